From an optimization exercise on the open Yosys and OpenROAD flow, aimed at small area; shortcuts taken in it are not production practice.
Only simulation tests tie the RTL to the original design; equivalence was not proved.
Order is by start time. A run may have started before the one above it ended, and the first run may already hold edits.
Not every run is shown, and edits may drop behaviour that the tests do not exercise.
In runs 6 to 14 the design's own scripts or RTL, not TritonCTS, make the clock network.
The clock input has no modelled driver; a real chip could not lean on it and would need a root buffer or a full tree.

**design/flow/design.v**
```verilog
`timescale 1ns / 1ps
module uart_tx_rx(
input clk,
input rst,  
input start,
input [7:0] txin,  
output reg tx,  
input rx,
output [7:0] rxout,
output rxdone, txdone   
);
parameter clk_value = 100_000, baud = 9600;  
parameter wait_count = clk_value/baud;  
reg bitDone;
integer count;
parameter idle = 0, send = 1, check = 2;
reg[1:0] state;
always@(posedge clk) begin
    if(rst) begin
        count <= 0;
        bitDone <= 0;
    end
    else if(state == idle) begin
        count <= 0;
    end
    else begin
        if(count ==  wait_count) begin
            bitDone <= 1;  
            count <= 0;  
        end
        else begin
            count <= count + 1;
            bitDone <= 0;
        end
    end
end
reg [9:0] txData;   
integer bitIndex;  
reg[9:0] shifttx;  
always@(posedge clk) begin
    if(rst) begin
        state <= idle;
        tx <= 1'b1;
        txData <= 0;
        bitIndex <= 0;
        shifttx <= 0;
    end
    else
    case(state)
        idle: begin
                tx <= 1'b1;   
                txData <= 0;  
                bitIndex <= 0;  
                shifttx <= 0;
                if(start == 1) begin
                    txData <= {1'b1, txin, 1'b0};  
                    state <= send;
                end
                else begin
                    state <= idle;  
                end
              end
        send: begin
                tx <= (bitIndex <= 9) ? txData[bitIndex] : 1'b1;  
                state <= check;
                shifttx <= {((bitIndex <= 9) ? txData[bitIndex] : 1'b1), shifttx[9:1]};
              end
        check: begin
                if(bitIndex <= 9)  
                    begin
                        if(bitDone == 1'b1)
                            begin
                                state <= send;
                                bitIndex <= bitIndex + 1;
                            end
                    end
                else begin     
                    state <= idle;
                    bitIndex <= 0;
                end
               end
        default: state <= idle;
    endcase
end
assign txdone = (bitIndex == 9 && bitDone == 1'b1) ? 1 : 0;  
integer rcount;  
integer rindex;  
parameter ridle = 0, rwait = 1, recv = 2, rcheck = 3;
reg [1:0] rstate;
reg [9:0] rxdata;
always@(posedge clk) begin
    if(rst) begin
        rstate <= ridle;
        rxdata <= 0;
        rindex <= 0;
        rcount <= 0;
    end
    else
    case(rstate)
        ridle: begin
                    rxdata <= 0;
                    rindex <= 0;
                    rcount <= 0;
                        if(rx == 0)  
                        begin
                            rstate <= rwait;
                        end
                        else begin
                            rstate <= ridle;
                        end
                end
        rwait: begin
                if(rcount < wait_count / 2)  
                    begin
                        rcount <= rcount + 1;
                        rstate <= rwait;
                    end
                    else begin
      rcount <= 0;
                        rstate <= recv;
                        rxdata <= {rx, rxdata[9:1]};  
                    end
                end
        recv: begin
                if(rindex <= 9) begin
                    if(bitDone == 1) begin
                        rindex <= rindex + 1;
                        rstate <= rwait;   
                    end
                end
                else begin
                    rstate <= ridle;
                    rindex <= 0;
                end
              end
        default: rstate <= idle;
    endcase
end
assign rxout = rxdata[8:1];  
assign rxdone = (rindex == 9 && bitDone == 1) ? 1 : 0;
endmodule
```
**design/flow/run.sh**
```bash
#!/bin/bash
# synth_recipe.tcl (not shown) runs the flow's synth.tcl, then flattens the netlist and writes it again
# the make line also repeats each setting of config.mk as NAME=value (left out here)
make -C /OpenROAD-flow-scripts/flow DESIGN_CONFIG=/design/flow/config.mk WORK_HOME=/design/flow/orfs CLKGATE_MAP_FILE= SYNTH_SCRIPT=/design/flow/synth_recipe.tcl finish
```
**design/flow/config.mk**
```make
export PLATFORM = sky130hd
export DESIGN_NAME = uart_tx_rx
export DESIGN_NICKNAME = uart_tx_rx
export VERILOG_FILES = /design/flow/design.v
export SDC_FILE = /design/flow/constraint.sdc
export NUM_CORES = 4
export LEC_CHECK = 0
export CAP_MARGIN = 20
export CORE_MARGIN = 2
export CORE_UTILIZATION = 40
export SLEW_MARGIN = 20
```
**design/flow/constraint.sdc**
```tcl
create_clock -name core_clock -period 10.0 [get_ports {clk}]
set_input_delay 2.0000 -clock core_clock [delete_from_list [all_inputs] [get_ports {clk}]]
set_output_delay 2.0000 -clock core_clock [all_outputs]
set_load 0.01 [all_outputs]
```
==> results of run 1 <==
cells in the mapped netlist (3+ instances only):
library cell	instances	area (µm²)
dfxtp_1	152	3043
nand2_1	88	330.3
nor2_1	70	262.8
a21oi_1	68	340.3
nand3_1	66	330.3
clkbuf_1	54	202.7
nand4_1	51	319.1
nor4_1	47	294.0
o21ai_0	41	205.2
inv_1	34	127.6
o31ai_1	32	240.2
or4_1	31	232.7
or3_1	28	175.2
a31oi_1	27	168.9
nor3_1	22	110.1
xnor2_1	21	183.9
and3_1	14	87.58
xor2_1	13	113.9
ha_1	10	125.1
and4_1	9	78.83
buf_4	8	60.06
o311ai_0	8	70.07
a311oi_1	6	52.55
buf_1	6	22.52
a211oi_1	5	37.54
o211ai_1	5	37.54
a211o_1	4	35.03
a21o_1	4	30.03
nand4b_1	4	35.03
nor4b_1	4	35.03
o31a_1	4	35.03
or4b_2	4	40.04
a41oi_1	3	26.28
buf_2	3	15.01
mux2i_1	3	30.03
nand2b_1	3	18.77
nor2b_1	3	18.77
o21ba_2	3	30.03
o41ai_1	3	26.28
cell families (layout without fill, tap and decap cells):
| kind of cell | after synthesis | after routing | share of synthesized area [%] |
|---|---|---|---|
| adder cells (fa/ha/maj) | 10 | 10 | 1.573 |
| multiplexers | 6 | 6 | 0.9435 |
| buffers and inverters | 107 | 101 | 5.472 |
| flip-flops | 152 | 152 | 38.25 |
| AND/OR/NAND/NOR | 457 | 457 | 31.34 |
| XOR/XNOR | 34 | 34 | 3.743 |
| AO/OA/AOI/OAI | 230 | 230 | 18.68 |
final timing paths:
path              startpoint        end  slack (ns)  cells after the start
setup / recovery   rindex[6]     rxdone        5.51                      4
setup reg to reg   rindex[6]  rindex[2]        6.92                      5
hold reg to reg    rxdata[9]  rxdata[8]        0.44                      2
hold / removal     rxdata[9]  rxdata[8]        0.44                      2
per-stage QoR:
step           instance area [µm²]  setup WS [ns]  std cells  hold slack [ns]
2_1_floorplan                 7956          6.763        996           0.4285
6_report                      8874          5.509       1255           0.4428
5_1_grt                       8874          5.265       1255           0.4712
3_3_place_gp                  8313          5.677       1223           0.4400
4_1_cts                       8874          5.495       1255           0.4493
3_5_place_dp                  8318          5.804       1223           0.4399
registers in the layout (all words and copies together), names as in the netlist:
name      cells
rxdata        9
bitDone       1
bitIndex     32
count        32
state         2
rstate        2
tx            1
txData        9
rcount       32
rindex       32
worst max-delay path, stage by stage, from the launching register on:
cell and delay (ns):
dfxtp_1 0.36, nor4_1 0.37, nand4_1 0.30, nor3_1 0.42
clkdlybuf4s50_1 0.62
final cells by class:
| cell class | instances | area, µm² | area share [%] |
|---|---|---|---|
| inverter | 36 | 135.1 | 1.523 |
| clock inverter | 15 | 130.1 | 1.466 |
| sequential | 152 | 3043 | 34.29 |
| clock buffer | 17 | 425.4 | 4.794 |
| timing repair buffer | 33 | 297.8 | 3.356 |
| multi-input combinational | 737 | 4511 | 50.83 |
| tap | 265 | 331.6 | 3.737 |
metal layers:
| layer | share of wire, % | global-route usage, % |
|---|---|---|
| met3 | 3.5 | 3.742 |
| met4 | 0.98 | 4.901 |
| met5 | 0 | 0 |
| met2 | 44 | 27.02 |
| met1 | 52 | 26.38 |
==> notes.md, run 1 <==
status = timing/DRC/antenna clean
Mean Syn Cell Area = 7.988 µm²
dominant synthesized flop cell = dfxtp_1
# fillers = 1904
Post CTS Setup Buffer Count = 0
Post-CTS Hold Buffers = 0
routed vias = 7356
number of routed nets with antenna violations = 0
layout cell share with drive strength beyond 1 = 6.869%
largest net degree at the start of global routing = 58
EDFF count, synth = 0
RSZ-0062 raised after global routing = no
Max-cap violations = 0
Diodes inserted = 0
most common cell after layout, fill and taps aside = dfxtp_1
Worst Skew = 0.009682 ns
DRT Pass-1 Iters = 4
Total Routed Length = 18830 µm
register bit total from synthesis = 152
FFs w/ async S/R, synth = 0%
Clock Root Buffer = clkbuf_16
Port Buffers = 22
die area = 21040 µm²
routed len/inst = 15.00 µm
Seq/Total Area, Yosys = 38.25%
Die Wd = 145.0 µm
syn nets = 1018
Startpoint Class = register
Die H = 145.0 µm
worst hold path class = reg2reg
most frequent cells in the layout = dfxtp_1 (152), nand2_1 (88), nor2_1 (69)
final setup fails = 0
Clock Latency Late Sink = 0.43 ns
Slew @ Worst Pin = 0.8383 ns
Area Overhead vs Synth = 11.53%
DRT iter0 DRCs = 579
final RePlAce weighted congestion = 0.8174
first-pass GRT wire length = 32500 µm
Finished Core Util = 45.59%
H-tree levels = 4
Crit Path Max Fanout = 7
Tmin final = 4.491 ns
GRT Total Usage = 18.09%
CTS Buf Count = 17
required time worst endpoint = 8.00 ns
Clock Path Buffers = 2
CP arrival = 2.49 ns
CTS tree = done
Slew Limit Fails = 0
total core area = 19460 µm²
DR vias/cell = 5.861
Post-route DRC = 0
initial antenna violation count = 0
Syn Inst Count = 996
IO Count = 23
CP Class = reg2out
Final nets = 999
synthesized area = 7956 µm²
Starting Density = 40.88%
fin crit share = 44.91%
DPL Wire Length = 12460 µm
gr ovfl total = 0
total clock sinks = 152
fmax = 0.2227 GHz
CP Capture Type = output pin
vias in the first global route = 6457
Fin. Hold Viols = 0
Yosys warnings = 1
Clock Pin Slew Worst Setup and Hold Paths = 0.06 ns
setup_tns = 0 ns
std cell rows = 51
Distinct cells, synth = 63
PostCTS Resize Cnt = 0
max_slew headroom = 43.40%
Power of run 1 is not shown: the default activity estimate is doubtful for this run.
==> inputs of run 2 (changes only) <==
==> design/flow/design.v (replaced) <==
`timescale 1ns / 1ps
module uart_tx_rx(
input clk,
input rst,  
input start,
input [7:0] txin,
output tx,
input rx,
output [7:0] rxout,
output rxdone, txdone
);
reg [3:0] m;    
reg [3:0] c;    
reg [7:0] d;    
wire idle  = c[3] & c[2] & ~c[1];           
wire m10   = m[3] & m[1];                   
wire m9    = m[3] & m[0];                   
wire cend  = c[3] & ~c[2] & c[0];           
wire go    = idle & start;
wire bitDone = m9 & ~(c[3] & c[2] & ~c[0]);  
always @(posedge clk) begin
    if (go)
        m <= 4'd9;
    else if (m10)
        m <= 4'd0;
    else
        m <= m + 4'd1;
end
always @(posedge clk) begin
    if (rst)
        c <= 4'd12;
    else if (idle) begin
        if (start) c <= 4'd14;
    end
    else if (cend)
        c <= 4'd12;
    else if (m10)
        c <= c + 4'd1;
end
always @(posedge clk)
    if (idle) d <= txin;
assign tx = c[3] ? ~(c[2] & c[1] & (c[0] | m[1])) : d[c[2:0]];
assign txdone = m9 & (c == 4'd8);
reg [2:0] rc;
reg [3:0] ri;
reg [7:0] rd;
wire ri9  = ri[3] & ri[0];
wire ri10 = ri[3] & ri[1];
always @(posedge clk) begin
    if (rst)
        rc <= 3'd7;
    else case (rc)
        3'd7: if (!rx) rc <= 3'd0;
        3'd6: if (ri10) rc <= 3'd7; else if (bitDone) rc <= 3'd0;
        default: rc <= rc + 3'd1;
    endcase
end
always @(posedge clk) begin
    if (rc == 3'd7)
        ri <= 4'd0;
    else if (rc == 3'd6 && !ri10 && bitDone)
        ri <= ri + 4'd1;
end
always @(posedge clk)
    if (rc == 3'd5 && !ri9) rd <= {rx, rd[7:1]};
assign rxout = rd;
assign rxdone = ri9 & bitDone;
endmodule
==> run 2 against run 1 <==
- synthesized cell count down 88%
- global-route usage down 3.5 points
- register-to-register slack better by 1.5 ns
- hold slack better by 0.010 ns
- critical endpoint is now tx
- final area down 80%
- core utilization up 5.3 points
- sequential share of layout area up 11 points
- routed wire length down 86%
- non-clock buffer count down 11
- via count down 87%
==> notes.md, run 2 <==
die area = 4109 µm²
DRT Pass-1 Iters = 4
slowest stage delay, CP = 0.64 ns
gr ovfl total = 0
Synth top area share = 33.25%
most common cell after layout, fill and taps aside = clkdlybuf4s50_1
syn nets = 139
Post CTS Setup Buffer Count = 0
Clock Pin Slew Worst Setup and Hold Paths = 0.10 ns
Startpoint Class = register
max_slew headroom = 68.66%
crit path cell chain = mux4_1, mux2i_1, o21ai_1, clkdlybuf4s50_1
DPL Wire Length = 1967 µm
setup_tns = 0 ns
FFs w/ async S/R, synth = 0%
Non-Filler Instances = 190
CP arrival = 2.30 ns
Die H = 64.11 µm
slowest CP cell = mux4_1
DR vias/cell = 5.105
Die Wd = 64.11 µm
H-tree levels = 2
routed vias = 970
EDFF count, synth = 16
Starting Density = 42.31%
RSZ-0062 raised after global routing = no
number of routed nets with antenna violations = 0
Diodes inserted = 0
Clock Path Buffers = 2
std cell rows = 21
routed len/inst = 13.72 µm
Buf/Inv on CP = 1
vias in the first global route = 922
Clock Root Buffer = clkbuf_4
Yosys warnings = 1
Crit Path Max Fanout = 12
Area Overhead vs Synth = 20.35%
Slew Limit Fails = 0
Post-synth top cells = edfxtp_1 (16), dfxtp_1 (15), nand2_1 (10), nor2_1 (10), ha_1 (8)
top-count cell post-synth = edfxtp_1
CTS Buf Count = 5
first-pass GRT wire length = 4464 µm
delay-heaviest family, CP = multiplexers
CP Capture Type = output pin
Worst Skew = 0.01151 ns
fmax = 0.2328 GHz
Top Registers = d (8), rd (8)
CTS tree = done
layout cell share with drive strength beyond 1 = 9.028%
total core area = 3416 µm²
Mean Syn Cell Area = 12.14 µm²
final RePlAce weighted congestion = 0.8201
Clock Latency Late Sink = 0.33 ns
Max-cap violations = 0
Tmin final = 4.295 ns
register bit total from synthesis = 31
required time worst endpoint = 8.00 ns
total clock sinks = 31
Distinct cells, synth = 39
largest net degree at the start of global routing = 13
Total Routed Length = 2607 µm
cell area after layout = 1739 µm²
fin crit share = 42.95%
Seq/Total Area, Yosys = 54.03%
GRT Total Usage = 14.59%
dpl cells = 182
IO Count = 23
Post-CTS Hold Buffers = 0
CP Class = reg2out
worst hold path class = reg2reg
Post-route DRC = 0
initial antenna violation count = 0
Fin. Hold Viols = 0
Synth area leaders = edfxtp_1 (33%), dfxtp_1 (21%), ha_1 (6.9%)
final setup fails = 0
Final nets = 163
most frequent cells in the layout = clkdlybuf4s50_1 (22), edfxtp_1 (16), dfxtp_1 (15)
synthesized area = 1445 µm²
dominant synthesized flop cell = edfxtp_1
status = timing/DRC/antenna clean
dpl cell area = 1690 µm²
Port Buffers = 22
Syn Inst Count = 119
cell taking the most area after synthesis = edfxtp_1
DRT iter0 DRCs = 53
PostCTS Resize Cnt = 0
Slew @ Worst Pin = 0.4694 ns
-- run 2: cell count changes after synthesis, moves of 40 or more --
cell / before / now
dfxtp_1: 152 / 15
nand2_1: 88 / 10
nand3_1: 66 / 1
a21oi_1: 68 / 4
nor2_1: 70 / 10
clkbuf_1: 54 / 1
nand4_1: 51 / 1
nor4_1: 47 / 0
o21ai_0: 41 / 1
-- run 2: per-layer routing --
layer  vias to the layer above  part of all wire, %  GRT usage [%]
met5                         -                    0              0
met4                         0                  2.2          7.181
met3                         6                  4.5          5.282
met2                        24                   47          22.79
met1                       456                   46          17.80
li1                        484                    -              -
-- run 2: final timing paths --
check | slack (ns) | from | cells after the start | end
setup reg to reg | 8.43 | c[0] | 5 | c[1]
setup / recovery | 5.70 | c[0] | 4 | tx
hold / removal | 0.45 | rd[5] | 0 | rd[4]
hold reg to reg | 0.45 | rd[5] | 0 | rd[4]
-- run 2: worst register-to-register path, cell delays in order, from the launching register on --
cell	delay, ns
dfxtp_1	0.59
inv_1	0.09
ha_1	0.33
o21a_1	0.21
a211oi_2	0.16
a211oi_2	0.06
-- run 2: per-stage QoR --
step                      hold WS (ns)  util (%)  setup slack (ns)
final                           0.4532     50.92             5.705
after global routing            0.4693     50.92             5.611
after CTS                       0.4586     50.92             5.689
after detailed placement        0.4375     49.49             6.071
after global placement          0.4333     49.49             6.158
after floorplan                 0.4940         -             6.798
-- run 2: logic make-up after synthesis --
logic type	after synthesis	share of synthesized area (%)
mux	7	6.840
xor+xnor	4	2.425
simple gates	38	14.98
compound gates	21	11.25
flops	31	54.03
fa+ha+maj	8	6.927
buf+inv	10	3.550
-- run 2: cell type report --
| class | instances | area, µm² |
|---|---|---|
| Sequential cell | 31 | 780.7 |
| Clock inverter | 2 | 7.507 |
| Timing Repair Buffer | 22 | 220.2 |
| Clock buffer | 6 | 41.29 |
| Tap cell | 46 | 57.56 |
| Inverter | 5 | 18.77 |
| Multi-Input combinational cell | 78 | 613.1 |
| Fill cell | 327 | 1677 |
Power of run 2 is not shown: the default activity estimate is doubtful for this run.
==> inputs of run 3 (changes only) <==
==> design/flow/flow/run.sh (new file) <==
#!/bin/bash
set -euo pipefail
bash standard.sh \
  "BUFFER_PORTS_ARGS=-buffer_cell sky130_fd_sc_hd__buf_1" \
  "CTS_ARGS=-sink_clustering_enable -repair_clock_nets -dont_use_dummy_load -buf_list sky130_fd_sc_hd__clkbuf_8 -root_buf sky130_fd_sc_hd__clkbuf_8" \
  finish > standard.log 2>&1
==> design/flow/standard.sh (new file) <==
#!/bin/bash
# synth_recipe.tcl (not shown) runs the flow's synth.tcl, then flattens the netlist and writes it again
# the make line also repeats each setting of config.mk as NAME=value (left out here)
make -C /OpenROAD-flow-scripts/flow DESIGN_CONFIG=/design/flow/config.mk WORK_HOME=/design/flow/orfs CLKGATE_MAP_FILE= SYNTH_SCRIPT=/design/flow/synth_recipe.tcl "${@:-finish}"
--- a/design/flow/config.mk
+++ b/design/flow/config.mk
@@ -9,3 +9,3 @@
 export CORE_MARGIN = 2
-export CORE_UTILIZATION = 40
+export CORE_UTILIZATION = 70
 export SLEW_MARGIN = 20
removed: design/flow/run.sh
==> run 3 against run 2 <==
- highest routed layer unchanged
- non-clock buffer count is the same
- largest cell class unchanged
- synthesized area stayed put
- via count is 0.72% higher
==> notes.md, run 3 <==
Buf/Inv on CP = 1
CTS Buf Count = 5
required time worst endpoint = 8.00 ns
Post-CTS Hold Buffers = 0
Area Overhead vs Synth = 10.56%
H-tree levels = 2
Reg2Reg Depth = 4
most common cell after layout, fill and taps aside = buf_1
total core area = 1962 µm²
Seq/Total Area, Yosys = 54.03%
DPL Wire Length = 1770 µm
status = timing/DRC/antenna clean
Max-cap violations = 0
WHS = 0.4564 ns
register bit total from synthesis = 31
Fin. Hold Viols = 0
setup_tns = 0 ns
CP Capture Type = output pin
first-pass GRT wire length = 4091 µm
Startpoint Class = register
DR vias/cell = 5.815
fin crit share = 38.03%
std cell rows = 16
largest net degree at the start of global routing = 13
Synth top area share = 33.25%
DRT Pass-1 Iters = 4
Reg-to-Reg End = c[1]
Syn Inst Count = 119
Sequential Area = 780.7 µm²
Clock Path Buffers = 2
Final nets = 163
FFs w/ async S/R, synth = 0%
routed vias = 977
Die Wd = 49.44 µm
CP Class = reg2out
worst hold path class = reg2reg
gr ovfl total = 0
Multi-input gate area = 613.1 µm²
Yosys warnings = 1
syn nets = 139
routed len/inst = 14.91 µm
Port Buffers = 22
worst hold path endpoint = rd[4]
layout cell share with drive strength beyond 1 = 9.220%
Diodes inserted = 0
total clock sinks = 31
CP arrival = 1.80 ns
Total Routed Length = 2505 µm
# fillers = 131
fmax = 0.2629 GHz
Slew Limit Fails = 0
IO Count = 23
slowest stage delay, CP = 0.60 ns
Post-synth top cells = edfxtp_1 (16), dfxtp_1 (15), nand2_1 (10), nor2_1 (10), ha_1 (8)
PostCTS Resize Cnt = 0
initial antenna violation count = 0
Distinct cells, synth = 39
CTS tree = done
RSZ-0062 raised after global routing = no
GRT Total Usage = 23.66%
Critical R2R Launch = c[2]
synthesized area = 1445 µm²
Top Registers = d (8), rd (8)
max_slew headroom = 68.17%
final setup fails = 0
Tmin final = 3.803 ns
number of routed nets with antenna violations = 0
Slew @ Worst Pin = 0.4769 ns
Synth area leaders = edfxtp_1 (33%), dfxtp_1 (21%), ha_1 (6.9%)
top-count cell post-synth = edfxtp_1
Clock Pin Slew Worst Setup and Hold Paths = 0.06 ns
DRT iter0 DRCs = 20
Crit Path Max Fanout = 12
Worst Hold Depth = 0
internal reg-to-reg setup slack = 8.42 ns
final RePlAce weighted congestion = 0.7891
die area = 2444 µm²
Post CTS Setup Buffer Count = 0
Clock Latency Late Sink = 0.28 ns
EDFF count, synth = 16
delay-heaviest family, CP = multiplexers
Post-route DRC = 0
vias in the first global route = 917
crit path cell chain = mux4_1, mux2i_1, o21ai_1, buf_1
cell taking the most area after synthesis = edfxtp_1
Hold Startpoint = rd[5]
dominant synthesized flop cell = edfxtp_1
Starting Density = 73.66%
Worst Skew = 0.01491 ns
most frequent cells in the layout = buf_1 (22), edfxtp_1 (16), dfxtp_1 (15)
Die H = 49.44 µm
Mean Syn Cell Area = 12.14 µm²
Clock Root Buffer = clkbuf_8
slowest CP cell = mux4_1
## run 3: cell count changes in the layout (fill, tap and decap cells not counted)
cell,change
buf_1,+22
clkbuf_1,-1
clkbuf_4,-5
clkbuf_8,+5
clkdlybuf4s50_1,-22
clkinv_1,-2
## run 3: worst max-delay path by stage
stage | startpoint | endpoint | slack, ns | cells past startpoint
final | c[0] | tx | 6.20 | 4
after global routing | c[0] | tx | 6.09 | 4
after CTS | c[0] | tx | 6.19 | 4
after detailed placement | c[0] | tx | 6.49 | 4
after global placement | c[0] | tx | 6.51 | 4
after floorplan | c[0] | tx | 6.80 | 4
## run 3: layout make-up
type,instances,share of cell area [%]
flip-flops and latches,31,48.86
multi-input cells,78,38.37
repair buffers,22,5.168
clock buffers,5,4.307
well taps,27,2.114
inverters,5,1.175
## run 3: routing by layer
layer	wire [µm]	global-route usage, %	up-vias
met4	32	8.333	0
met2	1284	39.64	26
met5	0	0	-
li1	-	-	482
met3	129	11.04	3
met1	1058	26.40	466
## run 3: kinds of logic after synthesis
logic type	count (synthesis)	synth area share (%)
compound gates	21	11.25
xor+xnor	4	2.425
fa+ha+maj	8	6.927
buf+inv	10	3.550
flops	31	54.03
mux	7	6.840
simple gates	38	14.98
## run 3: through the flow
step | cell area [µm²] | std cells | setup WS (ns) | util, %
finish | 1598 | 168 | 6.197 | 81.44
global route | 1598 | 168 | 6.086 | 81.44
CTS | 1598 | 168 | 6.193 | 81.44
detailed placement | 1529 | 163 | 6.491 | 77.93
global placement | 1529 | 163 | 6.513 | 77.93
floorplan | 1445 | 119 | 6.798 | -
Power of run 3 is not shown: the default activity estimate is doubtful for this run.
==> inputs of run 4 (changes only) <==
==> design/flow/flow/run.sh (replaced) <==
#!/bin/bash
set -euo pipefail
bash standard.sh \
  "BUFFER_PORTS_ARGS=-buffer_cell sky130_fd_sc_hd__buf_1" \
  "CTS_ARGS=-sink_clustering_enable -sink_clustering_size 40 -sink_clustering_max_diameter 200 -repair_clock_nets -dont_use_dummy_load -buf_list sky130_fd_sc_hd__clkbuf_8 -root_buf sky130_fd_sc_hd__clkbuf_8" \
  finish > standard.log 2>&1
==> run 4 against run 3 <==
- fmax unchanged
- sequential cell count did not move
- register-to-register slack barely moved
- core utilization is the same
- critical path depth unchanged
==> notes.md, run 4 <==
Buf/Inv on CP = 1
setup_tns = 0 ns
total clock sinks = 31
Top Registers = d (8), rd (8)
Fin. Hold Viols = 0
DR vias/cell = 5.815
final RePlAce weighted congestion = 0.7891
Tmin final = 3.803 ns
Distinct cells, synth = 39
Seq/Total Area, Yosys = 54.03%
CP arrival = 1.80 ns
slowest CP cell = mux4_1
vias in the first global route = 917
number of routed nets with antenna violations = 0
gr ovfl total = 0
Max-cap violations = 0
die area = 2444 µm²
Clock Latency Late Sink = 0.28 ns
# fillers = 131
cell taking the most area after synthesis = edfxtp_1
Post-route DRC = 0
largest net degree at the start of global routing = 13
Total Routed Length = 2505 µm
Clock Root Buffer = clkbuf_8
RSZ-0062 raised after global routing = no
Slew @ Worst Pin = 0.4769 ns
routed len/inst = 14.91 µm
Synth area leaders = edfxtp_1 (33%), dfxtp_1 (21%), ha_1 (6.9%)
Clock Path Buffers = 2
DPL Wire Length = 1770 µm
initial antenna violation count = 0
PostCTS Resize Cnt = 0
Diodes inserted = 0
max_slew headroom = 68.17%
routed vias = 977
CTS Buf Count = 5
Post-synth top cells = edfxtp_1 (16), dfxtp_1 (15), nand2_1 (10), nor2_1 (10), ha_1 (8)
Mean Syn Cell Area = 12.14 µm²
Yosys warnings = 1
Clock Pin Slew Worst Setup and Hold Paths = 0.06 ns
Final nets = 163
register bit total from synthesis = 31
final setup fails = 0
Synth top area share = 33.25%
Worst Skew = 0.01491 ns
fmax = 0.2629 GHz
Post-CTS Hold Buffers = 0
dominant synthesized flop cell = edfxtp_1
layout cell share with drive strength beyond 1 = 9.220%
syn nets = 139
status = timing/DRC/antenna clean
std cell rows = 16
slowest stage delay, CP = 0.60 ns
total core area = 1962 µm²
most frequent cells in the layout = buf_1 (22), edfxtp_1 (16), dfxtp_1 (15)
worst hold path class = reg2reg
most common cell after layout, fill and taps aside = buf_1
IO Count = 23
Crit Path Max Fanout = 12
Starting Density = 73.66%
GRT Total Usage = 23.66%
Die Wd = 49.44 µm
Post CTS Setup Buffer Count = 0
Slew Limit Fails = 0
CP Capture Type = output pin
first-pass GRT wire length = 4091 µm
Startpoint Class = register
Area Overhead vs Synth = 10.56%
EDFF count, synth = 16
Syn Inst Count = 119
Port Buffers = 22
top-count cell post-synth = edfxtp_1
delay-heaviest family, CP = multiplexers
CTS tree = done
CP Class = reg2out
Non-Filler Instances = 168
dpl cells = 163
fin crit share = 38.03%
DRT Pass-1 Iters = 4
H-tree levels = 2
crit path cell chain = mux4_1, mux2i_1, o21ai_1, buf_1
DRT iter0 DRCs = 20
synthesized area = 1445 µm²
Die H = 49.44 µm
FFs w/ async S/R, synth = 0%
required time worst endpoint = 8.00 ns
## run 4: cell counts in the layout (fill, tap and decap cells not counted)
Identical to the previous run, type by type.
## run 4: through the flow
| stage | hold WS (ns) | worst slack [ns] | util, % | area, µm² |
|---|---|---|---|---|
| final | 0.4564 | 6.197 | 81.44 | 1598 |
| after floorplan | 0.4940 | 6.798 | - | 1445 |
| after detailed placement | 0.4488 | 6.491 | 77.93 | 1529 |
| after global routing | 0.4746 | 6.086 | 81.44 | 1598 |
| after CTS | 0.4573 | 6.193 | 81.44 | 1598 |
| after global placement | 0.4304 | 6.513 | 77.93 | 1529 |
## run 4: path summary, 6_finish.rpt
kind              startpoint  slack, ns  cells past startpoint    end
setup / recovery        c[0]       6.20                      4     tx
hold / removal         rd[5]       0.46                      0  rd[4]
setup reg to reg        c[2]       8.42                      4   c[1]
hold reg to reg        rd[5]       0.46                      0  rd[4]
## run 4: area by class of cell
cell class | count | area [µm²] | area share (%)
Clock buffer | 5 | 68.82 | 4.307
Sequential cell | 31 | 780.7 | 48.86
Multi-Input combinational cell | 78 | 613.1 | 38.37
Tap cell | 27 | 33.78 | 2.114
Inverter | 5 | 18.77 | 1.175
Timing Repair Buffer | 22 | 82.58 | 5.168
## run 4: kinds of logic (layout without fill, tap and decap cells)
family	Yosys count	count (layout)	synth area share [%]
AOI/OAI and AO/OA	21	21	11.25
DFF	31	31	54.03
buffers and inverters	10	32	3.550
muxes	7	7	6.840
xor gates and xnor gates	4	4	2.425
and+or+nand+nor	38	38	14.98
adders and majority gates	8	8	6.927
## run 4: routing by layer
layer	GRT usage [%]	wire length, µm
met4	8.333	32
met3	11.04	129
met1	26.40	1058
met5	0	0
met2	39.64	1284
Power of run 4 is not shown: the default activity estimate is doubtful for this run.
==> inputs of run 5 (changes only) <==
==> design/flow/flow/run.sh (replaced) <==
#!/bin/bash
set -euo pipefail
bash standard.sh \
  "BUFFER_PORTS_ARGS=-buffer_cell sky130_fd_sc_hd__buf_1" \
  "CTS_ARGS=-repair_clock_nets -dont_use_dummy_load -buf_list sky130_fd_sc_hd__clkbuf_4 -root_buf sky130_fd_sc_hd__clkbuf_4" \
  finish > standard.log 2>&1
--- a/design/flow/config.mk
+++ b/design/flow/config.mk
@@ -9,3 +9,3 @@
 export CORE_MARGIN = 2
-export CORE_UTILIZATION = 70
+export CORE_UTILIZATION = 85
 export SLEW_MARGIN = 20
==> run 5 against run 4 <==
- the run now fails in 3_1_place_gp_skip_io
- synthesized cell count unchanged
- synthesized area unchanged
==> notes.md, run 5 <==
Synth Area in Compound Gates = 11.26%
EDFF count, synth = 16
register bit total from synthesis = 31
Die H = 45.23 µm
Synth area leaders = edfxtp_1 (33%), dfxtp_1 (21%), ha_1 (6.9%)
status = did not finish
Exit stage = 3_1_place_gp_skip_io
Synth top area share = 33.25%
Post-Synth XOR/XNOR Area = 2.424%
Starting Density = 93.75%
FFs w/ async S/R, synth = 0%
Synth Area in Adders = 6.926%
First Err = [ERROR GPL-0301] Utilization 101.291 % exceeds 100%.
Mean Syn Cell Area = 12.14 µm²
Seq/Total Area, Yosys = 54.03%
cell taking the most area after synthesis = edfxtp_1
Synth Area in Simple Gates = 14.98%
Yosys warnings = 1
Die Wd = 45.23 µm
Syn Inst Count = 119
synthesized area = 1445 µm²
top-count cell post-synth = edfxtp_1
largest family of logic cells by synthesized area = simple AND/OR/NAND/NOR gates
std cell rows = 14
syn nets = 139
mux share of post-synthesis cell area = 6.840%
Post-synth top cells = edfxtp_1 (16), dfxtp_1 (15), nand2_1 (10), nor2_1 (10), ha_1 (8)
dominant synthesized flop cell = edfxtp_1
Distinct cells, synth = 39
-- run 5: cell counts after synthesis --
No cell type changed its count.
-- run 5: cell families after synthesis --
logic type,count (synthesis)
XOR/XNOR,4
AND/OR/NAND/NOR,38
buffers and inverters,10
multiplexers,7
AO/OA/AOI/OAI,21
adder cells (fa/ha/maj),8
flip-flops,31
==> inputs of run 6 (changes only) <==
==> design/flow/design.v (replaced) <==
`timescale 1ns / 1ps
module uart_tx_rx(
input clk,
input rst,  
input start,
input [7:0] txin,
output tx,
input rx,
output [7:0] rxout,
output rxdone, txdone
);
reg [3:0] m_q;    
reg [3:0] c_q;    
reg [7:0] d;      
wire [3:0] m = m_q ^ 4'd3;
wire [3:0] c = c_q ^ 4'd4;
wire idle = c[3] & c[2] & ~c[1];            
wire cend = c[3] & ~c[2] & c[0];            
wire go   = idle & start;
wire m9   = m[3] & m[0];
wire m10  = m[3] & m[1];
wire inc  = idle ? start : m10;
wire bitDone = m9 & (~(c[3] & c[2]) | (c[1] & c[0]));  
wire [3:0] m_n, c_n;
assign m_n[0] = go | ~(m[0] | m10);
assign m_n[1] = ~go & ~m10 & (m[1] ^ m[0]);
assign m_n[2] = ~go & (m[2] ^ (m[1] & m[0]));
assign m_n[3] = go | (m[3] & ~m[1]) | (m[2] & m[1] & m[0]);
assign c_n[0] = rst | (c[0] ^ inc);
assign c_n[1] = ~rst & (c[1] ^ (inc & c[0]));
assign c_n[2] = rst | cend | (c[2] ^ (inc & c[1] & c[0]));
assign c_n[3] = rst | (c[3] ^ (inc & c[2] & c[1] & c[0]));
always @(posedge clk) begin
    m_q <= m_n ^ 4'd3;
    c_q <= c_n ^ 4'd4;
end
always @(posedge clk)
    if (idle) d <= txin;
assign tx = c[3] ? ~(c[2] & c[1] & (c[0] | m[1])) : d[c[2:0]];
assign txdone = m9 & c[3] & ~c[2] & ~c[0];   
reg [2:0] rc_q;   
reg [3:0] ri_q;   
reg [7:0] rd;
wire [2:0] rc = rc_q ^ 3'd4;
wire [3:0] ri = ri_q ^ 4'd6;
wire ri9   = ri[3] & ri[0];
wire ri10  = ri[3] & ri[1];
wire ridle = rc[2] & rc[1] & rc[0];
wire recv  = rc[2] & rc[1] & ~rc[0];
wire samp  = rc[2] & ~rc[1] & rc[0];
reg [2:0] rc_n;
always @(*) begin
    if (rst)
        rc_n = 3'd7;
    else if (ridle)
        rc_n = rx ? 3'd7 : 3'd0;
    else if (recv)
        rc_n = ri10 ? 3'd7 : (bitDone ? 3'd0 : 3'd6);
    else
        rc_n = rc + 3'd1;
end
wire rinc = recv & bitDone & ~ri10;
wire [3:0] ri_n;
assign ri_n[0] = ~ridle & (ri[0] ^ rinc);
assign ri_n[1] = ~ridle & (ri[1] ^ (rinc & ri[0]));
assign ri_n[2] = ~ridle & (ri[2] ^ (rinc & ri[1] & ri[0]));
assign ri_n[3] = ~ridle & (ri[3] ^ (rinc & ri[2] & ri[1] & ri[0]));
always @(posedge clk) begin
    rc_q <= rc_n ^ 3'd4;
    ri_q <= ri_n ^ 4'd6;
end
always @(posedge clk)
    if (samp & ~ri9) rd <= {rx, rd[7:1]};
assign rxout = rd;
assign rxdone = ri9 & bitDone;
endmodule
==> design/flow/flow/run.sh (replaced) <==
#!/bin/bash
# The standard layout (standard.sh) with these changes, all for cell area:
#  - synthesis: flow/synth.tcl (no adder cells, ABC area script flow/abc.script)
#  - ports buffered with buf_1
#  - clock: CTS_HOOK_N buffers of type CTS_HOOK_CELL instead of TritonCTS's tree (flow/cts_hook.tcl)
set -euo pipefail
here=$(pwd)
export FLOW_ABC_SCRIPT=$here/flow/abc.script
export CTS_HOOK_CELL=${CTS_HOOK_CELL:-clkbuf_16} CTS_HOOK_N=${CTS_HOOK_N:-1}
bash standard.sh \
  "SYNTH_SCRIPT=$here/flow/synth.tcl" \
  "BUFFER_PORTS_ARGS=-buffer_cell sky130_fd_sc_hd__buf_1" \
  "PRE_CTS_TCL=$here/flow/cts_hook.tcl" \
  finish > standard.log 2>&1
==> design/flow/flow/abc.script (new file) <==
strash
dch
amap
==> design/flow/flow/cts_hook.tcl (new file) <==
# Clock tree: CTS_HOOK_N clock buffers of type CTS_HOOK_CELL, each driving the
# clock pins of one group of registers (grouped by x position) and placed at
# that group's centre; the clock port drives only the buffers. TritonCTS is
# not run.
set blk [ord::get_db_block]
set master [[ord::get_db] findMaster sky130_fd_sc_hd__$::env(CTS_HOOK_CELL)]
set nbuf $::env(CTS_HOOK_N)
set clknet [$blk findNet clk]
set sinks {}
foreach it [$clknet getITerms] {
  set bb [[$it getInst] getBBox]
  lappend sinks [list [expr {([$bb xMin] + [$bb xMax]) / 2}] [expr {([$bb yMin] + [$bb yMax]) / 2}] $it]
}
set sinks [lsort -integer -index 0 $sinks]
set total [llength $sinks]
$clknet setSigType CLOCK
for {set g 0} {$g < $nbuf} {incr g} {
  set lo [expr {$g * $total / $nbuf}]
  set hi [expr {($g + 1) * $total / $nbuf - 1}]
  set inst [odb::dbInst_create $blk $master clkbuf_root_$g]
  set net [odb::dbNet_create $blk clk_root_$g]
  $net setSigType CLOCK
  set sx 0; set sy 0; set k 0
  foreach s [lrange $sinks $lo $hi] {
    incr sx [lindex $s 0]; incr sy [lindex $s 1]; incr k
    set it [lindex $s 2]
    $it disconnect
    $it connect $net
  }
  $inst setLocation [expr {$sx / $k}] [expr {$sy / $k}]
  $inst setPlacementStatus PLACED
  [$inst findITerm A] connect $clknet
  [$inst findITerm X] connect $net
  puts "cts_hook: clkbuf_root_$g drives $k clock pins"
}
rename clock_tree_synthesis orfs_clock_tree_synthesis_unused
proc clock_tree_synthesis {args} { set_propagated_clock [all_clocks] }
==> design/flow/flow/synth.tcl (new file) <==
# The standard flow's synthesis script (synth_recipe.tcl) with two changes for area:
# no half/full adder extraction (the adder cells are large for these
# small counters) and ABC run with the area script in flow/abc.script.
proc synth {args} { yosys synth -nofsm -noshare {*}$args }
proc extract_fa {args} { puts "extract_fa skipped" }
proc abc {args} {
  set i [lsearch $args -script]
  set args [lreplace $args $i [expr {$i+1}] -script $::env(FLOW_ABC_SCRIPT)]
  yosys abc {*}$args
}
source $::env(SCRIPTS_DIR)/synth.tcl
# left out here: clear keep_hierarchy, flatten, clean up, hide names made inside functions, write 1_2_yosys.v
--- a/design/flow/config.mk
+++ b/design/flow/config.mk
@@ -9,3 +9,3 @@
 export CORE_MARGIN = 2
-export CORE_UTILIZATION = 85
+export CORE_UTILIZATION = 35
 export SLEW_MARGIN = 20
==> run 6 against run 5 <==
- the run now finishes clean
- synthesized area decreased by 20%
- synthesized cell count decreased by 9.2%
==> notes.md, run 6 <==
Post-route DRC = 0
layout cell share with drive strength beyond 1 = 0.7634%
Yosys warnings = 1
dominant synthesized flop cell = edfxtp_1
Reg2Reg Depth = 10
Slew @ Worst Pin = 0.7600 ns
Area Overhead vs Synth = 14.05%
DR vias/cell = 4.777
Worst Skew = 0.003010 ns
Top Registers = d (8), rd (8)
RSZ-0062 raised after global routing = no
most frequent cells in the layout = buf_1 (22), nor2_1 (18), edfxtp_1 (16)
DRT iter0 DRCs = 59
die area = 3783 µm²
fmax = 0.2763 GHz
delay-heaviest family, CP = compound AO/OA/AOI/OAI gates
number of routed nets with antenna violations = 0
Startpoint Class = register
synthesized area = 1157 µm²
Mean Syn Cell Area = 10.72 µm²
routed vias = 836
CP Class = reg2out
Syn Inst Count = 108
Die H = 61.51 µm
Clock Latency Late Sink = 0.16 ns
EDFF count, synth = 16
crit path cell chain = clkinv_1, a22oi_1, o21ai_0, a211oi_1, a31oi_1, buf_1
std cell rows = 20
DRT Pass-1 Iters = 4
slowest CP cell = dfxtp_1
Synth top area share = 41.51%
PostCTS Resize Cnt = 0
fin crit share = 36.19%
Final nets = 145
Max-cap violations = 0
Post-CTS Hold Buffers = 0
min setup slack post-route = 6.381 ns
first-pass GRT wire length = 3243 µm
Diodes inserted = 0
Worst path depth = 6
Die Wd = 61.51 µm
cell taking the most area after synthesis = edfxtp_1
gr ovfl total = 0
Tmin final = 3.619 ns
max_slew headroom = 49.15%
total core area = 3103 µm²
vias in the first global route = 771
CP Capture Type = output pin
Worst Hold Depth = 0
pre-CTS setup slack = 6.586 ns
register bit total from synthesis = 31
initial antenna violation count = 0
Post-synth top cells = nor2_1 (18), edfxtp_1 (16), dfxtp_1 (15)
Synth area leaders = edfxtp_1 (42%), dfxtp_1 (26%), nor2_1 (5.8%)
metal3 WL = 89 µm
setup_tns = 0 ns
Slew Limit Fails = 0
Distinct cells, synth = 21
Fin. Hold Viols = 0
largest net degree at the start of global routing = 32
final setup fails = 0
worst hold path class = reg2reg
IO Count = 23
Seq/Total Area, Yosys = 67.46%
most common cell after layout, fill and taps aside = buf_1
CP arrival = 1.62 ns
routed len/inst = 11.00 µm
DPL Wire Length = 1513 µm
final RePlAce weighted congestion = 0.8968
Starting Density = 37.30%
Post CTS Setup Buffer Count = 0
met1 WL = 908 µm
required time worst endpoint = 8.00 ns
Port Buffers = 22
slowest stage delay, CP = 0.47 ns
met2 wire length = 892 µm
syn nets = 120
top sig layer = met4
GRT Total Usage = 10.75%
Buf/Inv on CP = 2
FFs w/ async S/R, synth = 0%
Total Routed Length = 1925 µm
top-count cell post-synth = nor2_1
status = timing/DRC/antenna clean
Crit Path Max Fanout = 8
Clock Pin Slew Worst Setup and Hold Paths = 0.10 ns
run 6: cell count changes after synthesis, sizes merged, moves of 3 or more:
cell | before | now
and3 | 3 | 0
buf | 4 | 0
clkinv | 0 | 11
ha | 8 | 0
inv | 5 | 0
mux2i | 5 | 0
nand2b | 4 | 1
nor2 | 10 | 18
o21a | 4 | 1
o21ai | 2 | 10
o221ai | 0 | 3
xor2 | 3 | 0
run 6: through the flow:
step | instances | hold WS (ns) | instance area (µm²) | util [%]
final | 175 | 0.4587 | 1320 | 42.54
after global routing | 175 | 0.4796 | 1320 | 42.54
after CTS | 175 | 0.4627 | 1320 | 42.54
after detailed placement | 174 | 0.4364 | 1295 | 41.73
after global placement | 174 | 0.4372 | 1295 | 41.73
after floorplan | 108 | 0.4304 | 1157 | -
run 6: worst register-to-register path, stage by stage (launching register included):
cell	delay [ns]
dfxtp_1	0.39
clkinv_1	0.11
nor2_1	0.16
clkinv_1	0.10
nor2_1	0.59
nand2_1	0.19
o21ai_0	0.16
nand2_1	0.15
nor2_1	0.19
nor2_1	0.06
a2111oi_0	0.26
run 6: cell type report:
class	instances	area, µm²
Buffer	1	25.02
Fill cell	315	1783
Inverter	11	41.29
Multi-Input combinational cell	66	335.3
Sequential cell	31	780.7
Tap cell	44	55.05
Timing Repair Buffer	22	82.58
run 6: final timing paths:
path                 end    from  slack (ns)
setup reg to reg  c_q[2]  c_q[3]        7.53
setup / recovery      tx  c_q[0]        6.38
hold / removal     rd[2]   rd[3]        0.46
hold reg to reg    rd[2]   rd[3]        0.46
run 6: logic make-up after synthesis:
| group | after synthesis | synth area share (%) |
|---|---|---|
| flip-flops | 31 | 67.46 |
| AND/OR/NAND/NOR | 38 | 13.95 |
| AO/OA/AOI/OAI | 28 | 15.03 |
| buffers and inverters | 11 | 3.568 |
run 6: metal layers:
metal  up-vias  global-route usage [%]
met4         0                   3.040
li1        434                       -
met3         4                   1.261
met2        18                   17.29
met5         -                       0
met1       380                   15.32
Power of run 6 is not shown: the default activity estimate is doubtful for this run.
==> inputs of run 7 (changes only) <==
==> design/flow/design.v (replaced) <==
`timescale 1ns / 1ps
module uart_tx_rx(
input clk,
input rst,  
input start,
input [7:0] txin,
output tx,
input rx,
output [7:0] rxout,
output rxdone, txdone
);
reg [3:0] m_q;    
reg [3:0] c_q;    
reg [7:0] d;      
wire [3:0] m = m_q ^ 4'd8;
wire [3:0] c = c_q ^ 4'd1;
wire cidle = c[3] & ~c[1] & c[0];           
wire idle  = cidle & m[0];                  
wire go    = idle & start;
wire m9    = m[3] & m[0];
wire m10   = m[3] & m[1];
wire inc   = go | m10;                     
wire mset  = cidle | rst;
wire bitDone = m9 & ~(c[3] & (c[1] ^ c[0]));  
wire [3:0] m_n, c_n;
assign m_n[0] = mset | ~(m[0] | m10);
assign m_n[1] = ~mset & ~m10 & (m[1] ^ m[0]);
assign m_n[2] = ~mset & (m[2] ^ (m[1] & m[0]));
assign m_n[3] = mset | (m[3] & ~m[1]) | (m[2] & m[1] & m[0]);
assign c_n[0] = rst | (c[0] ^ inc);
assign c_n[1] = ~rst & (c[1] ^ (inc & c[0]));
assign c_n[2] = ~rst & (c[2] ^ (inc & c[1] & c[0] & ~c[3]));
assign c_n[3] = rst | (c[3] ^ (inc & c[1] & c[0] & (c[2] | c[3])));
always @(posedge clk) begin
    m_q <= m_n ^ 4'd8;
    c_q <= c_n ^ 4'd1;
end
always @(posedge clk)
    if (cidle) d <= txin;
assign tx = c[3] ? ~(c[1] & (c[0] | m[1])) : d[c[2:0]];
assign txdone = m9 & c[3] & ~c[1] & ~c[0];   
reg [2:0] rc_q;   
reg [3:0] ri_q;   
reg [7:0] rd;
wire [2:0] rc = rc_q ^ 3'd0;
wire [3:0] ri = ri_q ^ 4'd4;
wire ri9   = ri[3] & ri[0];
wire ri10  = ri[3] & ri[1];
wire ridle = rc[2] & rc[1] & rc[0];
wire recv  = rc[2] & rc[1] & ~rc[0];
wire samp  = rc[2] & ~rc[1] & rc[0];
reg [2:0] rc_n;
always @(*) begin
    if (rst)
        rc_n = 3'd7;
    else if (ridle)
        rc_n = rx ? 3'd7 : 3'd0;
    else if (recv)
        rc_n = ri10 ? 3'd7 : (bitDone ? 3'd0 : 3'd6);
    else
        rc_n = rc + 3'd1;
end
wire rinc = recv & bitDone & ~ri10;
wire [3:0] ri_n;
assign ri_n[0] = ~ridle & (ri[0] ^ rinc);
assign ri_n[1] = ~ridle & (ri[1] ^ (rinc & ri[0]));
assign ri_n[2] = ~ridle & (ri[2] ^ (rinc & ri[1] & ri[0]));
assign ri_n[3] = ~ridle & (ri[3] ^ (rinc & ri[2] & ri[1] & ri[0]));
always @(posedge clk) begin
    rc_q <= rc_n ^ 3'd0;
    ri_q <= ri_n ^ 4'd4;
end
always @(posedge clk)
    if (samp & ~ri9) rd <= {rx, rd[7:1]};
assign rxout = rd;
assign rxdone = ri9 & bitDone;
endmodule
--- a/design/flow/flow/run.sh
+++ b/design/flow/flow/run.sh
@@ -2,3 +2,3 @@
 # The standard layout (standard.sh) with these changes, all for cell area:
-#  - synthesis: flow/synth.tcl (no adder cells, ABC area script flow/abc.script)
+#  - synthesis: flow/synth.tcl (no adder cells; ABC with the best of the area scripts flow/abc*.script)
 #  - ports buffered with buf_1
@@ -7,3 +7,3 @@
 here=$(pwd)
-export FLOW_ABC_SCRIPT=$here/flow/abc.script
+export FLOW_ABC_DIR=$here/flow
 export CTS_HOOK_CELL=${CTS_HOOK_CELL:-clkbuf_16} CTS_HOOK_N=${CTS_HOOK_N:-1}
==> design/flow/flow/abc1.script (new file) <==
strash
dch
amap
==> design/flow/flow/abc10.script (new file) <==
strash
dch
amap
strash
dch
amap
==> design/flow/flow/abc2.script (new file) <==
strash
dch -f
amap
==> design/flow/flow/abc3.script (new file) <==
strash
dch
amap
strash
dch -f
amap
==> design/flow/flow/abc4.script (new file) <==
strash
rewrite -z
refactor -z
dch
amap
==> design/flow/flow/abc5.script (new file) <==
strash
dch
map -a
topo
dnsize
==> design/flow/flow/abc6.script (new file) <==
strash
ifraig
dch -f
amap
==> design/flow/flow/abc7.script (new file) <==
strash
dch
map -a
strash
dch
map -a
strash
dch
map -a
==> design/flow/flow/abc8.script (new file) <==
strash
dc2
dch
amap
==> design/flow/flow/abc9.script (new file) <==
&get -n
&st
&synch2
&nf -R 1000
&put
==> design/flow/flow/synth.tcl (replaced) <==
# The standard flow's synthesis script (synth_recipe.tcl) with two changes for area:
# no half/full adder extraction (the adder cells are large for these small
# counters), and the mapping ABC run is done with each of the area scripts
# flow/abc*.script in turn, keeping the one that gives the smallest area.
proc synth {args} { yosys synth -nofsm -noshare {*}$args }
proc extract_fa {args} { puts "extract_fa skipped" }
proc abc {args} {
  set i [lsearch $args -script]
  set liberty [lindex $args [expr {[lsearch $args -liberty] + 1}]]
  set scripts [lsort [glob $::env(FLOW_ABC_DIR)/abc*.script]]
  yosys design -save before_abc
  set best_area 1e30
  set best_script ""
  foreach s $scripts {
    yosys design -load before_abc
    yosys abc {*}[lreplace $args $i [expr {$i + 1}] -script $s]
    yosys tee -q -o $::env(RESULTS_DIR)/abc_try.txt stat -liberty $liberty
    set f [open $::env(RESULTS_DIR)/abc_try.txt]
    set txt [read $f]
    close $f
    regexp {Chip area for module '[^']*': ([0-9.]+)} $txt -> area
    puts "abc try: $s area $area"
    if {$area < $best_area - 0.001} { set best_area $area; set best_script $s }
  }
  puts "abc best: $best_script area $best_area"
  yosys design -load before_abc
  yosys abc {*}[lreplace $args $i [expr {$i + 1}] -script $best_script]
}
source $::env(SCRIPTS_DIR)/synth.tcl
# left out here: clear keep_hierarchy, flatten, clean up, hide names made inside functions, write 1_2_yosys.v
removed: design/flow/flow/abc.script
==> run 7 against run 6 <==
- first-iteration DRC count fell by 80%
- final area fell by 2.7%
- sequential cell count did not move
- via count fell by 3.6%
- critical path depth did not move
- register-to-register slack improved by 0.40 ns
- core utilization fell by 0.45 points
==> notes.md, run 7 <==
EDFF count, synth = 16
FFs w/ async S/R, synth = 0%
Mean Syn Cell Area = 11.34 µm²
IO Count = 23
Post-route DRC = 0
vias in the first global route = 687
Starting Density = 36.76%
Sequential Area = 780.7 µm²
Crit Path Max Fanout = 9
DPL Wire Length = 1443 µm
Slew Limit Fails = 0
Fin. Hold Viols = 0
GRT Total Usage = 10.05%
RSZ-0062 raised after global routing = no
initial antenna violation count = 0
DRT iter0 DRCs = 12
worst hold path class = reg2reg
max_slew headroom = 48.57%
Top Registers = d (8), rd (8)
CP Class = reg2out
Yosys warnings = 1
CP Capture Type = output pin
Post-Synth XOR/XNOR Area = 0%
first-pass GRT wire length = 2967 µm
final setup fails = 0
# fillers = 307
metal3 WL = 60 µm
slowest CP cell = dfxtp_1
cell taking the most area after synthesis = edfxtp_1
crit path cell chain = clkinv_1, o221ai_1, a21oi_1, a21oi_1, o41ai_1, buf_1
syn nets = 111
largest family of logic cells by synthesized area = compound AO/OA/AOI/OAI gates
gr ovfl total = 0
DRT Pass-1 Iters = 4
Synth Area in Simple Gates = 11.26%
Worst Skew = 0.003044 ns
number of routed nets with antenna violations = 0
Area Overhead vs Synth = 14.49%
Tmin final = 3.625 ns
register bit total from synthesis = 31
Synth area leaders = edfxtp_1 (43%), dfxtp_1 (27%), nor2_1 (5.4%)
Syn Inst Count = 99
DR vias/cell = 4.855
mux share of post-synthesis cell area = 0%
fmax = 0.2759 GHz
critical path's most frequent cell = a21oi_1
Synth top area share = 42.81%
dominant synthesized flop cell = edfxtp_1
Distinct cells, synth = 20
Clock Pin Slew Worst Setup and Hold Paths = 0.10 ns
Multi-input gate area = 304.0 µm²
met1 WL = 889 µm
status = timing/DRC/antenna clean
std cell rows = 20
largest net degree at the start of global routing = 32
PostCTS Resize Cnt = 0
Die H = 60.63 µm
Post CTS Setup Buffer Count = 0
met2 wire length = 856 µm
Total Routed Length = 1839 µm
Reg2Reg Depth = 7
total core area = 3053 µm²
Synth Area in Compound Gates = 15.83%
routed len/inst = 11.08 µm
Max-cap violations = 0
Startpoint Class = register
Seq/Total Area, Yosys = 69.57%
routed vias = 806
Post-CTS Hold Buffers = 0
Worst Hold Depth = 0
required time worst endpoint = 8.00 ns
setup_tns = 0 ns
layout cell share with drive strength beyond 1 = 0.8197%
Post-synth top cells = edfxtp_1 (16), nor2_1 (16), dfxtp_1 (15)
final RePlAce weighted congestion = 0.8223
slowest stage delay, CP = 0.50 ns
Slew @ Worst Pin = 0.7686 ns
Die Wd = 60.63 µm
Synth Area in Adders = 0%
Final nets = 136
most common cell after layout, fill and taps aside = buf_1
Diodes inserted = 0
fin crit share = 36.25%
top sig layer = met4
die area = 3675 µm²
Clock Latency Late Sink = 0.16 ns
synthesized area = 1122 µm²
Port Buffers = 22
CP arrival = 1.62 ns
most frequent cells in the layout = buf_1 (22), nor2_1 (16), edfxtp_1 (16)
run 7: changes by cell type after synthesis, sizes merged, moves of 2 or more:
cell / change
nand2: -4
a211oi: -2
a221oi: +2
nor2: -2
o21a: +2
o22ai: +2
or2: -2
run 7: metrics by stage:
step | utilization, % | cells | cell area [µm²] | hold slack [ns] | worst slack [ns]
2_1_floorplan | - | 99 | 1122 | 0.4364 | 6.880
3_3_place_gp | 41.27 | 165 | 1260 | 0.4368 | 6.727
3_5_place_dp | 41.27 | 165 | 1260 | 0.4372 | 6.586
4_1_cts | 42.09 | 166 | 1285 | 0.4652 | 6.371
5_1_grt | 42.09 | 166 | 1285 | 0.4797 | 6.211
6_report | 42.09 | 166 | 1285 | 0.4590 | 6.375
run 7: final timing paths:
path             end  slack [ns]  startpoint
max               tx        6.38      c_q[0]
min            rd[1]        0.46       rd[2]
max reg2reg  ri_q[2]        7.93      c_q[0]
min reg2reg    rd[1]        0.46       rd[2]
run 7: logic make-up after synthesis:
kind of cell,count (synthesis)
DFF,31
and+or+nand+nor,30
AOI/OAI and AO/OA,28
buffers and inverters,10
run 7: layer usage:
| layer | track usage, % | vias to the layer above |
|---|---|---|
| li1 | - | 410 |
| met1 | 14.54 | 379 |
| met2 | 17.20 | 15 |
| met3 | 0.6397 | 2 |
| met4 | 1.242 | 0 |
| met5 | 0 | - |
run 7: final cells by class:
| cell class | count | share of cell area, % |
|---|---|---|
| plain buffers | 1 | 1.947 |
| flip-flops and latches | 31 | 60.76 |
| well taps | 44 | 4.284 |
| repair buffers | 22 | 6.426 |
| multi-input cells | 58 | 23.66 |
| inverters | 10 | 2.921 |
run 7: critical path, delay by kind of cell (launching register included):
kind,cells,cell delay [ns]
buffers and inverters,2,0.38
AO/OA/AOI/OAI,4,0.57
flip-flops,1,0.50
Power of run 7 is not shown: the default activity estimate is doubtful for this run.
==> inputs of run 8 (changes only) <==
--- a/design/flow/flow/run.sh
+++ b/design/flow/flow/run.sh
@@ -8,3 +8,3 @@
 export FLOW_ABC_DIR=$here/flow
-export CTS_HOOK_CELL=${CTS_HOOK_CELL:-clkbuf_16} CTS_HOOK_N=${CTS_HOOK_N:-1}
+export CTS_HOOK_CELL=${CTS_HOOK_CELL:-clkbuf_4} CTS_HOOK_N=${CTS_HOOK_N:-3}
 bash standard.sh \
--- a/design/flow/config.mk
+++ b/design/flow/config.mk
@@ -10,2 +10,3 @@
 export CORE_UTILIZATION = 35
+export PLACE_DENSITY = 0.6
 export SLEW_MARGIN = 20
==> run 8 against run 7 <==
- global-route usage is 0.22 points higher
- die area is the same
- via count up 2.0%
- clock skew increased by 0.0085 ns
- routed wire length grew 2.1%
- hold slack about the same
- sequential share of layout area rose by 0.12 points
- sequential cell count is the same
- worst setup slack got worse by 0.0056 ns
- core utilization is 0.082 points lower
- synthesized area did not move
- highest routed layer unchanged
==> notes.md, run 8 <==
Seq/Total Area, Yosys = 69.57%
EDFF count, synth = 16
Synth top area share = 42.81%
cell taking the most area after synthesis = edfxtp_1
setup_tns = 0 ns
Buf/Inv on CP = 2
Clock Pin Slew Worst Setup and Hold Paths = 0.11 ns
DRT iter0 DRCs = 11
initial antenna violation count = 0
worst hold path class = reg2reg
critical path's most frequent cell = a21oi_1
status = timing/DRC/antenna clean
Fin. Hold Viols = 0
DRT Pass-1 Iters = 4
syn nets = 111
register bit total from synthesis = 31
largest net degree at the start of global routing = 12
Clock Latency Late Sink = 0.17 ns
Post-route DRC = 0
# fillers = 311
max_slew headroom = 48.71%
PostCTS Resize Cnt = 0
Yosys warnings = 1
layout cell share with drive strength beyond 1 = 2.419%
Mean Syn Cell Area = 11.34 µm²
Multi-input gate area = 304.0 µm²
fin crit share = 36.30%
most common cell after layout, fill and taps aside = buf_1
Syn Inst Count = 99
delay-heaviest family, CP = compound AO/OA/AOI/OAI gates
Diodes inserted = 0
slowest CP cell = dfxtp_1
RSZ-0062 raised after global routing = no
die area = 3675 µm²
Max-cap violations = 0
vias in the first global route = 717
dominant synthesized flop cell = edfxtp_1
CP Capture Type = output pin
Distinct cells, synth = 20
DR vias/cell = 4.893
CP Class = reg2out
Crit Path Max Fanout = 9
first-pass GRT wire length = 3036 µm
Startpoint Class = register
most frequent cells in the layout = buf_1 (22), nor2_1 (16), edfxtp_1 (16)
Sequential Area = 780.7 µm²
total core area = 3053 µm²
DPL Wire Length = 1443 µm
IO Count = 23
GRT Total Usage = 10.28%
final setup fails = 0
Slew Limit Fails = 0
Starting Density = 36.76%
FFs w/ async S/R, synth = 0%
synthesized area = 1122 µm²
slowest stage delay, CP = 0.50 ns
Tmin final = 3.630 ns
Post-synth top cells = edfxtp_1 (16), nor2_1 (16), dfxtp_1 (15)
fmax = 0.2755 GHz
required time worst endpoint = 8.00 ns
Post-CTS Hold Buffers = 0
std cell rows = 20
Port Buffers = 22
number of routed nets with antenna violations = 0
CP arrival = 1.63 ns
Worst Skew = 0.01154 ns
final RePlAce weighted congestion = 0.8223
Post CTS Setup Buffer Count = 0
Final nets = 138
Total Routed Length = 1878 µm
gr ovfl total = 0
crit path cell chain = clkinv_1, o221ai_1, a21oi_1, a21oi_1, o41ai_1, buf_1
Slew @ Worst Pin = 0.7665 ns
Finished Core Util = 42.01%
Die Wd = 60.63 µm
routed len/inst = 11.18 µm
routed vias = 822
Top Registers = d (8), rd (8)
Die H = 60.63 µm
Synth area leaders = edfxtp_1 (43%), dfxtp_1 (27%), nor2_1 (5.4%)
Area Overhead vs Synth = 14.27%
-- run 8: cell counts after synthesis --
No cell type changed its count.
-- run 8: layer usage --
| layer | wire [µm] | share of wire [%] | vias to the layer above | GRT usage [%] |
|---|---|---|---|---|
| li1 | - | - | 415 | - |
| met1 | 849 | 45 | 382 | 14.13 |
| met2 | 900 | 48 | 21 | 17.51 |
| met3 | 91 | 4.8 | 4 | 1.279 |
| met4 | 38 | 2.0 | 0 | 2.174 |
| met5 | 0 | 0 | - | 0 |
-- run 8: final cells by class --
class	instances	area share, %
Buffer	3	1.756
Inverter	10	2.927
Multi-Input combinational cell	58	23.71
Sequential cell	31	60.88
Tap cell	44	4.293
Timing Repair Buffer	22	6.439
-- run 8: logic make-up after synthesis --
logic type      after synthesis  share of synthesized area (%)
buf+inv                      10                          3.345
compound gates               28                          15.83
simple gates                 30                          11.26
flops                        31                          69.57
-- run 8: through the flow --
| step | setup WS (ns) | hold slack (ns) | instance area (µm²) | cells |
|---|---|---|---|---|
| finish | 6.370 | 0.4587 | 1282 | 168 |
| global route | 6.209 | 0.4805 | 1282 | 168 |
| global placement | 6.727 | 0.4368 | 1260 | 165 |
| CTS | 6.372 | 0.4636 | 1282 | 168 |
| floorplan | 6.880 | 0.4364 | 1122 | 99 |
| detailed placement | 6.586 | 0.4372 | 1260 | 165 |
-- run 8: worst register-to-register path, cell delays in order (launching register included) --
cell	delay, ns
dfxtp_1	0.50
clkinv_1	0.25
o22ai_1	0.16
o21ai_0	0.16
nor3_1	0.28
and2_0	0.23
nand2_1	0.10
a211o_1	0.29
-- run 8: worst paths after layout --
path,from,slack (ns),depth (start not counted),to
worst min-delay path,rd[2],0.46,0,rd[1]
worst min register to register,rd[2],0.46,0,rd[1]
worst max register to register,c_q[0],7.92,7,ri_q[2]
worst max-delay path,c_q[0],6.37,6,tx
Power of run 8 is not shown: the default activity estimate is doubtful for this run.
==> inputs of run 9 (changes only) <==
--- a/design/flow/design.v
+++ b/design/flow/design.v
@@ -14,3 +14,3 @@
 reg [7:0] d;      
-wire [3:0] m = m_q ^ 4'd8;
+wire [3:0] m = m_q ^ 4'd0;
 wire [3:0] c = c_q ^ 4'd1;
@@ -19,4 +19,4 @@
 wire go    = idle & start;
-wire m9    = m[3] & m[0];
-wire m10   = m[3] & m[1];
+wire m9    = (~m[1] & ~m[2]);
+wire m10   = (~m[2] & ~m[3]);
 wire inc   = go | m10;                     
@@ -24,7 +24,5 @@
 wire bitDone = m9 & ~(c[3] & (c[1] ^ c[0]));  
-wire [3:0] m_n, c_n;
-assign m_n[0] = mset | ~(m[0] | m10);
-assign m_n[1] = ~mset & ~m10 & (m[1] ^ m[0]);
-assign m_n[2] = ~mset & (m[2] ^ (m[1] & m[0]));
-assign m_n[3] = mset | (m[3] & ~m[1]) | (m[2] & m[1] & m[0]);
+wire mf = (~m[0] & ~m[1]) | (~m[2] & m[3]) | (m[2] & ~m[3]);
+wire [3:0] m_n = mset ? 4'd9 : {m[2:0], mf};
+wire [3:0] c_n;
 assign c_n[0] = rst | (c[0] ^ inc);
@@ -34,3 +32,3 @@
 always @(posedge clk) begin
-    m_q <= m_n ^ 4'd8;
+    m_q <= m_n ^ 4'd0;
     c_q <= c_n ^ 4'd1;
--- a/design/flow/config.mk
+++ b/design/flow/config.mk
@@ -10,3 +10,2 @@
 export CORE_UTILIZATION = 35
-export PLACE_DENSITY = 0.6
 export SLEW_MARGIN = 20
==> run 9 against run 8 <==
- synthesized area shrank 1.1%
- register-to-register slack lost 0.02 ns
- core utilization decreased by 0.066 points
- cell count fell by 1.2%
- clock skew shrank 0.0072 ns
- via count is 5.6% lower
- first-iteration DRC count up 55%
- global-route usage grew 0.70 points
- die area is 1.0% lower
- final area shrank 0.98%
- fmax grew 2.6%
- worst setup slack better by 0.092 ns
- highest routed layer unchanged
==> notes.md, run 9 <==
Worst Skew = 0.004334 ns
Non-Filler Instances = 166
layout cell share with drive strength beyond 1 = 2.459%
PostCTS Resize Cnt = 0
DRT Pass-1 Iters = 4
required time worst endpoint = 8.00 ns
Synth Area in Adders = 0%
Starting Density = 36.65%
Critical R2R Launch = c_q[1]
die area = 3637 µm²
Startpoint Class = register
Area Overhead vs Synth = 14.43%
GR Util met1 = 14.05%
DRT iter0 DRCs = 17
Total Routed Length = 1869 µm
Slew @ Worst Pin = 0.7903 ns
Worst Hold Depth = 0
routed vias = 776
# fillers = 292
final setup fails = 0
Seq/Total Area, Yosys = 70.35%
setup_tns = 0 ns
cell taking the most area after synthesis = edfxtp_1
Synth area leaders = edfxtp_1 (43%), dfxtp_1 (27%), nor2_1 (5.1%)
worst hold path endpoint = rd[6]
syn nets = 109
dpl cells = 163
mux share of post-synthesis cell area = 0%
internal reg-to-reg setup slack = 7.90 ns
CP arrival = 1.54 ns
fin crit share = 35.38%
EDFF count, synth = 16
routing usage on met2 = 18.94%
Reg-to-Reg End = c_q[2]
Mean Syn Cell Area = 11.44 µm²
Distinct cells, synth = 22
CP Class = reg2out
Finished Core Util = 41.94%
Hold Startpoint = rd[7]
Final nets = 136
Synth top area share = 43.29%
GRT Total Usage = 10.97%
gr busiest metal = met2
CP Capture Type = output pin
WHS = 0.4600 ns
Fin. Hold Viols = 0
Post-Synth XOR/XNOR Area = 0%
Post-CTS Hold Buffers = 0
largest net degree at the start of global routing = 12
Slew Limit Fails = 0
most frequent cells in the layout = buf_1 (22), edfxtp_1 (16), nor2_1 (15), dfxtp_1 (15), clkinv_1 (10)
FFs w/ async S/R, synth = 0%
worst hold path class = reg2reg
gr ovfl total = 0
Diodes inserted = 0
Clock Pin Slew Worst Setup and Hold Paths = 0.10 ns
Post-route DRC = 0
Top Registers = d (8), rd (8)
largest family of logic cells by synthesized area = compound AO/OA/AOI/OAI gates
max_slew headroom = 47.12%
Synth Area in Simple Gates = 11.95%
Port Buffers = 22
Crit Path Max Fanout = 9
initial antenna violation count = 0
Syn Inst Count = 97
Die H = 60.31 µm
Post CTS Setup Buffer Count = 0
Reg2Reg Depth = 9
dominant synthesized flop cell = edfxtp_1
GR Util met3 = 2.165%
register bit total from synthesis = 31
top-count cell post-synth = edfxtp_1
Die Wd = 60.31 µm
vias in the first global route = 711
first-pass GRT wire length = 3111 µm
total core area = 3028 µm²
Tmin final = 3.538 ns
DR vias/cell = 4.675
Post-synth top cells = edfxtp_1 (16), dfxtp_1 (15), nor2_1 (15)
routed len/inst = 11.26 µm
final RePlAce weighted congestion = 0.8502
Clock Latency Late Sink = 0.16 ns
Max-cap violations = 0
synthesized area = 1110 µm²
IO Count = 23
status = timing/DRC/antenna clean
DPL Wire Length = 1423 µm
std cell rows = 20
most common cell after layout, fill and taps aside = buf_1
fmax = 0.2827 GHz
number of routed nets with antenna violations = 0
Yosys warnings = 1
RSZ-0062 raised after global routing = no
Synth Area in Compound Gates = 14.32%
## run 9: changes by cell type after synthesis
cell and change:
a21oi_1 -1, a21o_1 +1, nor2b_1 +1, o211ai_1 +1, nand2_1 +1, nor2_1 -1, a2111oi_0 -1, o21ai_0 -1
o21a_1 -2
## run 9: worst max-delay path by stage
| stage | startpoint | slack, ns | endpoint | cells after the start |
|---|---|---|---|---|
| 2_1_floorplan | c_q[0] | 6.88 | tx | 5 |
| 3_3_place_gp | c_q[0] | 6.72 | tx | 6 |
| 3_5_place_dp | c_q[0] | 6.64 | tx | 6 |
| 4_1_cts | c_q[0] | 6.44 | tx | 6 |
| 5_1_grt | c_q[0] | 6.34 | rxdone | 5 |
| 6_report | c_q[0] | 6.46 | tx | 6 |
## run 9: logic make-up after synthesis
| group | after synthesis |
|---|---|
| DFF | 31 |
| buffers and inverters | 10 |
| and+or+nand+nor | 31 |
| AOI/OAI and AO/OA | 25 |
## run 9: area by class of cell
cell class	instances	area [µm²]	share of cell area, %
sequential	31	780.7	61.48
multi-input combinational	56	291.5	22.96
timing repair buffer	22	82.58	6.502
tap	44	55.05	4.335
inverter	10	37.54	2.956
buffer	3	22.52	1.773
## run 9: critical path: stages (launching register included)
cell	delay [ns]
dfxtp_1	0.49
clkinv_1	0.24
o221ai_1	0.24
a21oi_1	0.09
a21oi_1	0.12
o41ai_1	0.08
buf_1	0.13
## run 9: through the flow
step / setup WS (ns) / cell area (µm²)
finish: 6.462 / 1270
floorplan: 6.880 / 1110
detailed placement: 6.641 / 1247
global placement: 6.724 / 1247
CTS: 6.443 / 1270
global route: 6.344 / 1270
## run 9: routing by layer
metal | part of all wire, % | vias up
met3 | 5.0 | 6
met4 | 2.8 | 0
li1 | - | 403
met5 | 0 | -
met1 | 44 | 348
met2 | 48 | 19
Power of run 9 is not shown: the default activity estimate is doubtful for this run.
==> inputs of run 10 (changes only) <==
--- a/design/flow/design.v
+++ b/design/flow/design.v
@@ -43,3 +43,3 @@
 wire [2:0] rc = rc_q ^ 3'd0;
-wire [3:0] ri = ri_q ^ 4'd4;
+wire [3:0] ri = ri_q ^ 4'd12;
 wire ri9   = ri[3] & ri[0];
@@ -68,3 +68,3 @@
     rc_q <= rc_n ^ 3'd0;
-    ri_q <= ri_n ^ 4'd4;
+    ri_q <= ri_n ^ 4'd12;
 end
==> run 10 against run 9 <==
- still clean
- critical path depth unchanged
- clock skew up 0.015 ns
- via count decreased by 0.13%
- hold slack improved by 0.0029 ns
- final area is essentially flat
- routed wire length down 0.86%
- sequential share of layout area fell by 0.060 points
- core utilization is essentially flat
- synthesized cell count down 3.1%
- first-iteration DRC count up 18%
- critical endpoint unchanged
- largest cell class unchanged
- highest routed layer unchanged
==> notes.md, run 10 <==
required time worst endpoint = 8.00 ns
Distinct cells, synth = 22
routed len/inst = 11.30 µm
WHS = 0.4630 ns
Reg2Reg Depth = 8
Diodes inserted = 0
Post-route DRC = 0
setup_tns = 0 ns
Hold Startpoint = rd[4]
GRT Total Usage = 11.01%
CP Capture Type = output pin
Synth area leaders = edfxtp_1 (44%), dfxtp_1 (27%), o21ai_0 (4.5%)
RSZ-0062 raised after global routing = no
DPL Wire Length = 1401 µm
initial antenna violation count = 0
Synth top area share = 43.54%
dominant synthesized flop cell = edfxtp_1
Starting Density = 36.45%
slowest stage delay, CP = 0.45 ns
crit path cell chain = clkinv_1, o22ai_1, o22ai_1, a31oi_1, o31ai_1, buf_1
cell taking the most area after synthesis = edfxtp_1
Post-CTS Hold Buffers = 0
die area = 3618 µm²
layout cell share with drive strength beyond 1 = 3.333%
Final nets = 134
Crit Path Max Fanout = 7
std cell rows = 20
final setup fails = 0
worst hold path endpoint = rd[3]
Finished Core Util = 41.98%
most common cell after layout, fill and taps aside = buf_1
slowest CP cell = dfxtp_1
DRT iter0 DRCs = 20
Worst Hold Depth = 0
Post CTS Setup Buffer Count = 0
Reg-to-Reg End = ri_q[2]
Tmin final = 3.562 ns
Worst Skew = 0.01912 ns
register bit total from synthesis = 31
Startpoint Class = register
Top Registers = d (8), rd (8)
Clock Pin Slew Worst Setup and Hold Paths = 0.12 ns
synthesized area = 1104 µm²
Slew @ Worst Pin = 0.6042 ns
Syn Inst Count = 94
Buf/Inv on CP = 2
final RePlAce weighted congestion = 0.8420
Mean Syn Cell Area = 11.74 µm²
Clock Latency Late Sink = 0.17 ns
status = timing/DRC/antenna clean
EDFF count, synth = 16
Die Wd = 60.15 µm
PostCTS Resize Cnt = 0
Slew Limit Fails = 0
delay-heaviest family, CP = compound AO/OA/AOI/OAI gates
largest net degree at the start of global routing = 12
Post-synth top cells = edfxtp_1 (16), dfxtp_1 (15), nor2_1 (10), o21ai_0 (10), clkinv_1 (8)
fin crit share = 35.62%
DRT Pass-1 Iters = 4
Yosys warnings = 1
Total Routed Length = 1853 µm
Fin. Hold Viols = 0
worst hold path class = reg2reg
Die H = 60.15 µm
IO Count = 23
DR vias/cell = 4.726
most frequent cells in the layout = buf_1 (22), edfxtp_1 (16), dfxtp_1 (15)
syn nets = 106
top-count cell post-synth = edfxtp_1
critical path's most frequent cell = o22ai_1
CP arrival = 1.56 ns
CP Class = reg2out
number of routed nets with antenna violations = 0
internal reg-to-reg setup slack = 8.07 ns
Max-cap violations = 0
Critical R2R Launch = c_q[0]
vias in the first global route = 765
total core area = 3028 µm²
first-pass GRT wire length = 3194 µm
fmax = 0.2807 GHz
Port Buffers = 22
routed vias = 775
Area Overhead vs Synth = 15.19%
gr ovfl total = 0
Seq/Total Area, Yosys = 70.75%
FFs w/ async S/R, synth = 0%
# fillers = 292
max_slew headroom = 59.57%
-- run 10: cell types whose count changed after synthesis, sizes merged, moves of 2 or more --
cell | previous run | this run
nor2 | 15 | 10
o22ai | 2 | 4
clkinv | 10 | 8
o21ai | 8 | 10
o221ai | 2 | 0
-- run 10: how the worst max path moves through the flow --
stage | start | endpoint | slack [ns] | depth (start not counted)
global placement | c_q[1] | rxdone | 6.74 | 5
global route | c_q[0] | tx | 6.27 | 6
floorplan | c_q[0] | tx | 6.90 | 5
detailed placement | c_q[0] | tx | 6.67 | 6
finish | c_q[0] | tx | 6.44 | 6
CTS | c_q[0] | tx | 6.44 | 6
-- run 10: layout make-up --
cell class / count / area, µm² / area share (%)
Inverter: 8 / 30.03 / 2.362
Tap cell: 44 / 55.05 / 4.331
Sequential cell: 31 / 780.7 / 61.42
Timing Repair Buffer: 23 / 90.09 / 7.087
Buffer: 3 / 22.52 / 1.772
Multi-Input combinational cell: 55 / 292.8 / 23.03
-- run 10: routing by layer --
metal	vias to the layer above	wire [µm]	track usage (%)
li1	400	-	-
met1	355	847	15.28
met2	17	896	18.32
met3	3	92	1.732
met4	0	17	1.905
met5	-	0	0
-- run 10: metrics by stage --
stage | setup WS, ns | std cells | cell area (µm²)
floorplan | 6.900 | 94 | 1104
global route | 6.267 | 164 | 1271
global placement | 6.738 | 161 | 1249
CTS | 6.443 | 164 | 1271
detailed placement | 6.668 | 161 | 1249
finish | 6.438 | 164 | 1271
-- run 10: cell families after synthesis --
family,count (synthesis),synth area share (%)
AO/OA/AOI/OAI,27,14.97
buffers and inverters,8,2.721
flip-flops,31,70.75
AND/OR/NAND/NOR,28,11.57
Power of run 10 is not shown: the default activity estimate is doubtful for this run.
==> inputs of run 11 (changes only) <==
--- a/design/flow/config.mk
+++ b/design/flow/config.mk
@@ -10,2 +10,3 @@
 export CORE_UTILIZATION = 35
+export GPL_TIMING_DRIVEN = 0
 export SLEW_MARGIN = 20
==> run 11 against run 10 <==
- hold slack lost 0.00062 ns
- final area shrank 0.20%
- clock skew shrank 0.0068 ns
- fmax shrank 1.7%
- cell count shrank 0.61%
- largest cell class unchanged
- sequential cell count is the same
- register-to-register slack lost 0.24 ns
==> notes.md, run 11 <==
status = timing/DRC/antenna clean
routed len/inst = 11.76 µm
required time worst endpoint = 8.00 ns
Post-Synth XOR/XNOR Area = 0%
first-pass GRT wire length = 3153 µm
CP arrival = 1.62 ns
most frequent cells in the layout = buf_1 (22), edfxtp_1 (16), dfxtp_1 (15)
Seq/Total Area, Yosys = 70.75%
EDFF count, synth = 16
largest net degree at the start of global routing = 12
Mean Syn Cell Area = 11.74 µm²
Die Wd = 60.15 µm
Diodes inserted = 0
DPL Wire Length = 1434 µm
Tmin final = 3.624 ns
Finished Core Util = 41.90%
Synth area leaders = edfxtp_1 (44%), dfxtp_1 (27%), o21ai_0 (4.5%)
Yosys warnings = 1
Slew @ Worst Pin = 0.7846 ns
DRT Pass-1 Iters = 4
Post-route DRC = 0
Area Overhead vs Synth = 14.97%
Final nets = 133
CP Capture Type = output pin
Sequential Area = 780.7 µm²
Synth Area in Compound Gates = 14.97%
cell area after layout = 1269 µm²
Top Registers = d (8), rd (8)
fin crit share = 36.24%
number of routed nets with antenna violations = 0
largest family of logic cells by synthesized area = compound AO/OA/AOI/OAI gates
routed vias = 767
RSZ-0062 raised after global routing = no
Post-synth top cells = edfxtp_1 (16), dfxtp_1 (15), nor2_1 (10), o21ai_0 (10), clkinv_1 (8)
internal reg-to-reg setup slack = 7.83 ns
Startpoint Class = register
fmax = 0.2759 GHz
Post-CTS Hold Buffers = 0
vias in the first global route = 751
final RePlAce weighted congestion = 0.8491
DR vias/cell = 4.706
Fin. Hold Viols = 0
Total Routed Length = 1917 µm
# fillers = 310
total core area = 3028 µm²
Crit Path Max Fanout = 7
DRT iter0 DRCs = 15
dpl cell area = 1246 µm²
Starting Density = 36.45%
Distinct cells, synth = 22
Max-cap violations = 0
Synth Area in Adders = 0%
Die H = 60.15 µm
Port Buffers = 22
FFs w/ async S/R, synth = 0%
Synth Area in Simple Gates = 11.56%
mux share of post-synthesis cell area = 0%
register bit total from synthesis = 31
final setup fails = 0
max_slew headroom = 47.41%
PostCTS Resize Cnt = 0
cell taking the most area after synthesis = edfxtp_1
top-count cell post-synth = edfxtp_1
synthesized area = 1104 µm²
Worst Skew = 0.01227 ns
initial antenna violation count = 0
syn nets = 106
CP Class = reg2out
die area = 3618 µm²
worst hold path class = reg2reg
Syn Inst Count = 94
Multi-input gate area = 297.8 µm²
Post CTS Setup Buffer Count = 0
layout cell share with drive strength beyond 1 = 3.361%
most common cell after layout, fill and taps aside = buf_1
GRT Total Usage = 10.81%
pre-CTS setup slack = 6.590 ns
min setup slack post-route = 6.376 ns
Slew Limit Fails = 0
dominant synthesized flop cell = edfxtp_1
IO Count = 23
gr ovfl total = 0
Clock Latency Late Sink = 0.17 ns
std cell rows = 20
Clock Pin Slew Worst Setup and Hold Paths = 0.11 ns
setup_tns = 0 ns
Synth top area share = 43.54%
## run 11: layout make-up
cell class,count,area share [%]
inverter,8,2.367
multi-input combinational,55,23.47
buffer,3,1.775
timing repair buffer,22,6.509
tap,44,4.339
sequential,31,61.54
## run 11: routing by layer
metal | global-route usage, % | routed length (µm) | up-vias
met3 | 1.299 | 81 | 3
met5 | 0 | 0 | -
li1 | - | - | 393
met4 | 1.905 | 10 | 0
met2 | 19.57 | 963 | 17
met1 | 13.84 | 862 | 354
## run 11: worst paths after layout
check	start	to	cells past startpoint
worst max-delay path	c_q[0]	tx	6
worst min-delay path	rd[6]	rd[5]	0
worst max register to register	c_q[3]	c_q[2]	6
worst min register to register	rd[6]	rd[5]	0
## run 11: per-stage QoR
step / hold WS [ns] / instances
after CTS: 0.4633 / 163
after floorplan: 0.4380 / 94
after global routing: 0.4803 / 163
after detailed placement: 0.4370 / 160
after global placement: 0.4386 / 160
final: 0.4624 / 163
## run 11: cells by family after synthesis
logic type	after synthesis
flip-flops	31
buffers and inverters	8
AND/OR/NAND/NOR	28
AO/OA/AOI/OAI	27
## run 11: worst max-delay path, cell delays in order (launching register included)
cell      delay, ns
dfxtp_1        0.48
clkinv_1       0.25
o22ai_1        0.22
o22ai_1        0.10
a31oi_1        0.18
o31ai_1        0.09
buf_1          0.13
Power of run 11 is not shown: the default activity estimate is doubtful for this run.
==> inputs of run 12 (changes only) <==
--- a/design/flow/config.mk
+++ b/design/flow/config.mk
@@ -7,3 +7,3 @@
 export LEC_CHECK = 0
-export CAP_MARGIN = 20
+export CAP_MARGIN = 0
 export CORE_MARGIN = 2
@@ -11,2 +11,2 @@
 export GPL_TIMING_DRIVEN = 0
-export SLEW_MARGIN = 20
+export SLEW_MARGIN = 0
==> run 12 against run 11 <==
- fmax shrank 0.27%
- hold slack lost 0.0010 ns
- largest cell class unchanged
- via count grew 2.1%
- highest routed layer unchanged
- global-route usage grew 0.19 points
- sequential cell count is the same
- sequential share of layout area is the same
- register-to-register slack lost 0.03 ns
- final area is the same
- critical path depth is the same
- critical path type unchanged
- routed wire length grew 0.73%
- cell count is the same
==> notes.md, run 12 <==
layout cell share with drive strength beyond 1 = 3.361%
cell area after layout = 1269 µm²
Startpoint Class = register
DRT Pass-1 Iters = 4
Finished Core Util = 41.90%
syn nets = 106
Post CTS Setup Buffer Count = 0
DRT iter0 DRCs = 29
cell taking the most area after synthesis = edfxtp_1
gr busiest metal = met2
CP arrival = 1.63 ns
Post-synth top cells = edfxtp_1 (16), dfxtp_1 (15), nor2_1 (10), o21ai_0 (10), clkinv_1 (8)
Port Buffers = 22
fin crit share = 36.34%
crit path cell chain = clkinv_1, o22ai_1, o22ai_1, a31oi_1, o31ai_1, buf_1
Reg-to-Reg End = c_q[2]
final RePlAce weighted congestion = 0.8491
vias in the first global route = 760
Synth Area in Adders = 0%
number of routed nets with antenna violations = 0
Mean Syn Cell Area = 11.74 µm²
routed vias = 783
Clock Latency Late Sink = 0.17 ns
Die Wd = 60.15 µm
setup_tns = 0 ns
DPL Wire Length = 1426 µm
Synth top area share = 43.54%
worst hold path class = reg2reg
Syn Inst Count = 94
Final nets = 133
first-pass GRT wire length = 3215 µm
max_slew headroom = 46.63%
CP Capture Type = output pin
final setup fails = 0
GR Util met3 = 1.732%
initial antenna violation count = 0
Diodes inserted = 0
slowest stage delay, CP = 0.48 ns
largest net degree at the start of global routing = 12
DR vias/cell = 4.804
Yosys warnings = 1
FFs w/ async S/R, synth = 0%
PostCTS Resize Cnt = 0
Clock Pin Slew Worst Setup and Hold Paths = 0.11 ns
std cell rows = 20
dominant synthesized flop cell = edfxtp_1
Worst Setup SP = c_q[0]
Post-Synth XOR/XNOR Area = 0%
total core area = 3028 µm²
required time worst endpoint = 8.00 ns
Synth Area in Simple Gates = 11.56%
Critical R2R Launch = c_q[3]
register bit total from synthesis = 31
Synth Area in Compound Gates = 14.97%
WHS = 0.4614 ns
synthesized area = 1104 µm²
GR Util met1 = 14.40%
internal reg-to-reg setup slack = 7.80 ns
most frequent cells in the layout = buf_1 (22), edfxtp_1 (16), dfxtp_1 (15)
routed len/inst = 11.85 µm
largest family of logic cells by synthesized area = compound AO/OA/AOI/OAI gates
Fin. Hold Viols = 0
gr ovfl total = 0
Seq/Total Area, Yosys = 70.75%
Post-CTS Hold Buffers = 0
Worst Skew = 0.01274 ns
Distinct cells, synth = 22
slowest CP cell = dfxtp_1
CP Class = reg2out
fmax = 0.2752 GHz
die area = 3618 µm²
mux share of post-synthesis cell area = 0%
status = timing/DRC/antenna clean
Max-cap violations = 0
Die H = 60.15 µm
Slew Limit Fails = 0
IO Count = 23
Post-route DRC = 0
top-count cell post-synth = edfxtp_1
routing usage on met2 = 18.79%
Tmin final = 3.634 ns
Total Routed Length = 1931 µm
# fillers = 299
Slew @ Worst Pin = 0.7962 ns
Reg2Reg Depth = 6
critical path's most frequent cell = o22ai_1
Synth area leaders = edfxtp_1 (44%), dfxtp_1 (27%), o21ai_0 (4.5%)
Crit Path Max Fanout = 7
Top Registers = d (8), rd (8)
EDFF count, synth = 16
RSZ-0062 raised after global routing = no
Area Overhead vs Synth = 14.97%
Starting Density = 36.45%
Worst Setup EP = tx
GRT Total Usage = 10.99%
most common cell after layout, fill and taps aside = buf_1
dpl cell area = 1241 µm²
==> run 12: cell counts after synthesis <==
Identical to the previous run, type by type.
==> run 12: layout make-up <==
class	instances	area, µm²	area share, %
flip-flops and latches	31	780.7	61.54
well taps	44	55.05	4.339
multi-input cells	55	297.8	23.47
repair buffers	22	82.58	6.509
plain buffers	3	22.52	1.775
inverters	8	30.03	2.367
==> run 12: kinds of logic after synthesis <==
| kind of cell | count (synthesis) |
|---|---|
| simple gates | 28 |
| flops | 31 |
| buf+inv | 8 |
| compound gates | 27 |
==> run 12: metal layers <==
| layer | wire length [µm] | share of wire, % |
|---|---|---|
| met5 | 0 | 0 |
| met4 | 17 | 0.88 |
| met3 | 95 | 4.9 |
| met2 | 954 | 49 |
| met1 | 863 | 45 |
==> run 12: worst min path at each step <==
stage             from  endpoint  cells after the start
3_5_place_dp     rd[6]     rd[5]                      0
4_1_cts          rd[6]     rd[5]                      0
2_1_floorplan  ri_q[2]   ri_q[2]                      2
6_report         rd[6]     rd[5]                      0
5_1_grt          rd[6]     rd[5]                      0
3_3_place_gp     rd[7]     rd[6]                      0
==> run 12: stage by stage <==
| step | std cells | worst slack [ns] |
|---|---|---|
| 2_1_floorplan | 94 | 6.900 |
| 3_3_place_gp | 160 | 6.600 |
| 3_5_place_dp | 160 | 6.631 |
| 4_1_cts | 163 | 6.409 |
| 5_1_grt | 163 | 6.187 |
| 6_report | 163 | 6.366 |
==> run 12: worst max-delay path, delay by kind of cell (launching register included) <==
kind | cells | cell delay, ns
flops | 1 | 0.48
compound gates | 4 | 0.59
buf+inv | 2 | 0.39
Power of run 12 is not shown: the default activity estimate is doubtful for this run.
==> inputs of run 13 (changes only) <==
--- a/design/flow/config.mk
+++ b/design/flow/config.mk
@@ -7,3 +7,3 @@
 export LEC_CHECK = 0
-export CAP_MARGIN = 0
+export CAP_MARGIN = 20
 export CORE_MARGIN = 2
@@ -11,2 +11,3 @@
 export GPL_TIMING_DRIVEN = 0
-export SLEW_MARGIN = 0
+export PLACE_DENSITY = 0.85
+export SLEW_MARGIN = 20
==> run 13 against run 12 <==
- still clean
- die area stayed put
- first-iteration DRC count is 72% lower
- global-route usage down 0.71 points
- critical endpoint unchanged
==> notes.md, run 13 <==
final setup fails = 0
Top Registers = d (8), rd (8)
number of routed nets with antenna violations = 0
RSZ-0062 raised after global routing = no
FFs w/ async S/R, synth = 0%
total core area = 3028 µm²
Slew Limit Fails = 0
routed len/inst = 11.39 µm
Synth area leaders = edfxtp_1 (44%), dfxtp_1 (27%), o21ai_0 (4.5%)
worst hold path endpoint = rd[1]
max_slew headroom = 50.98%
fin crit share = 35.77%
internal reg-to-reg setup slack = 7.86 ns
initial antenna violation count = 0
Hold Startpoint = rd[2]
Post-synth top cells = edfxtp_1 (16), dfxtp_1 (15), nor2_1 (10), o21ai_0 (10), clkinv_1 (8)
Die H = 60.15 µm
CP Class = reg2out
Worst Skew = 0.01075 ns
syn nets = 106
Mean Syn Cell Area = 11.74 µm²
Seq/Total Area, Yosys = 70.75%
dominant synthesized flop cell = edfxtp_1
worst hold path class = reg2reg
Reg-to-Reg End = ri_q[2]
Crit Path Max Fanout = 7
Clock Pin Slew Worst Setup and Hold Paths = 0.10 ns
gr ovfl total = 0
Slew @ Worst Pin = 0.7314 ns
die area = 3618 µm²
register bit total from synthesis = 31
status = timing/DRC/antenna clean
synthesized area = 1104 µm²
Post-CTS Hold Buffers = 0
DRT Pass-1 Iters = 4
Distinct cells, synth = 22
Diodes inserted = 0
Total Routed Length = 1857 µm
Die Wd = 60.15 µm
GRT Total Usage = 10.28%
most frequent cells in the layout = buf_1 (22), edfxtp_1 (16), dfxtp_1 (15)
largest net degree at the start of global routing = 12
required time worst endpoint = 8.00 ns
std cell rows = 20
CP arrival = 1.58 ns
final RePlAce weighted congestion = 0.7680
layout cell share with drive strength beyond 1 = 3.361%
CP Capture Type = output pin
Reg2Reg Depth = 8
PostCTS Resize Cnt = 0
setup_tns = 0 ns
Startpoint Class = register
first-pass GRT wire length = 2980 µm
Area Overhead vs Synth = 14.97%
cell taking the most area after synthesis = edfxtp_1
Post-route DRC = 0
Tmin final = 3.577 ns
Worst Hold Depth = 0
Syn Inst Count = 94
most common cell after layout, fill and taps aside = buf_1
Synth top area share = 43.54%
Clock Latency Late Sink = 0.16 ns
Yosys warnings = 1
vias in the first global route = 758
Post CTS Setup Buffer Count = 0
DPL Wire Length = 1454 µm
top-count cell post-synth = edfxtp_1
routed vias = 776
Final nets = 133
# fillers = 285
Port Buffers = 22
IO Count = 23
Max-cap violations = 0
DRT iter0 DRCs = 8
Critical R2R Launch = c_q[1]
fmax = 0.2796 GHz
EDFF count, synth = 16
Starting Density = 36.45%
DR vias/cell = 4.761
Fin. Hold Viols = 0
==> run 13: cell counts in the layout (fill, tap and decap cells not counted) <==
Identical to the previous run, type by type.
==> run 13: how the worst max path moves through the flow <==
stage | end | depth (start not counted) | start
after floorplan | tx | 5 | c_q[0]
after global placement | tx | 6 | c_q[0]
after detailed placement | tx | 6 | c_q[0]
after CTS | tx | 6 | c_q[0]
after global routing | tx | 6 | c_q[0]
final | tx | 6 | c_q[0]
==> run 13: cells by family (layout without fill, tap and decap cells) <==
| family | after synthesis | in the layout | synth area share [%] |
|---|---|---|---|
| buf+inv | 8 | 33 | 2.721 |
| flops | 31 | 31 | 70.75 |
| compound gates | 27 | 27 | 14.97 |
| simple gates | 28 | 28 | 11.57 |
==> run 13: layout make-up <==
class | count | area (µm²) | share of cell area (%)
timing repair buffer | 22 | 82.58 | 6.509
sequential | 31 | 780.7 | 61.54
multi-input combinational | 55 | 297.8 | 23.47
inverter | 8 | 30.03 | 2.367
buffer | 3 | 22.52 | 1.775
tap | 44 | 55.05 | 4.339
==> run 13: per-layer routing <==
metal / part of all wire, % / GRT usage (%) / up-vias
met2: 52 / 20.50 / 21
met4: 1.2 / 3.175 / 0
met3: 4.7 / 1.299 / 4
met1: 42 / 10.90 / 353
met5: 0 / 0 / -
li1: - / - / 398
==> run 13: worst max-delay path: stages, from the launching register on <==
cell	delay, ns
dfxtp_1	0.46
clkinv_1	0.24
o22ai_1	0.22
o22ai_1	0.09
a31oi_1	0.17
o31ai_1	0.10
buf_1	0.14
==> run 13: stage by stage <==
| stage | worst slack, ns | cells | cell area (µm²) | utilization (%) | hold slack (ns) |
|---|---|---|---|---|---|
| floorplan | 6.900 | 94 | 1104 | - | 0.4380 |
| global placement | 6.638 | 160 | 1241 | 40.99 | 0.4381 |
| detailed placement | 6.630 | 160 | 1246 | 41.16 | 0.4459 |
| CTS | 6.416 | 163 | 1269 | 41.90 | 0.4725 |
| global route | 6.273 | 163 | 1269 | 41.90 | 0.4823 |
| finish | 6.423 | 163 | 1269 | 41.90 | 0.4641 |
Power of run 13 is not shown: the default activity estimate is doubtful for this run.
==> inputs of run 14 (changes only) <==
--- a/design/flow/config.mk
+++ b/design/flow/config.mk
@@ -9,5 +9,5 @@
 export CORE_MARGIN = 2
-export CORE_UTILIZATION = 35
+export CORE_UTILIZATION = 40
 export GPL_TIMING_DRIVEN = 0
-export PLACE_DENSITY = 0.85
+export PLACE_DENSITY = 0.9
 export SLEW_MARGIN = 20
==> run 14 against run 13 <==
- via count up 5.3%
- die area down 12%
- hold slack better by 0.0047 ns
- fmax down 2.6%
- routed wire length up 14%
- global-route usage up 3.1 points
- first-iteration DRC count rose to 3.8 times the previous value
- register-to-register slack worse by 0.02 ns
- synthesized area unchanged
- clock skew up 0.0017 ns
- critical endpoint unchanged
==> notes.md, run 14 <==
Synth top area share = 43.54%
initial antenna violation count = 0
# fillers = 235
layout cell share with drive strength beyond 1 = 3.361%
total core area = 2686 µm²
Startpoint Class = register
Hold Startpoint = rd[6]
worst hold path class = reg2reg
Buf/Inv on CP = 2
syn nets = 106
final setup fails = 0
routed len/inst = 14.13 µm
CP Class = reg2out
PostCTS Resize Cnt = 0
routed vias = 817
delay-heaviest family, CP = compound AO/OA/AOI/OAI gates
Port Buffers = 22
Seq/Total Area, Yosys = 70.75%
Max-cap violations = 0
Die H = 56.53 µm
Yosys warnings = 1
internal reg-to-reg setup slack = 7.84 ns
die area = 3195 µm²
Top Registers = d (8), rd (8)
Critical R2R Launch = c_q[3]
Tmin final = 3.672 ns
metal3 WL = 107 µm
gr ovfl total = 0
Die Wd = 56.53 µm
Final nets = 133
Non-Filler Instances = 150
synthesized area = 1104 µm²
Syn Inst Count = 94
fmax = 0.2723 GHz
setup_tns = 0 ns
Diodes inserted = 0
DRT iter0 DRCs = 30
dpl cells = 147
vias in the first global route = 821
crit path cell chain = clkinv_1, o22ai_1, o22ai_1, a31oi_1, o31ai_1, buf_1
Fin. Hold Viols = 0
Slew @ Worst Pin = 0.7723 ns
top-count cell post-synth = edfxtp_1
Post-route DRC = 0
Clock Latency Late Sink = 0.17 ns
EDFF count, synth = 16
IO Count = 23
final RePlAce weighted congestion = 0.7643
Worst Hold Depth = 0
RSZ-0062 raised after global routing = no
fin crit share = 36.72%
register bit total from synthesis = 31
CP arrival = 1.67 ns
required time worst endpoint = 8.00 ns
Reg-to-Reg End = c_q[2]
Post-synth top cells = edfxtp_1 (16), dfxtp_1 (15), nor2_1 (10), o21ai_0 (10), clkinv_1 (8)
Post-CTS Hold Buffers = 0
Total Routed Length = 2119 µm
status = timing/DRC/antenna clean
most common cell after layout, fill and taps aside = buf_1
DPL Wire Length = 1630 µm
slowest CP cell = dfxtp_1
std cell rows = 19
worst hold path endpoint = rd[5]
Crit Path Max Fanout = 7
cell taking the most area after synthesis = edfxtp_1
max_slew headroom = 48.23%
first-pass GRT wire length = 3525 µm
critical path's most frequent cell = o22ai_1
Clock Pin Slew Worst Setup and Hold Paths = 0.11 ns
CP Capture Type = output pin
number of routed nets with antenna violations = 0
most frequent cells in the layout = buf_1 (22), edfxtp_1 (16), dfxtp_1 (15)
Slew Limit Fails = 0
DR vias/cell = 5.447
GRT Total Usage = 13.38%
met1 WL = 825 µm
Worst Skew = 0.01245 ns
Reg2Reg Depth = 6
slowest stage delay, CP = 0.49 ns
Area Overhead vs Synth = 13.49%
DRT Pass-1 Iters = 4
largest net degree at the start of global routing = 12
Mean Syn Cell Area = 11.74 µm²
Starting Density = 41.08%
Synth area leaders = edfxtp_1 (44%), dfxtp_1 (27%), o21ai_0 (4.5%)
met2 wire length = 1126 µm
Post CTS Setup Buffer Count = 0
dominant synthesized flop cell = edfxtp_1
Distinct cells, synth = 22
FFs w/ async S/R, synth = 0%
top sig layer = met4
## run 14: cell counts after synthesis
Identical to the previous run, type by type.
## run 14: cell families (layout without fill, tap and decap cells)
| family | count (synthesis) | count (layout) | synth area share (%) |
|---|---|---|---|
| flip-flops | 31 | 31 | 70.75 |
| AO/OA/AOI/OAI | 27 | 27 | 14.97 |
| AND/OR/NAND/NOR | 28 | 28 | 11.57 |
| buffers and inverters | 8 | 33 | 2.721 |
## run 14: how the worst max path moves through the flow
stage,from,to,slack [ns],cells past startpoint
global placement,c_q[0],tx,6.66,6
CTS,c_q[0],tx,6.38,6
detailed placement,c_q[0],tx,6.59,6
floorplan,c_q[0],tx,6.90,5
global route,c_q[0],tx,6.27,6
finish,c_q[0],tx,6.33,6
## run 14: worst reg2reg max path, delay by kind of cell, from the launching register on
kind                   cells  cell delay [ns]
AOI/OAI and AO/OA          3             0.56
buffers and inverters      1             0.14
DFF                        1             0.40
and+or+nand+nor            2             0.96
## run 14: layout make-up
type	instances	area, µm²	share of cell area (%)
inverter	8	30.03	2.398
sequential	31	780.7	62.34
multi-input combinational	55	297.8	23.78
tap	31	38.79	3.097
timing repair buffer	22	82.58	6.593
buffer	3	22.52	1.798
## run 14: per-layer routing
metal | track usage (%) | up-vias
met5 | 0 | -
met4 | 4.422 | 0
met3 | 1.382 | 6
met2 | 25.42 | 35
met1 | 15.40 | 385
li1 | - | 391
## run 14: metrics by stage
stage	area, µm²	util, %	setup slack, ns	hold slack [ns]
final	1252	46.62	6.328	0.4688
after global routing	1252	46.62	6.269	0.4845
after CTS	1247	46.44	6.378	0.4770
after detailed placement	1225	45.60	6.592	0.4471
after global placement	1225	45.60	6.658	0.4349
after floorplan	1104	-	6.900	0.4380
Power of run 14 is not shown: the default activity estimate is doubtful for this run.

-- what the ideal ports hide --
Ports are ideal in the flow. The routed layouts listed here were re-timed in OpenROAD. Step 1: set_driving_cell puts a clkbuf_16 on clk and a buf_2 on each other input, an assumption about the parent block. Step 2 adds t to the input delays and takes it off the output delays; t is the mean of the earliest and latest rising clock arrival at the registers after step 1. Input paths then give back, and output paths get back, about the clock's delay inside the block. a / b / c = ideal ports / drivers / drivers and shift; a / b = the first two.
run	t (ns)	slack for setup (ns)	hold WS [ns]	pins driven straight from the clock port
run 1	0.469	5.509 / 5.461 / 5.817	0.443 / 0.443 / 0.443	1
run 2	0.352	5.705 / 5.682 / 6.034	0.453 / 0.453 / 0.453	1
run 3	0.294	6.197 / 6.175 / 6.470	0.456 / 0.456 / 0.456	1
run 4	0.294	6.197 / 6.175 / 6.470	0.456 / 0.456 / 0.456	1
run 6	0.191	6.381 / 6.352 / 6.542	0.459 / 0.459 / 0.459	1
run 7	0.197	6.375 / 6.342 / 6.539	0.459 / 0.459 / 0.459	1
run 8	0.195	6.370 / 6.337 / 6.532	0.459 / 0.459 / 0.459	3
run 9	0.197	6.462 / 6.425 / 6.622	0.460 / 0.460 / 0.460	3
run 10	0.201	6.438 / 6.401 / 6.602	0.463 / 0.463 / 0.463	3
run 11	0.192	6.376 / 6.344 / 6.536	0.462 / 0.462 / 0.462	3
run 12	0.195	6.366 / 6.334 / 6.528	0.461 / 0.461 / 0.461	3
run 13	0.191	6.423 / 6.391 / 6.582	0.464 / 0.464 / 0.464	3
run 14	0.194	6.328 / 6.295 / 6.489	0.469 / 0.469 / 0.469	3
After both steps setup and hold are still met in every run listed.
